Context: an optimization exercise on an open-source flow, tuned for small area and a short achievable clock period. The choices shown serve that exercise and are no tape-out recipe.
RTL that was checked went through simulation tests only; none was proved equivalent to the original.
The runs stand in the order in which they began. Some may have run side by side, so a run need not build on the results above it, and the first need not be the original design.
Not every run is shown, and edits may drop behaviour that the tests do not exercise.
Only the layout flow was run in run 1; the RTL was not checked for function there.

--- design/flow/config.mk ---
export PLATFORM = sky130hd
export DESIGN_NAME = ExecBackend
export DESIGN_NICKNAME = ExecBackend
export VERILOG_FILES = /design/flow/design.v
export SDC_FILE = /design/flow/constraint.sdc
export NUM_CORES = 4
export LEC_CHECK = 0
export CAP_MARGIN = 20
export CORE_MARGIN = 2
export CORE_UTILIZATION = 40
export SETUP_SLACK_MARGIN = 0.3
export SLEW_MARGIN = 20
--- design/flow/constraint.sdc ---
create_clock -name core_clock -period 5.5 [get_ports {clk}]
set_input_delay 1.1000 -clock core_clock [delete_from_list [all_inputs] [get_ports {clk}]]
set_output_delay 1.1000 -clock core_clock [all_outputs]
set_load 0.01 [all_outputs]
--- design/flow/design.v ---
`timescale 1ps/1ps
module ReservationStation(input clk, input rst,
    input wen, input flush,
    input [3:0]instr_index, input [3:0]instr_opcode, input [7:0]instr_i, input [3:0]in_op1, input [3:0]in_op2, input [15:0]in_val1, input [15:0]in_val2, input is_val_op1, input is_val_op2,
    output [3:0]out_instr_index, output [3:0]out_opcode, output [7:0]out_i, output out_valid,
    output [15:0]out_val1, output [15:0]out_val2, output is_full,
    input [3:0]cdb_valid_flat, input [15:0]cdb_rob_index_flat, input [63:0]cdb_result_flat
    );
    genvar n;
    wire cdb_valid[0:3];
    wire [3:0]cdb_rob_index[0:3];
    wire [15:0]cdb_result[0:3];
    generate
        for (n=0;n<4;n=n+1) assign cdb_valid[3-n] = cdb_valid_flat[1*n+0:1*n];
        for (n=0;n<4;n=n+1) assign cdb_rob_index[3-n] = cdb_rob_index_flat[4*n+3:4*n];
        for (n=0;n<4;n=n+1) assign cdb_result[3-n] = cdb_result_flat[16*n+15:16*n];
    endgenerate
    reg [15:0]instruction_indices[0:3];  
    reg [3:0]instr_opcodes[0:3];  
    reg [7:0]instr_i_values[0:3];      
    reg instruction_valid[0:3];   
    reg [3:0]op1[0:3];    
    reg op1_valid[0:3];   
    reg [15:0]val1[0:3];  
    reg [3:0]op2[0:3];    
    reg op2_valid[0:3];   
    reg [15:0]val2[0:3];  
    reg [3:0] out_instr_index_reg;  
    reg [3:0] out_opcode_reg;  
    reg [7:0] out_i_reg;       
    reg       out_valid_reg;             
    reg [15:0]out_val1_reg;        
    reg [15:0]out_val2_reg;        
    reg is_full_reg;
    assign out_instr_index = out_instr_index_reg;
    assign out_opcode = out_opcode_reg;
    assign out_i = out_i_reg;
    assign out_valid = out_valid_reg;
    assign out_val1 = out_val1_reg;
    assign out_val2 = out_val2_reg;
    assign is_full = is_full_reg;
    integer i;
    wire i0_valid = instruction_valid[2'b00];
    wire [3:0] i0_opcode = instr_opcodes[0];
    wire i0_op1_valid = op1_valid[0];
    wire i0_op2_valid = op2_valid[0];
    always @(posedge clk) begin
        if (rst) begin
            instruction_valid[0] <= 0;
            instruction_valid[1] <= 0;
            instruction_valid[2] <= 0;
            instruction_valid[3] <= 0;
            out_valid_reg <= 0;
            is_full_reg <= 0;
        end
        else if (~flush) begin
            if (wen & ~instruction_valid[2'b00]) begin
                instruction_valid[2'b00] <= 1;
                instr_opcodes[2'b00] <= instr_opcode;
                instr_i_values[2'b00] <= instr_i;
                instruction_indices[2'b00] <= instr_index;
                op1[2'b00] <= in_op1;
                op2[2'b00] <= in_op2;
                val1[2'b00] <= in_val1;
                val2[2'b00] <= in_val2;
                op1_valid[2'b00] <= is_val_op1;
                op2_valid[2'b00] <= is_val_op2;
            end
            else if (wen & ~instruction_valid[2'b01]) begin
                instruction_valid[2'b01] <= 1;
                instr_opcodes[2'b01] <= instr_opcode;
                instr_i_values[2'b01] <= instr_i;
                instruction_indices[2'b01] <= instr_index;
                op1[2'b01] <= in_op1;
                op2[2'b01] <= in_op2;
                val1[2'b01] <= in_val1;
                val2[2'b01] <= in_val2;
                op1_valid[2'b01] <= is_val_op1;
                op2_valid[2'b01] <= is_val_op2;
            end
            else if (wen & ~instruction_valid[2'b10]) begin
                instruction_valid[2'b10] <= 1;
                instr_opcodes[2'b10] <= instr_opcode;
                instr_i_values[2'b10] <= instr_i;
                instruction_indices[2'b10] <= instr_index;
                op1[2'b10] <= in_op1;
                op2[2'b10] <= in_op2;
                val1[2'b10] <= in_val1;
                val2[2'b10] <= in_val2;
                op1_valid[2'b10] <= is_val_op1;
                op2_valid[2'b10] <= is_val_op2;
            end
            else if (wen & ~instruction_valid[2'b11]) begin
                instruction_valid[2'b11] <= 1;
                instr_opcodes[2'b11] <= instr_opcode;
                instr_i_values[2'b11] <= instr_i;
                instruction_indices[2'b11] <= instr_index;
                op1[2'b11] <= in_op1;
                op2[2'b11] <= in_op2;
                val1[2'b11] <= in_val1;
                val2[2'b11] <= in_val2;
                op1_valid[2'b11] <= is_val_op1;
                op2_valid[2'b11] <= is_val_op2;
            end
            is_full_reg <= instruction_valid[0] & instruction_valid[1] & instruction_valid[2] & instruction_valid[3];
            for(i = 0; i < 4; i = i + 1) begin
                if (instruction_valid[i] & ~op1_valid[i] & cdb_valid[0] & (cdb_rob_index[0] == op1[i])) begin
                    val1[i] <= cdb_result[0];
                    op1_valid[i] <= 1;
                end
                else if (instruction_valid[i] & ~op1_valid[i] & cdb_valid[1] & (cdb_rob_index[1] == op1[i])) begin
                    val1[i] <= cdb_result[1];
                    op1_valid[i] <= 1;
                end
                else if (instruction_valid[i] & ~op1_valid[i] & cdb_valid[2] & (cdb_rob_index[2] == op1[i])) begin
                    val1[i] <= cdb_result[2];
                    op1_valid[i] <= 1;
                end
                else if (instruction_valid[i] & ~op1_valid[i] & cdb_valid[3] & (cdb_rob_index[3] == op1[i])) begin
                    val1[i] <= cdb_result[3];
                    op1_valid[i] <= 1;
                end
                if (instruction_valid[i] & ~op2_valid[i] & cdb_valid[0] & (cdb_rob_index[0] == op2[i])) begin
                    val2[i] <= cdb_result[0];
                    op2_valid[i] <= 1;
                end
                else if (instruction_valid[i] & ~op2_valid[i] & cdb_valid[1] & (cdb_rob_index[1] == op2[i])) begin
                    val2[i] <= cdb_result[1];
                    op2_valid[i] <= 1;
                end
                else if (instruction_valid[i] & ~op2_valid[i] & cdb_valid[2] & (cdb_rob_index[2] == op2[i])) begin
                    val2[i] <= cdb_result[2];
                    op2_valid[i] <= 1;
                end
                else if (instruction_valid[i] & ~op2_valid[i] & cdb_valid[3] & (cdb_rob_index[3] == op2[i])) begin
                    val2[i] <= cdb_result[3];
                    op2_valid[i] <= 1;
                end
            end
            if (instruction_valid[2'b00] & op1_valid[2'b00] & op2_valid[2'b00]) begin
                instruction_valid[2'b00] <= 0;
                out_instr_index_reg <= instruction_indices[2'b00];
                out_opcode_reg <= instr_opcodes[2'b00]; 
                out_i_reg <= instr_i_values[2'b00];
                out_valid_reg <= 1;      
                out_val1_reg <= val1[2'b00];       
                out_val2_reg <= val2[2'b00];
            end
            else if (instruction_valid[2'b01] & op1_valid[2'b01] & op2_valid[2'b01]) begin
                instruction_valid[2'b01] <= 0;
                out_instr_index_reg <= instruction_indices[2'b01];
                out_opcode_reg <= instr_opcodes[2'b01]; 
                out_i_reg <= instr_i_values[2'b01];
                out_valid_reg <= 1;      
                out_val1_reg <= val1[2'b01];       
                out_val2_reg <= val2[2'b01];
            end
            else if (instruction_valid[2'b10] & op1_valid[2'b10] & op2_valid[2'b10]) begin
                instruction_valid[2'b10] <= 0;
                out_instr_index_reg <= instruction_indices[2'b10];
                out_opcode_reg <= instr_opcodes[2'b10]; 
                out_i_reg <= instr_i_values[2'b10];
                out_valid_reg <= 1;      
                out_val1_reg <= val1[2'b10];       
                out_val2_reg <= val2[2'b10];
            end
            else if (instruction_valid[2'b11] & op1_valid[2'b11] & op2_valid[2'b11]) begin
                instruction_valid[2'b11] <= 0;
                out_instr_index_reg <= instruction_indices[2'b11];
                out_opcode_reg <= instr_opcodes[2'b11]; 
                out_i_reg <= instr_i_values[2'b11];
                out_valid_reg <= 1;      
                out_val1_reg <= val1[2'b11];       
                out_val2_reg <= val2[2'b11];
            end
            else begin
                out_valid_reg <= 0;
            end
        end
    end
endmodule
`timescale 1ps/1ps
module FXU
(input clk, input rst, input flush,
input [3:0] in_opcode, input [3:0] in_index, input in_valid,
input [15:0] in_va, input [15:0] in_vb, input [7:0] in_i,  
output out_valid, output [3:0] out_rob_index, output [15:0] out_return_value);
    reg m_valid;
    reg m_flush;
    reg [3:0] opcode;
    reg [3:0] rob_index;
    reg [15:0] va;
    reg [15:0] vb;
    reg [15:0] i;
    always @(posedge clk) begin 
        if (rst) begin
            m_valid <= 0;
            m_flush <= 0;
        end
        else begin
            m_valid <= in_valid;
            m_flush <= flush;
        end
        opcode <= in_opcode;
        rob_index <= in_index;
        va <= in_va;
        vb <= in_vb;
        i <= in_i;
    end
    wire isAdd = opcode == 4'b0000;
    wire isSub = opcode == 4'b0001;
    wire isMov = opcode == 4'b0100;
    wire isMovl = opcode == 4'b0101;
    wire isMovh = opcode == 4'b0110;
    assign out_return_value = 
    isAdd ? va + vb : 
    isSub ? va - vb :
    isMov ? va :
    isMovl ? {{8{i[7]}}, i} : 
    isMovh ? {i, va[7:0]} : 
    0;
    assign out_valid = m_valid & ~m_flush;
    assign out_rob_index = rob_index;
endmodule
`timescale 1ps/1ps
module BranchUnit
(input clk, input rst,
input [3:0] opcode, input [3:0] in_index, input in_valid,
input [15:0] vt, input [15:0] va,   
output out_valid, output [3:0] rob_index, output [15:0] branch_target);
    reg m_valid;
    reg [3:0] m_opcode;
    reg [3:0] m_in_index;
    reg [15:0] m_vt;
    reg [15:0] m_va;
    always @(posedge clk) begin 
        if (rst) m_valid <= 0;
        else m_valid <= in_valid;
        m_opcode <= opcode;
        m_in_index <= in_index;
        m_vt <= vt;
        m_va <= va;
    end
    wire isJz = m_opcode == 4'b1000;
    wire isJnz = m_opcode == 4'b1001;
    wire isJs = m_opcode == 4'b1010;
    wire isJns = m_opcode == 4'b1011;
    wire branch_taken = 
    isJz ? m_va == 0 : 
    isJnz ? m_va != 0 :
    isJs ? m_va[0] == 1 :
    isJns ? m_va[0] != 1 : 
    0;
    assign out_valid = m_valid & branch_taken;  
    assign rob_index = m_in_index;
    assign branch_target = m_vt;
endmodule
`timescale 1ps/1ps
module ExecBackend
(input clk, input rst, input flush,
input fxu0_valid, input [3:0] fxu0_rob_idx, input [3:0] fxu0_opcode, input [7:0] fxu0_imm,
input [3:0] fxu0_a_owner, input [3:0] fxu0_b_owner, input [15:0] fxu0_a_value, input [15:0] fxu0_b_value,
input fxu0_a_ready, input fxu0_b_ready,
input fxu1_valid, input [3:0] fxu1_rob_idx, input [3:0] fxu1_opcode, input [7:0] fxu1_imm,
input [3:0] fxu1_a_owner, input [3:0] fxu1_b_owner, input [15:0] fxu1_a_value, input [15:0] fxu1_b_value,
input fxu1_a_ready, input fxu1_b_ready,
input br_valid, input [3:0] br_rob_idx, input [3:0] br_opcode,
input [3:0] br_a_owner, input [3:0] br_b_owner, input [15:0] br_a_value, input [15:0] br_b_value,
input br_a_ready, input br_b_ready,
input lsu_cdb_valid, input [3:0] lsu_cdb_index, input [15:0] lsu_cdb_value,
output fxu0_full, output fxu1_full, output br_full,
output fxu0_cdb_valid, output [3:0] fxu0_cdb_index, output [15:0] fxu0_cdb_value,
output fxu1_cdb_valid, output [3:0] fxu1_cdb_index, output [15:0] fxu1_cdb_value,
output br_cdb_valid, output [3:0] br_cdb_index, output [15:0] br_cdb_target
);
    wire cdb_valid_0 = br_cdb_valid;
    wire cdb_valid_1 = lsu_cdb_valid;
    wire cdb_valid_2 = fxu1_cdb_valid;
    wire cdb_valid_3 = fxu0_cdb_valid;
    wire [3:0] cdb_valid = {cdb_valid_3, cdb_valid_2, cdb_valid_1, cdb_valid_0};
    wire [15:0] indices = {fxu0_cdb_index, fxu1_cdb_index, lsu_cdb_index, br_cdb_index};
    wire [63:0] new_values = {fxu0_cdb_value, fxu1_cdb_value, lsu_cdb_value, br_cdb_target};
    wire [3:0]res_fxu0_out_instr_index;
    wire [3:0]res_fxu0_out_opcode;
    wire [7:0]res_fxu0_out_i;
    wire res_fxu0_out_valid;
    wire [15:0]res_fxu0_op1_value;
    wire [15:0]res_fxu0_op2_value;
    ReservationStation fxu0_reservationstation
    (clk, rst,
    fxu0_valid, flush,
    fxu0_rob_idx, fxu0_opcode, fxu0_imm, fxu0_a_owner, fxu0_b_owner, fxu0_a_value, fxu0_b_value, fxu0_a_ready, fxu0_b_ready,
    res_fxu0_out_instr_index, res_fxu0_out_opcode, res_fxu0_out_i, res_fxu0_out_valid,
    res_fxu0_op1_value, res_fxu0_op2_value, fxu0_full,
    cdb_valid, indices, new_values);
    FXU fxu0
    (clk, rst, flush,
    res_fxu0_out_opcode, res_fxu0_out_instr_index, res_fxu0_out_valid,
    res_fxu0_op1_value, res_fxu0_op2_value, res_fxu0_out_i,
    fxu0_cdb_valid, fxu0_cdb_index, fxu0_cdb_value
    );
    wire [3:0]res_fxu1_out_instr_index;
    wire [3:0]res_fxu1_out_opcode;
    wire [7:0]res_fxu1_out_i;
    wire res_fxu1_out_valid;
    wire [15:0]res_fxu1_op1_value;
    wire [15:0]res_fxu1_op2_value;
    ReservationStation fxu1_reservationstation
    (clk, rst,
    fxu1_valid, flush,
    fxu1_rob_idx, fxu1_opcode, fxu1_imm, fxu1_a_owner, fxu1_b_owner, fxu1_a_value, fxu1_b_value, fxu1_a_ready, fxu1_b_ready,
    res_fxu1_out_instr_index, res_fxu1_out_opcode, res_fxu1_out_i, res_fxu1_out_valid,
    res_fxu1_op1_value, res_fxu1_op2_value, fxu1_full,
    cdb_valid, indices, new_values);
    FXU fxu1
    (clk, rst, flush,
    res_fxu1_out_opcode, res_fxu1_out_instr_index, res_fxu1_out_valid,
    res_fxu1_op1_value, res_fxu1_op2_value, res_fxu1_out_i,
    fxu1_cdb_valid, fxu1_cdb_index, fxu1_cdb_value
    );
    wire [3:0]res_branch_out_instr_index;
    wire [3:0]res_branch_out_opcode;
    wire [7:0]res_branch_out_i;
    wire res_branch_out_valid;
    wire [15:0]res_branch_op1_value;
    wire [15:0]res_branch_op2_value;
    wire [7:0] extra = 8'd0;
    wire no = 0;
    ReservationStation branch_unit_reservationstation
    (clk, rst,
    br_valid, no,
    br_rob_idx, br_opcode, extra, br_a_owner, br_b_owner, br_a_value, br_b_value, br_a_ready, br_b_ready,
    res_branch_out_instr_index, res_branch_out_opcode, res_branch_out_i, res_branch_out_valid,
    res_branch_op1_value, res_branch_op2_value, br_full,
    cdb_valid, indices, new_values);
    BranchUnit branch_unit
    (clk, rst,
    res_branch_out_opcode, res_branch_out_instr_index, res_branch_out_valid,
    res_branch_op1_value, res_branch_op2_value,
    br_cdb_valid, br_cdb_index, br_cdb_target
    );
endmodule
--- design/flow/run.sh ---
#!/bin/bash
# synth_recipe.tcl (not shown) runs the flow's synth.tcl, then flattens the netlist and writes it again
# the make line also repeats each setting of config.mk as NAME=value (left out here)
make -C /OpenROAD-flow-scripts/flow DESIGN_CONFIG=/design/flow/config.mk WORK_HOME=/design/flow/orfs CLKGATE_MAP_FILE= SYNTH_SCRIPT=/design/flow/synth_recipe.tcl finish
==> flow_metrics.py, run 1 <==
metrics = {
    "run_status": {
        "outcome": "finished clean",
    },
    "route": {
        "wl_per_cell_um": 29.3,
        "vias": 48100,
        "via_per_inst": 6.13,
        "first_iter_violations": 6632,
        "drt-total-wl_mm": 230,
        "drc": 0,
        "dr.pass1.iters": 8,
        "ant_nets": 0,
    },
    "sta": {
        "slew_violations": 0,
        "fmax_mhz": 194,
        "final-setup-viol-count": 0,
        "clock_skew_ns": 0.0613,
        "fin_crit_ns": 5.15,
        "slew_headroom": 0.177,
        "setup_tns_ns": 0,
        "rsz0062_at_grt": "yes",
        "final.period_utilization": 0.937,
        "worst_pin_slew_ns": 1.23,
        "hold_violations": 0,
    },
    "place": {
        "post-dp-hpwl_mm": 158,
        "port_buffers": 258,
        "place_inst": 7620,
        "gp_congestion": 0.952,
    },
    "global_routing": {
        "grt_pass1_vias": 44500,
        "gr-total-overflow": 0,
        "grt_pass1_wl_mm": 326,
        "grt_max_degree": 85,
        "antenna_found_initial": 26,
        "grt_use_total": 0.308,
    },
    "yosys": {
        "synth_most_common_cell": "edfxtp_1",
        "synth_cell_types": 81,
        "async_reset_ff_frac": 0,
        "synth_edf_count": 800,
        "synth_top_cell_area_share": 0.423,
        "synth-seq-cells": 958,
        "synth_top_cell_by_area": "edfxtp_1",
        "yosysWarnings": 13,
        "syn_area_um2": 56800,
        "synthesis.nets": 6061,
        "seq_area_frac_synth": 0.479,
        "synthCells": 5804,
        "yosys-top-cells-count": "edfxtp_1 (800), a21oi_1 (682), nor2_1 (538)",
        "avgSynthCellArea_um2": 9.78,
        "ys.flop_type": "edfxtp_1",
        "synth.area.top_cells": "edfxtp_1 (42%), mux2i_1 (9.4%), a211oi_1 (6.1%)",
    },
    "min_path": {
        "hold_path_class": "register to register",
    },
    "die": {
        "die_area_um2": 145000,
        "start_util": 0.402,
        "ios": 259,
        "die-height_um": 381,
        "row_count": 138,
        "die_w_um": 381,
        "core_um2": 141000,
    },
    "flow_run": {
        "maxCapViolCount": 0,
    },
    "setup_path": {
        "start_kind": "register",
        "crit_buf_inv": 4,
        "required_ns": 4.40,
        "max_stage_delay_ns": 0.47,
        "cp_common_cell": "inv_1",
        "path_class": "register to output port",
        "crit_arrival_ns": 4.05,
        "cp_cell_sequence": "inv_1, ha_1, a21o_1, nor2b_1, nand4_1, a21oi_1, o21ai_1, o31ai_2, mux2i_1, a2111oi_4, buf_12, inv_1, clkdlybuf4s50_1",
        "crit_slowest_cell": "clkdlybuf4s50_1",
        "crit_family": "compound AO/OA/AOI/OAI gates",
        "cp_max_fo": 7,
        "crit_path_end_kind": "output port",
    },
    "cells_and_area": {
        "drive_gt1_frac": 0.111,
        "post-route-util": 0.469,
        "area_growth_syn_to_layout_pct": 16.6,
        "fill_cells": 13100,
        "finalNonFillerCells": 7845,
        "nets": 6110,
    },
    "cts": {
        "cts.clk_slew.worst_paths_ns": 0.06,
        "cts_num_sinks": 958,
        "cts_root_buffer": "clkbuf_16",
        "cts_buffers": 107,
        "clockBufferDepth": 3,
        "clk_latency_ns": 0.78,
        "cts_tree": "done",
        "cts_max_level": 3,
    },
}
## final timing paths
path,start,endpoint,slack [ns],cells past startpoint
max,fxu0.vb[8],fxu0_cdb_value[15],0.35,13
min,fxu1_reservationstation.out_opcode_reg[2],fxu1.opcode[2],0.33,0
max reg2reg,branch_unit.m_va[2],fxu1_reservationstation.val2[2][10],1.21,9
min reg2reg,fxu1_reservationstation.out_opcode_reg[2],fxu1.opcode[2],0.33,0
## worst reg2reg max path, delay by kind of cell (launching register included)
kind                   cells  cell delay, ns
buffers and inverters      2            0.77
and+or+nand+nor            5            2.27
DFF                        1            0.29
AOI/OAI and AO/OA          1            0.21
muxes                      1            0.43
## cells in the final DEF (no fill, tap or decap), types with 86 or more instances in the layout
cell               n
nand2_1          418
a211oi_1         457
inv_1            101
buf_4            266
nand3_1           86
mux2i_1          532
xor2_1           115
nor2_1           532
edfxtp_1         800
dfxtp_1          144
a21oi_1          668
clkdlybuf4s50_1  247
o21ai_0          355
xnor2_1          281
clkbuf_16        112
## metal layers
layer | global-route usage | vias to the layer above | part of all wire
met1 | 0.420 | 23100 | 0.41
met2 | 0.440 | 3050 | 0.41
li1 | - | 21300 | -
met4 | 0.157 | 28 | 0.055
met5 | 0 | - | 0.00075
met3 | 0.0918 | 550 | 0.13
## logic make-up after synthesis
| family | synth area share |
|---|---|
| multiplexers | 0.0959 |
| XOR/XNOR | 0.0611 |
| AND/OR/NAND/NOR | 0.114 |
| adder cells (fa/ha/maj) | 0.0146 |
| buffers and inverters | 0.0515 |
| flip-flops | 0.479 |
| AO/OA/AOI/OAI | 0.184 |
## through the flow
| step | hold slack (ns) | area (um2) | setup WS [ns] |
|---|---|---|---|
| 2_1_floorplan | 0.323 | 56800 | 0.801 |
| 3_3_place_gp | 0.324 | 62000 | 0.629 |
| 3_5_place_dp | 0.327 | 62000 | 0.612 |
| 4_1_cts | 0.332 | 66000 | 0.215 |
| 5_1_grt | 0.335 | 66200 | 0.156 |
| 6_report | 0.333 | 66200 | 0.347 |
## what timing repair did
action | in CTS | in global routing
gates cloned | 0 | 0
gates resized for setup | 15 | 29
setup endpoints to repair | 15 | 18
hold buffers | 0 | 0
buffers inserted | 6 | 7
pin swaps | 9 | 14
endpoints found under the hold margin | 0 | 0
## final cells by class
| type | instances | area [um2] | area share |
|---|---|---|---|
| Tap cell | 1890 | 2360 | 0.0357 |
| Clock inverter | 60 | 827 | 0.0125 |
| Timing Repair Buffer | 533 | 4720 | 0.0713 |
| Clock buffer | 144 | 3030 | 0.0458 |
| Antenna cell | 7 | 17.5 | 0.000265 |
| Multi-Input combinational cell | 4151 | 27700 | 0.418 |
| Inverter | 102 | 383 | 0.00578 |
| Sequential cell | 958 | 27200 | 0.411 |
Power of run 1 is not shown: the default activity estimate is doubtful for this run.
==> run 2: changes to the inputs <==
==> design/flow/design.v (replaced) <==
`timescale 1ps/1ps
module ReservationStation(input clk, input rst,
    input wen, input flush,
    input [3:0] instr_index, input [3:0] instr_opcode, input [7:0] instr_i,
    input [3:0] in_op1, input [3:0] in_op2, input [15:0] in_val1, input [15:0] in_val2,
    input is_val_op1, input is_val_op2,
    output is_full,
    output iss_valid, output [3:0] iss_index, output [2:0] iss_kind,
    output [15:0] iss_val1, output [15:0] iss_val2,
    input [3:0] cdb_v, input [15:0] cdb_idx, input [63:0] cdb_val
    );
    wire op_add  = instr_opcode == 4'd0;
    wire op_sub  = instr_opcode == 4'd1;
    wire op_mov  = instr_opcode == 4'd4;
    wire op_movl = instr_opcode == 4'd5;
    wire op_movh = instr_opcode == 4'd6;
    wire d_arith = op_add | op_sub;
    wire d_hi = op_sub | op_mov;
    wire d_lo = d_arith | op_mov | op_movh;
    wire [2:0] d_kind = {d_arith, d_hi, d_lo};
    wire [15:0] d_val1;
    assign d_val1[7:0]  = op_movl ? instr_i : (d_lo ? in_val1[7:0] : 8'd0);
    assign d_val1[15:8] = op_movh ? instr_i : ((d_arith | op_mov) ? in_val1[15:8] : 8'd0);
    reg [3:0] valid;
    reg [3:0] rdy1, rdy2;
    reg [3:0] rob [0:3];
    reg [2:0] kind [0:3];
    reg [3:0] tag1 [0:3];
    reg [3:0] tag2 [0:3];
    reg [15:0] val1 [0:3];
    reg [15:0] val2 [0:3];
    reg [3:0] iss;
    reg full_r;
    assign is_full = full_r;
    wire run = ~rst & ~flush;
    wire [3:0] free = {~valid[3] & valid[2] & valid[1] & valid[0],
                       ~valid[2] & valid[1] & valid[0],
                       ~valid[1] & valid[0],
                       ~valid[0]};
    wire [3:0] wr = free & {4{wen & run}};
    wire [3:0] rdy = valid & rdy1 & rdy2;
    wire [3:0] pick = {rdy[3] & ~rdy[2] & ~rdy[1] & ~rdy[0],
                       rdy[2] & ~rdy[1] & ~rdy[0],
                       rdy[1] & ~rdy[0],
                       rdy[0]};
    genvar n;
    generate for (n = 0; n < 4; n = n + 1) begin : e
        wire [3:0] m1, m2;
        genvar c;
        for (c = 0; c < 4; c = c + 1) begin : ch
            assign m1[c] = cdb_v[c] & (cdb_idx[4*c+3:4*c] == tag1[n]);
            assign m2[c] = cdb_v[c] & (cdb_idx[4*c+3:4*c] == tag2[n]);
        end
        wire [15:0] s1 = m1[0] ? cdb_val[15:0] : m1[1] ? cdb_val[31:16] : m1[2] ? cdb_val[47:32] : cdb_val[63:48];
        wire [15:0] s2 = m2[0] ? cdb_val[15:0] : m2[1] ? cdb_val[31:16] : m2[2] ? cdb_val[47:32] : cdb_val[63:48];
        wire snoop1 = run & valid[n] & ~rdy1[n] & (|m1);
        wire snoop2 = run & valid[n] & ~rdy2[n] & (|m2);
        always @(posedge clk) begin
            if (wr[n]) begin
                rob[n] <= instr_index;
                kind[n] <= d_kind;
                tag1[n] <= in_op1;
                tag2[n] <= in_op2;
            end
            if (wr[n]) begin
                val1[n] <= d_val1;
                rdy1[n] <= is_val_op1;
            end else if (snoop1) begin
                if (kind[n][0]) val1[n][7:0] <= s1[7:0];
                if (kind[n][1] | kind[n][2]) val1[n][15:8] <= s1[15:8];
                rdy1[n] <= 1'b1;
            end
            if (wr[n]) begin
                val2[n] <= in_val2;
                rdy2[n] <= is_val_op2;
            end else if (snoop2) begin
                val2[n] <= s2;
                rdy2[n] <= 1'b1;
            end
            if (rst) valid[n] <= 1'b0;
            else if (wr[n]) valid[n] <= 1'b1;
            else if (run & pick[n]) valid[n] <= 1'b0;
        end
    end endgenerate
    always @(posedge clk) begin
        if (rst) begin
            iss <= 4'd0;
            full_r <= 1'b0;
        end else if (~flush) begin
            iss <= pick;
            full_r <= &valid;
        end
    end
    assign iss_valid = |iss;
    assign iss_index = ({4{iss[0]}} & rob[0]) | ({4{iss[1]}} & rob[1]) | ({4{iss[2]}} & rob[2]) | ({4{iss[3]}} & rob[3]);
    assign iss_kind = ({3{iss[0]}} & kind[0]) | ({3{iss[1]}} & kind[1]) | ({3{iss[2]}} & kind[2]) | ({3{iss[3]}} & kind[3]);
    assign iss_val1 = ({16{iss[0]}} & val1[0]) | ({16{iss[1]}} & val1[1]) | ({16{iss[2]}} & val1[2]) | ({16{iss[3]}} & val1[3]);
    assign iss_val2 = ({16{iss[0]}} & val2[0]) | ({16{iss[1]}} & val2[1]) | ({16{iss[2]}} & val2[2]) | ({16{iss[3]}} & val2[3]);
endmodule
module BranchStation(input clk, input rst,
    input wen,
    input [3:0] instr_index, input [3:0] instr_opcode,
    input [3:0] in_op1, input [3:0] in_op2, input [15:0] in_val1, input [15:0] in_val2,
    input is_val_op1, input is_val_op2,
    output is_full,
    output iss_valid, output [3:0] iss_index, output iss_taken, output [15:0] iss_target,
    input [3:0] cdb_v, input [15:0] cdb_idx, input [63:0] cdb_val
    );
    wire op_en = instr_opcode[3:2] == 2'b10;
    wire t0 = op_en & (instr_opcode[1:0] == 2'b00 || instr_opcode[1:0] == 2'b11);
    wire t1 = op_en & instr_opcode[0];
    wire t2 = op_en & (instr_opcode[1:0] == 2'b01 || instr_opcode[1:0] == 2'b10);
    wire d_z = in_val2 == 16'd0;
    wire d_taken = d_z ? t0 : (in_val2[0] ? t2 : t1);
    wire [2:0] d_cond = {t2, t1, is_val_op2 ? d_taken : t0};
    wire [3:0] cz, cb;
    genvar c;
    generate for (c = 0; c < 4; c = c + 1) begin : cls
        assign cz[c] = cdb_val[16*c+15:16*c] == 16'd0;
        assign cb[c] = cdb_val[16*c];
    end endgenerate
    reg [3:0] valid;
    reg [3:0] rdy1, rdy2;
    reg [3:0] rob [0:3];
    reg [2:0] cond [0:3];
    reg [3:0] tag1 [0:3];
    reg [3:0] tag2 [0:3];
    reg [15:0] val1 [0:3];
    reg [3:0] iss;
    reg full_r;
    assign is_full = full_r;
    wire [3:0] free = {~valid[3] & valid[2] & valid[1] & valid[0],
                       ~valid[2] & valid[1] & valid[0],
                       ~valid[1] & valid[0],
                       ~valid[0]};
    wire [3:0] wr = free & {4{wen & ~rst}};
    wire [3:0] rdy = valid & rdy1 & rdy2;
    wire [3:0] pick = {rdy[3] & ~rdy[2] & ~rdy[1] & ~rdy[0],
                       rdy[2] & ~rdy[1] & ~rdy[0],
                       rdy[1] & ~rdy[0],
                       rdy[0]};
    genvar n;
    generate for (n = 0; n < 4; n = n + 1) begin : e
        wire [3:0] m1, m2;
        genvar k;
        for (k = 0; k < 4; k = k + 1) begin : ch
            assign m1[k] = cdb_v[k] & (cdb_idx[4*k+3:4*k] == tag1[n]);
            assign m2[k] = cdb_v[k] & (cdb_idx[4*k+3:4*k] == tag2[n]);
        end
        wire [15:0] s1 = m1[0] ? cdb_val[15:0] : m1[1] ? cdb_val[31:16] : m1[2] ? cdb_val[47:32] : cdb_val[63:48];
        wire sz = m2[0] ? cz[0] : m2[1] ? cz[1] : m2[2] ? cz[2] : cz[3];
        wire sb = m2[0] ? cb[0] : m2[1] ? cb[1] : m2[2] ? cb[2] : cb[3];
        wire snoop1 = ~rst & valid[n] & ~rdy1[n] & (|m1);
        wire snoop2 = ~rst & valid[n] & ~rdy2[n] & (|m2);
        always @(posedge clk) begin
            if (wr[n]) begin
                rob[n] <= instr_index;
                tag1[n] <= in_op1;
                tag2[n] <= in_op2;
            end
            if (wr[n]) begin
                val1[n] <= in_val1;
                rdy1[n] <= is_val_op1;
            end else if (snoop1) begin
                val1[n] <= s1;
                rdy1[n] <= 1'b1;
            end
            if (wr[n]) begin
                cond[n] <= d_cond;
                rdy2[n] <= is_val_op2;
            end else if (snoop2) begin
                cond[n][0] <= sz ? cond[n][0] : (sb ? cond[n][2] : cond[n][1]);
                rdy2[n] <= 1'b1;
            end
            if (rst) valid[n] <= 1'b0;
            else if (wr[n]) valid[n] <= 1'b1;
            else if (pick[n]) valid[n] <= 1'b0;
        end
    end endgenerate
    always @(posedge clk) begin
        if (rst) begin
            iss <= 4'd0;
            full_r <= 1'b0;
        end else begin
            iss <= pick;
            full_r <= &valid;
        end
    end
    assign iss_valid = |iss;
    assign iss_index = ({4{iss[0]}} & rob[0]) | ({4{iss[1]}} & rob[1]) | ({4{iss[2]}} & rob[2]) | ({4{iss[3]}} & rob[3]);
    assign iss_taken = (iss[0] & cond[0][0]) | (iss[1] & cond[1][0]) | (iss[2] & cond[2][0]) | (iss[3] & cond[3][0]);
    assign iss_target = ({16{iss[0]}} & val1[0]) | ({16{iss[1]}} & val1[1]) | ({16{iss[2]}} & val1[2]) | ({16{iss[3]}} & val1[3]);
endmodule
`timescale 1ps/1ps
module FXU
(input clk, input rst, input flush,
input [2:0] in_kind, input [3:0] in_index, input in_valid,
input [15:0] in_va, input [15:0] in_vb,
output out_valid, output [3:0] out_rob_index, output [15:0] out_return_value);
    reg m_valid;
    reg [3:0] rob_index;
    reg [15:0] result;
    wire is_sub = in_kind[1];
    wire [15:0] sum = in_va + (in_vb ^ {16{is_sub}}) + {15'd0, is_sub};
    always @(posedge clk) begin
        m_valid <= ~rst & ~flush & in_valid;
        rob_index <= in_index;
        result <= in_kind[2] ? sum : in_va;
    end
    assign out_valid = m_valid;
    assign out_rob_index = rob_index;
    assign out_return_value = result;
endmodule
`timescale 1ps/1ps
module BranchUnit
(input clk, input rst,
input in_taken, input [3:0] in_index, input in_valid, input [15:0] vt,
output out_valid, output [3:0] rob_index, output [15:0] branch_target);
    reg m_valid;
    reg [3:0] m_in_index;
    reg [15:0] m_vt;
    always @(posedge clk) begin
        m_valid <= ~rst & in_valid & in_taken;
        m_in_index <= in_index;
        m_vt <= vt;
    end
    assign out_valid = m_valid;
    assign rob_index = m_in_index;
    assign branch_target = m_vt;
endmodule
`timescale 1ps/1ps
module ExecBackend
(input clk, input rst, input flush,
input fxu0_valid, input [3:0] fxu0_rob_idx, input [3:0] fxu0_opcode, input [7:0] fxu0_imm,
input [3:0] fxu0_a_owner, input [3:0] fxu0_b_owner, input [15:0] fxu0_a_value, input [15:0] fxu0_b_value,
input fxu0_a_ready, input fxu0_b_ready,
input fxu1_valid, input [3:0] fxu1_rob_idx, input [3:0] fxu1_opcode, input [7:0] fxu1_imm,
input [3:0] fxu1_a_owner, input [3:0] fxu1_b_owner, input [15:0] fxu1_a_value, input [15:0] fxu1_b_value,
input fxu1_a_ready, input fxu1_b_ready,
input br_valid, input [3:0] br_rob_idx, input [3:0] br_opcode,
input [3:0] br_a_owner, input [3:0] br_b_owner, input [15:0] br_a_value, input [15:0] br_b_value,
input br_a_ready, input br_b_ready,
input lsu_cdb_valid, input [3:0] lsu_cdb_index, input [15:0] lsu_cdb_value,
output fxu0_full, output fxu1_full, output br_full,
output fxu0_cdb_valid, output [3:0] fxu0_cdb_index, output [15:0] fxu0_cdb_value,
output fxu1_cdb_valid, output [3:0] fxu1_cdb_index, output [15:0] fxu1_cdb_value,
output br_cdb_valid, output [3:0] br_cdb_index, output [15:0] br_cdb_target
);
    wire [3:0] cdb_v = {br_cdb_valid, lsu_cdb_valid, fxu1_cdb_valid, fxu0_cdb_valid};
    wire [15:0] cdb_idx = {br_cdb_index, lsu_cdb_index, fxu1_cdb_index, fxu0_cdb_index};
    wire [63:0] cdb_val = {br_cdb_target, lsu_cdb_value, fxu1_cdb_value, fxu0_cdb_value};
    wire f0_v; wire [3:0] f0_idx; wire [2:0] f0_kind; wire [15:0] f0_a, f0_b;
    ReservationStation fxu0_reservationstation
    (clk, rst, fxu0_valid, flush,
    fxu0_rob_idx, fxu0_opcode, fxu0_imm, fxu0_a_owner, fxu0_b_owner, fxu0_a_value, fxu0_b_value, fxu0_a_ready, fxu0_b_ready,
    fxu0_full, f0_v, f0_idx, f0_kind, f0_a, f0_b,
    cdb_v, cdb_idx, cdb_val);
    FXU fxu0
    (clk, rst, flush, f0_kind, f0_idx, f0_v, f0_a, f0_b,
    fxu0_cdb_valid, fxu0_cdb_index, fxu0_cdb_value);
    wire f1_v; wire [3:0] f1_idx; wire [2:0] f1_kind; wire [15:0] f1_a, f1_b;
    ReservationStation fxu1_reservationstation
    (clk, rst, fxu1_valid, flush,
    fxu1_rob_idx, fxu1_opcode, fxu1_imm, fxu1_a_owner, fxu1_b_owner, fxu1_a_value, fxu1_b_value, fxu1_a_ready, fxu1_b_ready,
    fxu1_full, f1_v, f1_idx, f1_kind, f1_a, f1_b,
    cdb_v, cdb_idx, cdb_val);
    FXU fxu1
    (clk, rst, flush, f1_kind, f1_idx, f1_v, f1_a, f1_b,
    fxu1_cdb_valid, fxu1_cdb_index, fxu1_cdb_value);
    wire b_v, b_taken; wire [3:0] b_idx; wire [15:0] b_target;
    BranchStation branch_unit_reservationstation
    (clk, rst, br_valid,
    br_rob_idx, br_opcode, br_a_owner, br_b_owner, br_a_value, br_b_value, br_a_ready, br_b_ready,
    br_full, b_v, b_idx, b_taken, b_target,
    cdb_v, cdb_idx, cdb_val);
    BranchUnit branch_unit
    (clk, rst, b_taken, b_idx, b_v, b_target,
    br_cdb_valid, br_cdb_index, br_cdb_target);
endmodule
==> run 2 against run 1 <==
Effect of this change: global-route usage increased by 0.16 points; highest routed layer unchanged; hold slack better by 0.11 ns; maximum frequency increased by 29%; sequential share of layout area is 5.4 points lower; wire length down 24%; synthesized cell count down 20%; critical path depth grew 1; area after synthesis fell by 25%; setup slack improved by 1.1 ns; clock-buffer cell count is 52 lower; sequential cell count down 344; cell area down 26%.
==> flow_metrics.py, run 2 <==
metrics = {
    "yosys": {
        "synth_edf_count": 524,
        "synthesis.nets": 4873,
        "synth-seq-cells": 614,
        "avgSynthCellArea_um2": 9.20,
        "ys.flop_type": "edfxtp_1",
        "synth_cell_types": 78,
        "async_reset_ff_frac": 0,
        "yosysWarnings": 15,
        "synth.area.top_cells": "edfxtp_1 (37%), mux2i_1 (7.9%), xor2_1 (6.2%)",
        "synth_top_cell_by_area": "edfxtp_1",
        "seq_area_frac_synth": 0.410,
        "synth_top_cell_area_share": 0.368,
        "yosys-top-cells-count": "edfxtp_1 (524), nand2_1 (513), a21oi_1 (447)",
        "syn_area_um2": 42800,
        "synthCells": 4650,
        "synth_most_common_cell": "edfxtp_1",
    },
    "min_path": {
        "min-delay-start": "branch_unit_reservationstation.rob[1][1]",
        "hold_depth": 2,
        "hold_path_class": "register to register",
        "hold_end": "branch_unit.m_in_index[1]",
    },
    "cells_and_area": {
        "nets": 4914,
        "seq_area_um2": 17600,
        "fill_cells": 10000,
        "mostFrequentLayoutCells": "edfxtp_1 (524), nand2_1 (513), a21oi_1 (446), nor2_1 (440), mux2i_1 (337)",
        "multi_input_area_um2": 23000,
        "area_growth_syn_to_layout_pct": 15.1,
        "drive_gt1_frac": 0.110,
        "final_common_cell": "edfxtp_1",
    },
    "cts": {
        "cts_max_level": 3,
        "cts_tree": "done",
        "cts_num_sinks": 614,
        "cts_post_setup_buffers_inserted": 0,
        "cts_resized": 0,
        "cts_buffers": 74,
        "cts_root_buffer": "clkbuf_16",
        "cts.clk_slew.worst_paths_ns": 0.06,
        "clk_latency_ns": 0.67,
        "clockBufferDepth": 3,
        "ctsHoldBuffers": 0,
    },
    "setup_path": {
        "timing.rr.end": "fxu0.result[14]",
        "path_class": "register to register",
        "crit_slowest_cell": "dfxtp_1",
        "r2r_slack_ns": 1.50,
        "cp_cell_sequence": "buf_12, a22oi_1, nand2_2, xor2_1, inv_1, fa_1, nor2b_1, o21ai_1, a21boi_1, nor3_1, o31a_1, o21ai_1, a31oi_1, o221a_1",
        "r2r_cells": 14,
        "crit_path_end_kind": "register",
        "required_ns": 6.03,
        "crit_family": "compound AO/OA/AOI/OAI gates",
        "reg2reg_from": "fxu0_reservationstation.iss[2]",
        "max_stage_delay_ns": 0.57,
        "cp_common_cell": "o21ai_1",
        "crit_arrival_ns": 4.54,
        "start_kind": "register",
        "crit_buf_inv": 2,
        "cp_max_fo": 34,
    },
    "route": {
        "via_per_inst": 6.19,
        "first_iter_violations": 4433,
        "vias": 38000,
        "wl_per_cell_um": 28.3,
        "drc": 0,
        "ant_nets": 0,
        "drt-total-wl_mm": 174,
        "dr.pass1.iters": 6,
    },
    "place": {
        "gp_congestion": 0.904,
        "place_ws_ns": 1.08,
        "post-dp-hpwl_mm": 114,
        "port_buffers": 258,
    },
    "sta": {
        "fin_ws_ns": 1.50,
        "hold_violations": 0,
        "fmax_mhz": 250,
        "clock_skew_ns": 0.0357,
        "fin_crit_ns": 4.00,
        "rsz0062_at_grt": "no",
        "final-setup-viol-count": 0,
        "setup_tns_ns": 0,
        "final.period_utilization": 0.728,
        "worst_pin_slew_ns": 1.22,
        "slew_headroom": 0.184,
        "slew_violations": 0,
    },
    "flow_run": {
        "maxCapViolCount": 0,
    },
    "die": {
        "row_count": 119,
        "die-height_um": 331,
        "core_um2": 106000,
        "start_util": 0.405,
        "die_area_um2": 110000,
        "ios": 259,
        "die_w_um": 331,
    },
    "run_status": {
        "outcome": "finished clean",
    },
    "global_routing": {
        "grt_pass1_wl_mm": 248,
        "grt_max_degree": 53,
        "grt_pass1_vias": 35700,
        "grt_use_total": 0.309,
        "antenna_found_initial": 5,
        "gr-total-overflow": 0,
    },
}
-- run 2: worst max path at each step --
stage / from / endpoint / slack (ns) / depth (start not counted)
6_report: fxu0_reservationstation.iss[2] / fxu0.result[14] / 1.50 / 14
5_1_grt: fxu1_reservationstation.iss[3] / fxu1.result[14] / 1.14 / 13
4_1_cts: fxu1_reservationstation.iss[3] / fxu1.result[14] / 1.54 / 13
3_5_place_dp: lsu_cdb_index[2] / fxu1_reservationstation.val1[3][6] / 1.08 / 6
3_3_place_gp: lsu_cdb_index[2] / fxu0_reservationstation.val2[3][6] / 1.09 / 8
2_1_floorplan: lsu_cdb_index[2] / fxu1_reservationstation.rdy2[1] / 1.48 / 8
-- run 2: stage by stage --
stage | hold WS (ns) | std cells | cell area [um2] | util
finish | 0.446 | 6145 | 49200 | 0.466
global placement | 0.432 | 6006 | 46700 | 0.442
floorplan | 0.428 | 4650 | 42800 | -
detailed placement | 0.440 | 6006 | 46700 | 0.442
global route | 0.462 | 6144 | 49200 | 0.466
CTS | 0.440 | 6144 | 49200 | 0.466
-- run 2: kinds of logic (layout without fill, tap and decap cells) --
logic type | after synthesis | count (layout) | synth area share
adder cells (fa/ha/maj) | 30 | 30 | 0.00912
XOR/XNOR | 438 | 438 | 0.0897
multiplexers | 345 | 345 | 0.0811
AO/OA/AOI/OAI | 1389 | 1389 | 0.210
flip-flops | 614 | 614 | 0.410
other | 0 | 1 | 0
buffers and inverters | 562 | 665 | 0.0648
AND/OR/NAND/NOR | 1272 | 1272 | 0.135
-- run 2: routing by layer --
metal  part of all wire  global-route usage
met1               0.39               0.395
met2               0.45               0.490
met3               0.10              0.0674
met4              0.058               0.166
met5            0.00027                   0
-- run 2: area by class of cell --
type | instances | area share
Antenna cell | 1 | 0.0000508
Clock buffer | 92 | 0.0407
Clock inverter | 46 | 0.0108
Inverter | 61 | 0.00465
Multi-Input combinational cell | 3474 | 0.466
Sequential cell | 614 | 0.357
Tap cell | 1391 | 0.0353
Timing Repair Buffer | 466 | 0.0857
-- run 2: worst register-to-register path, stage by stage (launching register included) --
cell and delay (ns):
dfxtp_1 0.57, buf_12 0.29, a22oi_1 0.12, nand2_2 0.50
xor2_1 0.34, inv_1 0.10, fa_1 0.42, nor2b_1 0.13
o21ai_1 0.10, a21boi_1 0.26, nor3_1 0.10, o31a_1 0.32
o21ai_1 0.28, a31oi_1 0.13, o221a_1 0.23
Power of run 2 is not shown: the default activity estimate is doubtful for this run.
==> run 3: changes to the inputs <==
--- a/design/flow/design.v
+++ b/design/flow/design.v
@@ -16,16 +16,14 @@
     wire op_movh = instr_opcode == 4'd6;
     wire d_arith = op_add | op_sub;
-    wire d_hi = op_sub | op_mov;
-    wire d_lo = d_arith | op_mov | op_movh;
-    wire [2:0] d_kind = {d_arith, d_hi, d_lo};
+    wire [2:0] d_kind = {d_arith, op_sub | op_mov | op_movh, ~d_arith & ~op_movh};
     wire [15:0] d_val1;
-    assign d_val1[7:0]  = op_movl ? instr_i : (d_lo ? in_val1[7:0] : 8'd0);
-    assign d_val1[15:8] = op_movh ? instr_i : ((d_arith | op_mov) ? in_val1[15:8] : 8'd0);
+    assign d_val1[15:8] = (op_movh | op_movl) ? instr_i : ((d_arith | op_mov) ? in_val1[15:8] : 8'd0);
+    assign d_val1[7:4]  = in_val1[7:4];
+    assign d_val1[3:0]  = is_val_op1 ? in_val1[3:0] : in_op1;
+    wire [15:0] d_val2 = {in_val2[15:4], is_val_op2 ? in_val2[3:0] : in_op2};
     reg [3:0] valid;
     reg [3:0] rdy1, rdy2;
     reg [3:0] rob [0:3];
     reg [2:0] kind [0:3];
-    reg [3:0] tag1 [0:3];
-    reg [3:0] tag2 [0:3];
     reg [15:0] val1 [0:3];
     reg [15:0] val2 [0:3];
@@ -49,9 +47,13 @@
         genvar c;
         for (c = 0; c < 4; c = c + 1) begin : ch
-            assign m1[c] = cdb_v[c] & (cdb_idx[4*c+3:4*c] == tag1[n]);
-            assign m2[c] = cdb_v[c] & (cdb_idx[4*c+3:4*c] == tag2[n]);
-        end
-        wire [15:0] s1 = m1[0] ? cdb_val[15:0] : m1[1] ? cdb_val[31:16] : m1[2] ? cdb_val[47:32] : cdb_val[63:48];
-        wire [15:0] s2 = m2[0] ? cdb_val[15:0] : m2[1] ? cdb_val[31:16] : m2[2] ? cdb_val[47:32] : cdb_val[63:48];
+            assign m1[c] = cdb_v[c] & (cdb_idx[4*c+3:4*c] == val1[n][3:0]);
+            assign m2[c] = cdb_v[c] & (cdb_idx[4*c+3:4*c] == val2[n][3:0]);
+        end
+        wire [3:0] p1 = {m1[3] & ~m1[2] & ~m1[1] & ~m1[0], m1[2] & ~m1[1] & ~m1[0], m1[1] & ~m1[0], m1[0]};
+        wire [3:0] p2 = {m2[3] & ~m2[2] & ~m2[1] & ~m2[0], m2[2] & ~m2[1] & ~m2[0], m2[1] & ~m2[0], m2[0]};
+        wire [15:0] s1 = ({16{p1[0]}} & cdb_val[15:0]) | ({16{p1[1]}} & cdb_val[31:16]) |
+                         ({16{p1[2]}} & cdb_val[47:32]) | ({16{p1[3]}} & cdb_val[63:48]);
+        wire [15:0] s2 = ({16{p2[0]}} & cdb_val[15:0]) | ({16{p2[1]}} & cdb_val[31:16]) |
+                         ({16{p2[2]}} & cdb_val[47:32]) | ({16{p2[3]}} & cdb_val[63:48]);
         wire snoop1 = run & valid[n] & ~rdy1[n] & (|m1);
         wire snoop2 = run & valid[n] & ~rdy2[n] & (|m2);
@@ -60,6 +62,4 @@
                 rob[n] <= instr_index;
                 kind[n] <= d_kind;
-                tag1[n] <= in_op1;
-                tag2[n] <= in_op2;
             end
             if (wr[n]) begin
@@ -67,10 +67,10 @@
                 rdy1[n] <= is_val_op1;
             end else if (snoop1) begin
-                if (kind[n][0]) val1[n][7:0] <= s1[7:0];
-                if (kind[n][1] | kind[n][2]) val1[n][15:8] <= s1[15:8];
+                val1[n][7:0] <= s1[7:0];
+                if (kind[n][2] | (kind[n][1] & kind[n][0])) val1[n][15:8] <= s1[15:8];
                 rdy1[n] <= 1'b1;
             end
             if (wr[n]) begin
-                val2[n] <= in_val2;
+                val2[n] <= d_val2;
                 rdy2[n] <= is_val_op2;
             end else if (snoop2) begin
@@ -124,5 +124,4 @@
     reg [3:0] rob [0:3];
     reg [2:0] cond [0:3];
-    reg [3:0] tag1 [0:3];
     reg [3:0] tag2 [0:3];
     reg [15:0] val1 [0:3];
@@ -145,10 +144,13 @@
         genvar k;
         for (k = 0; k < 4; k = k + 1) begin : ch
-            assign m1[k] = cdb_v[k] & (cdb_idx[4*k+3:4*k] == tag1[n]);
+            assign m1[k] = cdb_v[k] & (cdb_idx[4*k+3:4*k] == val1[n][3:0]);
             assign m2[k] = cdb_v[k] & (cdb_idx[4*k+3:4*k] == tag2[n]);
         end
-        wire [15:0] s1 = m1[0] ? cdb_val[15:0] : m1[1] ? cdb_val[31:16] : m1[2] ? cdb_val[47:32] : cdb_val[63:48];
-        wire sz = m2[0] ? cz[0] : m2[1] ? cz[1] : m2[2] ? cz[2] : cz[3];
-        wire sb = m2[0] ? cb[0] : m2[1] ? cb[1] : m2[2] ? cb[2] : cb[3];
+        wire [3:0] p1 = {m1[3] & ~m1[2] & ~m1[1] & ~m1[0], m1[2] & ~m1[1] & ~m1[0], m1[1] & ~m1[0], m1[0]};
+        wire [3:0] p2 = {m2[3] & ~m2[2] & ~m2[1] & ~m2[0], m2[2] & ~m2[1] & ~m2[0], m2[1] & ~m2[0], m2[0]};
+        wire [15:0] s1 = ({16{p1[0]}} & cdb_val[15:0]) | ({16{p1[1]}} & cdb_val[31:16]) |
+                         ({16{p1[2]}} & cdb_val[47:32]) | ({16{p1[3]}} & cdb_val[63:48]);
+        wire sz = |(p2 & cz);
+        wire sb = |(p2 & cb);
         wire snoop1 = ~rst & valid[n] & ~rdy1[n] & (|m1);
         wire snoop2 = ~rst & valid[n] & ~rdy2[n] & (|m2);
@@ -156,9 +158,8 @@
             if (wr[n]) begin
                 rob[n] <= instr_index;
-                tag1[n] <= in_op1;
                 tag2[n] <= in_op2;
             end
             if (wr[n]) begin
-                val1[n] <= in_val1;
+                val1[n] <= {in_val1[15:4], is_val_op1 ? in_val1[3:0] : in_op1};
                 rdy1[n] <= is_val_op1;
             end else if (snoop1) begin
@@ -202,13 +203,27 @@
     reg [15:0] result;
     wire is_sub = in_kind[1];
-    wire [15:0] sum = in_va + (in_vb ^ {16{is_sub}}) + {15'd0, is_sub};
+    wire [15:0] sum;
+    Adder16 add (in_va, in_vb ^ {16{is_sub}}, is_sub, sum);
     always @(posedge clk) begin
         m_valid <= ~rst & ~flush & in_valid;
         rob_index <= in_index;
-        result <= in_kind[2] ? sum : in_va;
+        result <= in_kind[2] ? sum : (in_kind[1] ? in_va : {8'd0, in_va[15:8]});
     end
     assign out_valid = m_valid;
     assign out_rob_index = rob_index;
     assign out_return_value = result;
+endmodule
+module Adder16(input [15:0] a, input [15:0] b, input cin, output [15:0] s);
+    wire [15:0] p = a ^ b;
+    wire [15:0] g0 = (a & b) | {15'd0, p[0] & cin};
+    wire [15:0] p0 = p;
+    wire [15:0] g1 = g0 | (p0 & {g0[14:0], 1'b0});
+    wire [15:0] p1 = p0 & {p0[14:0], 1'b0};
+    wire [15:0] g2 = g1 | (p1 & {g1[13:0], 2'b0});
+    wire [15:0] p2 = p1 & {p1[13:0], 2'b0};
+    wire [15:0] g3 = g2 | (p2 & {g2[11:0], 4'b0});
+    wire [15:0] p3 = p2 & {p2[11:0], 4'b0};
+    wire [15:0] g4 = g3 | (p3 & {g3[7:0], 8'b0});
+    assign s = p ^ {g4[14:0], cin};
 endmodule
 `timescale 1ps/1ps
--- a/design/flow/config.mk
+++ b/design/flow/config.mk
@@ -9,4 +9,4 @@
 export CORE_MARGIN = 2
 export CORE_UTILIZATION = 40
-export SETUP_SLACK_MARGIN = 0.3
+export SETUP_SLACK_MARGIN = 2.5
 export SLEW_MARGIN = 20
==> run 3 against run 2 <==
Effect of this change: still clean; wire length grew 3.4%; sequential share of layout area shrank 3.4 points; maximum frequency grew 14%; setup slack gained 0.49 ns; first-iteration DRC count grew 39%; core utilization grew 3.4 points; hold slack lost 0.0045 ns; clock-buffer cell count shrank 5; area after synthesis shrank 11%; largest cell class unchanged; highest routed layer unchanged.
==> flow_metrics.py, run 3 <==
metrics = {
    "run_status": {
        "outcome": "finished clean",
    },
    "setup_path": {
        "timing.rr.end": "fxu0.result[15]",
        "reg2reg_from": "fxu0_reservationstation.iss[3]",
        "r2r_slack_ns": 1.98,
        "r2r_cells": 12,
        "required_ns": 6.00,
        "max_stage_delay_ns": 0.42,
        "cp_cell_sequence": "buf_4, buf_4, bufbuf_16, a22oi_1, nand2_1, ha_1, and3_1, a311o_1, a221o_1, or4_1, a31oi_1, nand2_1",
        "crit_arrival_ns": 4.02,
        "start_kind": "register",
        "crit_path_start": "fxu0_reservationstation.iss[3]",
        "crit_slowest_cell": "ha_1",
        "crit_path_end_kind": "register",
        "cp_max_fo": 10,
        "path_class": "register to register",
    },
    "global_routing": {
        "antenna_found_initial": 6,
        "grt_use_total": 0.349,
        "use_met1": 0.440,
        "grt_use_met3": 0.132,
        "top_usage_layer": "met2",
        "grt_max_degree": 49,
        "grt_pass1_wl_mm": 251,
        "grt_pass1_vias": 35500,
        "gr-total-overflow": 0,
        "grt.met2_usage": 0.496,
    },
    "cts": {
        "cts_tree": "done",
        "cts_root_buffer": "clkbuf_16",
        "ctsHoldBuffers": 0,
        "cts_buffers": 66,
        "cts_num_sinks": 534,
        "cts.clk_slew.worst_paths_ns": 0.06,
        "clockBufferDepth": 3,
        "cts_max_level": 3,
        "clk_latency_ns": 0.66,
    },
    "yosys": {
        "synth_most_common_cell": "nor2_1",
        "synthesis.nets": 4571,
        "synth_edf_count": 444,
        "ys.flop_type": "edfxtp_1",
        "yosys-top-cells-count": "nor2_1 (523), clkbuf_1 (461), a22oi_1 (445)",
        "async_reset_ff_frac": 0,
        "synth-seq-cells": 534,
        "synthCells": 4348,
        "synth_top_cell_area_share": 0.351,
        "avgSynthCellArea_um2": 8.73,
        "synth.area.top_cells": "edfxtp_1 (35%), a22oi_1 (8.8%), a221oi_1 (8.2%)",
        "synth_cell_types": 61,
        "synth_top_cell_by_area": "edfxtp_1",
        "yosysWarnings": 12,
        "syn_area_um2": 38000,
        "seq_area_frac_synth": 0.399,
    },
    "route": {
        "ant_nets": 0,
        "first_iter_violations": 6148,
        "dr.pass1.iters": 10,
        "drc": 0,
        "drt-total-wl_mm": 180,
        "vias": 39100,
        "wl_per_cell_um": 30.9,
        "via_per_inst": 6.72,
    },
    "place": {
        "gp_congestion": 0.951,
        "post-dp-hpwl_mm": 109,
        "port_buffers": 258,
        "place_inst": 5526,
    },
    "die": {
        "ios": 259,
        "die-height_um": 312,
        "die_w_um": 312,
        "die_area_um2": 97400,
        "row_count": 113,
        "start_util": 0.401,
        "core_um2": 94600,
    },
    "cells_and_area": {
        "fill_cells": 8588,
        "final_common_cell": "nor2_1",
        "nets": 4719,
        "finalNonFillerCells": 5819,
        "mostFrequentLayoutCells": "nor2_1 (514), edfxtp_1 (444), a22oi_1 (437), nand2_1 (412), a221oi_1 (331)",
        "drive_gt1_frac": 0.163,
        "area_growth_syn_to_layout_pct": 24.5,
    },
    "min_path": {
        "hold_depth": 2,
        "hold_end": "fxu1.rob_index[2]",
        "min-delay-start": "fxu1_reservationstation.rob[1][2]",
        "hold_path_class": "register to register",
    },
    "sta": {
        "setup_tns_ns": 0,
        "fmax_mhz": 284,
        "hold_violations": 0,
        "final-setup-viol-count": 0,
        "rsz0062_at_grt": "yes",
        "final.period_utilization": 0.640,
        "fin_crit_ns": 3.52,
        "slew_headroom": 0.239,
        "worst_pin_slew_ns": 1.14,
        "clock_skew_ns": 0.0437,
        "slew_violations": 0,
    },
    "flow_run": {
        "maxCapViolCount": 0,
    },
}
-- run 3: cell families (layout without fill, tap and decap cells) --
family	Yosys count	count (layout)	share of synthesized area
XOR/XNOR	437	437	0.101
multiplexers	47	47	0.0132
AO/OA/AOI/OAI	1398	1398	0.262
flip-flops	534	534	0.399
adder cells (fa/ha/maj)	30	30	0.0103
buffers and inverters	582	777	0.0590
other	0	8	0
AND/OR/NAND/NOR	1320	1323	0.157
-- run 3: critical path: cells and delay by family, from the launching register on --
kind / cells / cell delay, ns
buf+inv: 3 / 0.56
simple gates: 4 / 0.99
compound gates: 4 / 1.07
fa+ha+maj: 1 / 0.42
flops: 1 / 0.36
-- run 3: per-stage QoR --
stage / area [um2] / util / setup WS, ns / hold slack [ns]
2_1_floorplan: 38900 / - / 2.05 / 0.428
3_3_place_gp: 42300 / 0.447 / 1.18 / 0.436
3_5_place_dp: 42300 / 0.448 / 1.24 / 0.438
4_1_cts: 46600 / 0.493 / 1.99 / 0.450
5_1_grt: 47200 / 0.500 / 1.83 / 0.469
6_report: 47300 / 0.500 / 1.98 / 0.441
-- run 3: worst max-delay path by stage --
stage / end / slack, ns / cells past startpoint
final: fxu0.result[15] / 1.98 / 12
after global routing: fxu0.result[15] / 1.83 / 14
after CTS: fxu0.result[15] / 1.99 / 14
after detailed placement: fxu0_reservationstation.val2[1][14] / 1.24 / 9
after global placement: branch_unit_reservationstation.cond[3][0] / 1.18 / 8
after floorplan: fxu0.result[15] / 2.05 / 15
-- run 3: what timing repair did --
item,4_1_cts,5_1_grt
gates resized for setup,167,67
endpoints found under the setup margin,666,219
pin swaps,56,43
buffers inserted,119,27
cloned,13,8
-- run 3: final cells by class --
| class | instances | area [um2] | area share |
|---|---|---|---|
| Timing Repair Buffer | 634 | 6280 | 0.133 |
| Multi-Input combinational cell | 3235 | 21800 | 0.462 |
| Timing Repair inverter | 1 | 7.51 | 0.000159 |
| Antenna cell | 8 | 20.0 | 0.000424 |
| Tap cell | 1265 | 1580 | 0.0335 |
| Inverter | 24 | 120 | 0.00254 |
| Sequential cell | 534 | 15200 | 0.322 |
| Clock buffer | 87 | 1800 | 0.0381 |
| Clock inverter | 31 | 374 | 0.00792 |
-- run 3: per-layer routing --
| metal | routed length (um) | vias up |
|---|---|---|
| li1 | - | 16600 |
| met1 | 64800 | 18600 |
| met2 | 73500 | 3170 |
| met3 | 27300 | 768 |
| met4 | 14100 | 4 |
| met5 | 128 | - |
Power of run 3 is not shown: the default activity estimate is doubtful for this run.
==> run 4: changes to the inputs <==
--- a/design/flow/design.v
+++ b/design/flow/design.v
@@ -6,6 +6,6 @@
     input is_val_op1, input is_val_op2,
     output is_full,
-    output iss_valid, output [3:0] iss_index, output [2:0] iss_kind,
-    output [15:0] iss_val1, output [15:0] iss_val2,
+    output iss_valid, output [3:0] iss_index,
+    output [15:0] iss_a, output [15:0] iss_b, output iss_cin,
     input [3:0] cdb_v, input [15:0] cdb_idx, input [63:0] cdb_val
     );
@@ -28,5 +28,4 @@
     reg [15:0] val1 [0:3];
     reg [15:0] val2 [0:3];
-    reg [3:0] iss;
     reg full_r;
     assign is_full = full_r;
@@ -36,5 +35,5 @@
                        ~valid[1] & valid[0],
                        ~valid[0]};
-    wire [3:0] wr = free & {4{wen & run}};
+    wire [3:0] wr = free & {4{wen & ~flush}};
     wire [3:0] rdy = valid & rdy1 & rdy2;
     wire [3:0] pick = {rdy[3] & ~rdy[2] & ~rdy[1] & ~rdy[0],
@@ -56,6 +55,6 @@
         wire [15:0] s2 = ({16{p2[0]}} & cdb_val[15:0]) | ({16{p2[1]}} & cdb_val[31:16]) |
                          ({16{p2[2]}} & cdb_val[47:32]) | ({16{p2[3]}} & cdb_val[63:48]);
-        wire snoop1 = run & valid[n] & ~rdy1[n] & (|m1);
-        wire snoop2 = run & valid[n] & ~rdy2[n] & (|m2);
+        wire snoop1 = ~flush & ~rdy1[n] & (|m1);
+        wire snoop2 = ~flush & ~rdy2[n] & (|m2);
         always @(posedge clk) begin
             if (wr[n]) begin
@@ -83,18 +82,35 @@
         end
     end endgenerate
+    wire [3:0] p_rob = ({4{pick[0]}} & rob[0]) | ({4{pick[1]}} & rob[1]) | ({4{pick[2]}} & rob[2]) | ({4{pick[3]}} & rob[3]);
+    wire [2:0] p_kind = ({3{pick[0]}} & kind[0]) | ({3{pick[1]}} & kind[1]) | ({3{pick[2]}} & kind[2]) | ({3{pick[3]}} & kind[3]);
+    wire [15:0] p_v1 = ({16{pick[0]}} & val1[0]) | ({16{pick[1]}} & val1[1]) | ({16{pick[2]}} & val1[2]) | ({16{pick[3]}} & val1[3]);
+    wire [15:0] p_v2 = ({16{pick[0]}} & val2[0]) | ({16{pick[1]}} & val2[1]) | ({16{pick[2]}} & val2[2]) | ({16{pick[3]}} & val2[3]);
+    wire p_sub = p_kind[2] & p_kind[1];
+    wire [15:0] p_a = (p_kind[2] | p_kind[1]) ? p_v1 : {8'd0, p_v1[15:8]};
+    wire [15:0] p_b = {16{p_kind[2]}} & (p_v2 ^ {16{p_sub}});
+    reg iv;
+    reg [3:0] irob;
+    reg [15:0] ia, ib;
+    reg icin;
     always @(posedge clk) begin
         if (rst) begin
-            iss <= 4'd0;
+            iv <= 1'b0;
             full_r <= 1'b0;
         end else if (~flush) begin
-            iss <= pick;
+            iv <= |rdy;
             full_r <= &valid;
         end
+        if (~flush) begin
+            irob <= p_rob;
+            ia <= p_a;
+            ib <= p_b;
+            icin <= p_sub;
+        end
     end
-    assign iss_valid = |iss;
-    assign iss_index = ({4{iss[0]}} & rob[0]) | ({4{iss[1]}} & rob[1]) | ({4{iss[2]}} & rob[2]) | ({4{iss[3]}} & rob[3]);
-    assign iss_kind = ({3{iss[0]}} & kind[0]) | ({3{iss[1]}} & kind[1]) | ({3{iss[2]}} & kind[2]) | ({3{iss[3]}} & kind[3]);
-    assign iss_val1 = ({16{iss[0]}} & val1[0]) | ({16{iss[1]}} & val1[1]) | ({16{iss[2]}} & val1[2]) | ({16{iss[3]}} & val1[3]);
-    assign iss_val2 = ({16{iss[0]}} & val2[0]) | ({16{iss[1]}} & val2[1]) | ({16{iss[2]}} & val2[2]) | ({16{iss[3]}} & val2[3]);
+    assign iss_valid = iv;
+    assign iss_index = irob;
+    assign iss_a = ia;
+    assign iss_b = ib;
+    assign iss_cin = icin;
 endmodule
 module BranchStation(input clk, input rst,
@@ -133,5 +149,5 @@
                        ~valid[1] & valid[0],
                        ~valid[0]};
-    wire [3:0] wr = free & {4{wen & ~rst}};
+    wire [3:0] wr = free & {4{wen}};
     wire [3:0] rdy = valid & rdy1 & rdy2;
     wire [3:0] pick = {rdy[3] & ~rdy[2] & ~rdy[1] & ~rdy[0],
@@ -153,6 +169,6 @@
         wire sz = |(p2 & cz);
         wire sb = |(p2 & cb);
-        wire snoop1 = ~rst & valid[n] & ~rdy1[n] & (|m1);
-        wire snoop2 = ~rst & valid[n] & ~rdy2[n] & (|m2);
+        wire snoop1 = ~rdy1[n] & (|m1);
+        wire snoop2 = ~rdy2[n] & (|m2);
         always @(posedge clk) begin
             if (wr[n]) begin
@@ -196,17 +212,16 @@
 module FXU
 (input clk, input rst, input flush,
-input [2:0] in_kind, input [3:0] in_index, input in_valid,
-input [15:0] in_va, input [15:0] in_vb,
+input [3:0] in_index, input in_valid,
+input [15:0] in_a, input [15:0] in_b, input in_cin,
 output out_valid, output [3:0] out_rob_index, output [15:0] out_return_value);
     reg m_valid;
     reg [3:0] rob_index;
     reg [15:0] result;
-    wire is_sub = in_kind[1];
     wire [15:0] sum;
-    Adder16 add (in_va, in_vb ^ {16{is_sub}}, is_sub, sum);
+    Adder16 add (in_a, in_b, in_cin, sum);
     always @(posedge clk) begin
         m_valid <= ~rst & ~flush & in_valid;
         rob_index <= in_index;
-        result <= in_kind[2] ? sum : (in_kind[1] ? in_va : {8'd0, in_va[15:8]});
+        result <= sum;
     end
     assign out_valid = m_valid;
@@ -265,21 +280,21 @@
     wire [15:0] cdb_idx = {br_cdb_index, lsu_cdb_index, fxu1_cdb_index, fxu0_cdb_index};
     wire [63:0] cdb_val = {br_cdb_target, lsu_cdb_value, fxu1_cdb_value, fxu0_cdb_value};
-    wire f0_v; wire [3:0] f0_idx; wire [2:0] f0_kind; wire [15:0] f0_a, f0_b;
+    wire f0_v, f0_cin; wire [3:0] f0_idx; wire [15:0] f0_a, f0_b;
     ReservationStation fxu0_reservationstation
     (clk, rst, fxu0_valid, flush,
     fxu0_rob_idx, fxu0_opcode, fxu0_imm, fxu0_a_owner, fxu0_b_owner, fxu0_a_value, fxu0_b_value, fxu0_a_ready, fxu0_b_ready,
-    fxu0_full, f0_v, f0_idx, f0_kind, f0_a, f0_b,
+    fxu0_full, f0_v, f0_idx, f0_a, f0_b, f0_cin,
     cdb_v, cdb_idx, cdb_val);
     FXU fxu0
-    (clk, rst, flush, f0_kind, f0_idx, f0_v, f0_a, f0_b,
+    (clk, rst, flush, f0_idx, f0_v, f0_a, f0_b, f0_cin,
     fxu0_cdb_valid, fxu0_cdb_index, fxu0_cdb_value);
-    wire f1_v; wire [3:0] f1_idx; wire [2:0] f1_kind; wire [15:0] f1_a, f1_b;
+    wire f1_v, f1_cin; wire [3:0] f1_idx; wire [15:0] f1_a, f1_b;
     ReservationStation fxu1_reservationstation
     (clk, rst, fxu1_valid, flush,
     fxu1_rob_idx, fxu1_opcode, fxu1_imm, fxu1_a_owner, fxu1_b_owner, fxu1_a_value, fxu1_b_value, fxu1_a_ready, fxu1_b_ready,
-    fxu1_full, f1_v, f1_idx, f1_kind, f1_a, f1_b,
+    fxu1_full, f1_v, f1_idx, f1_a, f1_b, f1_cin,
     cdb_v, cdb_idx, cdb_val);
     FXU fxu1
-    (clk, rst, flush, f1_kind, f1_idx, f1_v, f1_a, f1_b,
+    (clk, rst, flush, f1_idx, f1_v, f1_a, f1_b, f1_cin,
     fxu1_cdb_valid, fxu1_cdb_index, fxu1_cdb_value);
     wire b_v, b_taken; wire [3:0] b_idx; wire [15:0] b_target;
--- a/design/flow/config.mk
+++ b/design/flow/config.mk
@@ -9,4 +9,4 @@
 export CORE_MARGIN = 2
 export CORE_UTILIZATION = 40
-export SETUP_SLACK_MARGIN = 2.5
+export SETUP_SLACK_MARGIN = 3.0
 export SLEW_MARGIN = 20
==> run 4 against run 3 <==
Effect of this change: critical path type unchanged; maximum frequency is 27% higher; clock skew increased by 0.011 ns; via count grew 9.0%; sequential share of layout area down 0.88 points; wire length rose by 18%; cell count grew 3.3%; global-route usage is 3.3 points higher; largest cell class unchanged; synthesized cell count fell by 2.5%; clock-buffer cell count increased by 8; critical path depth shrank 3.
==> flow_metrics.py, run 4 <==
metrics = {
    "route": {
        "drt-total-wl_mm": 211,
        "wl_per_cell_um": 35.2,
        "ant_nets": 0,
        "vias": 42600,
        "dr.pass1.iters": 21,
        "first_iter_violations": 7768,
        "via_per_inst": 7.09,
        "drc": 0,
    },
    "sta": {
        "slew_violations": 0,
        "fmax_mhz": 360,
        "fin_crit_ns": 2.78,
        "rsz0062_at_grt": "yes",
        "worst_pin_slew_ns": 1.18,
        "holdWs_ns": 0.337,
        "final-setup-viol-count": 0,
        "hold_violations": 0,
        "setup_tns_ns": 0,
        "clock_skew_ns": 0.0550,
        "final.period_utilization": 0.505,
        "slew_headroom": 0.214,
    },
    "setup_path": {
        "crit_arrival_ns": 3.15,
        "crit_slowest_cell": "edfxtp_1",
        "r2r_cells": 9,
        "timing.rr.end": "fxu0_reservationstation.ia[3]",
        "r2r_slack_ns": 2.72,
        "start_kind": "register",
        "crit_path_end_kind": "register",
        "cp_cell_sequence": "and3_4, buf_12, nor2_4, a221oi_4, nor2_4, or3_4, buf_12, o211ai_1, o221ai_1",
        "required_ns": 5.87,
        "cp_max_fo": 4,
        "path_class": "register to register",
        "max_stage_delay_ns": 0.49,
        "reg2reg_from": "fxu0_reservationstation.rdy2[1]",
    },
    "place": {
        "post-dp-hpwl_mm": 119,
        "gp_congestion": 0.959,
        "port_buffers": 258,
    },
    "cts": {
        "cts_buffers": 69,
        "cts_tree": "done",
        "cts_root_buffer": "clkbuf_16",
        "cts.clk_slew.worst_paths_ns": 0.06,
        "cts_num_sinks": 602,
        "clockBufferDepth": 3,
        "cts_max_level": 3,
        "clk_latency_ns": 0.67,
    },
    "min_path": {
        "min-delay-start": "fxu0_reservationstation.irob[3]",
        "hold_end": "fxu0.rob_index[3]",
        "hold_path_class": "register to register",
        "hold_depth": 0,
    },
    "yosys": {
        "synth_top_cell_area_share": 0.386,
        "yosysWarnings": 12,
        "async_reset_ff_frac": 0,
        "synth_top_cell_by_area": "edfxtp_1",
        "synthesis.nets": 4463,
        "synth-seq-cells": 602,
        "yosys-top-cells-count": "edfxtp_1 (518), clkbuf_1 (370), nand2_1 (370)",
        "seq_area_frac_synth": 0.428,
        "syn_area_um2": 40300,
        "synth.area.top_cells": "edfxtp_1 (39%), a221oi_1 (6.7%), xor2_1 (6.1%)",
        "synthCells": 4238,
        "avgSynthCellArea_um2": 9.51,
        "ys.flop_type": "edfxtp_1",
        "synth_edf_count": 518,
        "synth_most_common_cell": "edfxtp_1",
        "synth_cell_types": 77,
    },
    "global_routing": {
        "grt_max_degree": 46,
        "grt_pass1_vias": 39100,
        "grt_pass1_wl_mm": 285,
        "antenna_found_initial": 13,
        "grt_use_total": 0.382,
        "gr-total-overflow": 0,
    },
    "die": {
        "core_um2": 100000,
        "die_w_um": 321,
        "die_area_um2": 103000,
        "start_util": 0.403,
        "die-height_um": 321,
        "row_count": 116,
        "ios": 259,
    },
    "cells_and_area": {
        "mostFrequentLayoutCells": "edfxtp_1 (518), buf_4 (402), nand2_1 (351), nor2_1 (274), xor2_1 (262)",
        "final_common_cell": "edfxtp_1",
        "nets": 4868,
        "area_growth_syn_to_layout_pct": 37.5,
        "drive_gt1_frac": 0.296,
    },
    "flow_run": {
        "maxCapViolCount": 0,
    },
    "run_status": {
        "outcome": "finished clean",
    },
}
[run 4: worst max-delay path by stage]
stage	start	endpoint	cells past startpoint
2_1_floorplan	lsu_cdb_index[3]	fxu0_reservationstation.rdy2[3]	8
4_1_cts	fxu0.m_valid	fxu1_reservationstation.val1[3][13]	9
5_1_grt	fxu0_reservationstation.rdy2[1]	fxu0_reservationstation.ia[3]	9
3_3_place_gp	lsu_cdb_valid	fxu0_reservationstation.val2[3][13]	7
3_5_place_dp	lsu_cdb_valid	fxu0_reservationstation.val2[3][6]	7
6_report	fxu0_reservationstation.rdy2[1]	fxu0_reservationstation.ia[3]	9
[run 4: layout make-up]
type / count / area, um2
Tap cell: 1298 / 1620
Fill cell: 8325 / 44600
Clock buffer: 95 / 2000
Inverter: 37 / 221
Timing Repair Buffer: 883 / 9440
Timing Repair inverter: 4 / 27.5
Antenna cell: 15 / 37.5
Sequential cell: 602 / 17400
Multi-Input combinational cell: 3046 / 24400
Clock inverter: 33 / 318
[run 4: stage by stage]
step | util | cells | setup slack (ns) | instance area (um2)
6_report | 0.554 | 6013 | 2.72 | 55400
5_1_grt | 0.554 | 5998 | 2.80 | 55400
4_1_cts | 0.519 | 5808 | 2.74 | 51900
3_5_place_dp | 0.455 | 5445 | 1.11 | 45500
3_3_place_gp | 0.455 | 5443 | 1.15 | 45500
2_1_floorplan | - | 4238 | 2.36 | 42500
[run 4: routing by layer]
| layer | GRT usage | routed length [um] | vias to the layer above | part of all wire |
|---|---|---|---|---|
| li1 | - | - | 17000 | - |
| met1 | 0.454 | 71400 | 20100 | 0.34 |
| met2 | 0.555 | 85400 | 4202 | 0.40 |
| met3 | 0.173 | 35100 | 1247 | 0.17 |
| met4 | 0.254 | 19300 | 16 | 0.091 |
| met5 | 0 | 255 | - | 0.0012 |
[run 4: what timing repair did]
action | in CTS | in global routing
cloned | 33 | 18
setup endpoints to repair | 882 | 607
hold buffers | 0 | 0
resized for setup | 448 | 359
pin swaps | 74 | 119
setup buffers | 202 | 172
[run 4: kinds of logic (layout without fill, tap and decap cells)]
family / count (synthesis) / in the layout / share of synthesized area
compound gates: 1476 / 1476 / 0.255
other cells: 0 / 15 / 0
flops: 602 / 602 / 0.428
mux: 41 / 41 / 0.0103
simple gates: 1061 / 1071 / 0.138
fa+ha+maj: 32 / 32 / 0.0107
buf+inv: 600 / 1052 / 0.0660
xor+xnor: 426 / 426 / 0.0926
[run 4: critical path: cells and delay by family (launching register included)]
kind / cells / cell delay [ns]
flops: 1 / 0.49
simple gates: 4 / 0.88
compound gates: 3 / 0.83
buf+inv: 2 / 0.28
Power of run 4 is not shown: the default activity estimate is doubtful for this run.
==> run 5: changes to the inputs <==
--- a/design/flow/design.v
+++ b/design/flow/design.v
@@ -63,18 +63,23 @@
             end
             if (wr[n]) begin
-                val1[n] <= d_val1;
+                val1[n][3:0] <= d_val1[3:0];
                 rdy1[n] <= is_val_op1;
             end else if (snoop1) begin
-                val1[n][7:0] <= s1[7:0];
-                if (kind[n][2] | (kind[n][1] & kind[n][0])) val1[n][15:8] <= s1[15:8];
+                val1[n][3:0] <= s1[3:0];
                 rdy1[n] <= 1'b1;
             end
+            if (wr[n]) val1[n][7:4] <= d_val1[7:4];
+            else if (~rdy1[n]) val1[n][7:4] <= s1[7:4];
+            if (wr[n]) val1[n][15:8] <= d_val1[15:8];
+            else if (~rdy1[n] & (kind[n][2] | (kind[n][1] & kind[n][0]))) val1[n][15:8] <= s1[15:8];
             if (wr[n]) begin
-                val2[n] <= d_val2;
+                val2[n][3:0] <= d_val2[3:0];
                 rdy2[n] <= is_val_op2;
             end else if (snoop2) begin
-                val2[n] <= s2;
+                val2[n][3:0] <= s2[3:0];
                 rdy2[n] <= 1'b1;
             end
+            if (wr[n]) val2[n][15:4] <= d_val2[15:4];
+            else if (~rdy2[n]) val2[n][15:4] <= s2[15:4];
             if (rst) valid[n] <= 1'b0;
             else if (wr[n]) valid[n] <= 1'b1;
@@ -177,10 +182,12 @@
             end
             if (wr[n]) begin
-                val1[n] <= {in_val1[15:4], is_val_op1 ? in_val1[3:0] : in_op1};
+                val1[n][3:0] <= is_val_op1 ? in_val1[3:0] : in_op1;
                 rdy1[n] <= is_val_op1;
             end else if (snoop1) begin
-                val1[n] <= s1;
+                val1[n][3:0] <= s1[3:0];
                 rdy1[n] <= 1'b1;
             end
+            if (wr[n]) val1[n][15:4] <= in_val1[15:4];
+            else if (~rdy1[n]) val1[n][15:4] <= s1[15:4];
             if (wr[n]) begin
                 cond[n] <= d_cond;
--- a/design/flow/config.mk
+++ b/design/flow/config.mk
@@ -11,2 +11,3 @@
 export SETUP_SLACK_MARGIN = 3.0
 export SLEW_MARGIN = 20
+export TNS_END_PERCENT = 5
==> run 5 against run 4 <==
Effect of this change: still clean on timing, DRC and antenna; sequential cell count did not move; area after synthesis rose by 2.5%; die area rose by 2.4%; setup slack got worse by 0.015 ns; critical path depth fell by 2.
==> flow_metrics.py, run 5 <==
metrics = {
    "sta": {
        "hold_violations": 0,
        "rsz0062_at_grt": "yes",
        "fin_ws_ns": 2.71,
        "setup_tns_ns": 0,
        "slew_headroom": 0.209,
        "fin_crit_ns": 2.79,
        "slew_violations": 0,
        "worst_pin_slew_ns": 1.19,
        "clock_skew_ns": 0.0504,
        "final.period_utilization": 0.508,
        "final-setup-viol-count": 0,
        "fmax_mhz": 358,
    },
    "cts": {
        "cts_tree": "done",
        "cts_buffers": 74,
        "cts.clk_slew.worst_paths_ns": 0.06,
        "cts_root_buffer": "clkbuf_16",
        "clk_latency_ns": 0.67,
        "clockBufferDepth": 3,
        "cts_max_level": 3,
        "ctsHoldBuffers": 0,
        "cts_num_sinks": 602,
    },
    "yosys": {
        "synth_edf_count": 518,
        "seq_area_frac_synth": 0.417,
        "synth-seq-cells": 602,
        "ys.flop_type": "edfxtp_1",
        "synth_cell_types": 79,
        "yosysWarnings": 12,
        "avgSynthCellArea_um2": 8.98,
        "synth_most_common_cell": "nand2_1",
        "synthCells": 4601,
        "synth.area.top_cells": "edfxtp_1 (38%), xor2_1 (6.5%), a221oi_1 (4.9%)",
        "synthesis.nets": 4826,
        "synth_top_cell_area_share": 0.377,
        "yosys-top-cells-count": "nand2_1 (522), edfxtp_1 (518), clkbuf_1 (410)",
        "synth_top_cell_by_area": "edfxtp_1",
        "syn_area_um2": 41300,
        "async_reset_ff_frac": 0,
    },
    "cells_and_area": {
        "mostFrequentLayoutCells": "nand2_1 (518), edfxtp_1 (518), xor2_1 (306), nor2_1 (304), o21ai_0 (270)",
        "post-route-util": 0.492,
        "design_area_um2": 50200,
        "area_growth_syn_to_layout_pct": 21.7,
        "nets": 4919,
        "drive_gt1_frac": 0.146,
    },
    "route": {
        "drc": 0,
        "drt-total-wl_mm": 201,
        "first_iter_violations": 7665,
        "ant_nets": 0,
        "wl_per_cell_um": 32.7,
        "vias": 42700,
        "via_per_inst": 6.95,
        "dr.pass1.iters": 12,
    },
    "place": {
        "gp_congestion": 0.970,
        "port_buffers": 258,
        "dpl_cell_area_um2": 44400,
        "place_ws_ns": 1.43,
        "post-dp-hpwl_mm": 122,
    },
    "setup_path": {
        "cp_max_fo": 17,
        "crit_slowest_cell": "edfxtp_1",
        "crit_path_end_kind": "register",
        "reg2reg_from": "fxu0_reservationstation.rdy1[2]",
        "path_class": "register to register",
        "crit_arrival_ns": 3.25,
        "cp_cell_sequence": "and3_4, and2_4, buf_4, a221o_1, o21ai_0, nand2b_1, o221ai_1",
        "crit_path_start": "fxu0_reservationstation.rdy1[2]",
        "required_ns": 5.96,
        "start_kind": "register",
        "max_stage_delay_ns": 0.60,
    },
    "die": {
        "die_w_um": 325,
        "row_count": 117,
        "die-height_um": 325,
        "ios": 259,
        "core_um2": 102000,
        "start_util": 0.405,
        "die_area_um2": 106000,
    },
    "global_routing": {
        "gr-total-overflow": 0,
        "grt_pass1_vias": 37800,
        "grt_pass1_wl_mm": 276,
        "grt_use_total": 0.359,
        "grt_max_degree": 61,
        "antenna_found_initial": 19,
    },
    "min_path": {
        "hold_path_class": "register to register",
        "min-delay-start": "fxu0_reservationstation.irob[2]",
    },
    "run_status": {
        "outcome": "finished clean",
    },
    "flow_run": {
        "maxCapViolCount": 0,
    },
}
[run 5: changes by cell type in the layout (fill, tap and decap cells not counted), moves of 52 or more]
cell / previous run / this run
nor3_1: 17 / 81
a221oi_2: 200 / 3
buf_4: 402 / 247
o21ai_1: 189 / 29
nand2_1: 351 / 518
a221oi_1: 99 / 226
clkdlybuf4s50_1: 163 / 215
a221o_1: 131 / 47
a32oi_1: 1 / 73
nor4_4: 72 / 15
buf_6: 75 / 11
nand3_1: 38 / 227
o21ai_0: 169 / 270
o311ai_0: 0 / 100
[run 5: worst max-delay path, delay by kind of cell (launching register included)]
kind,cells,cell delay (ns)
buffers and inverters,1,0.33
DFF,1,0.60
and+or+nand+nor,3,1.05
AOI/OAI and AO/OA,3,0.62
[run 5: kinds of logic (layout without fill, tap and decap cells)]
kind of cell / count (synthesis) / in the layout / share of synthesized area
compound gates: 1368 / 1368 / 0.230
buf+inv: 645 / 789 / 0.0671
mux: 39 / 39 / 0.00948
flops: 602 / 602 / 0.417
other cells: 0 / 22 / 0
xor+xnor: 424 / 424 / 0.0899
simple gates: 1491 / 1500 / 0.175
fa+ha+maj: 32 / 32 / 0.0104
[run 5: repair_timing]
action	CTS	global route
pin swaps	15	25
setup endpoints to repair	832	761
buffers inserted	95	57
gates resized for setup	218	187
gates cloned	16	11
[run 5: layout make-up]
class	instances	area [um2]
Timing Repair inverter	5	35.0
Antenna cell	22	55.1
Fill cell	9416	51800
Multi-Input combinational cell	3363	22300
Tap cell	1368	1710
Timing Repair Buffer	581	5990
Inverter	67	353
Clock buffer	108	2200
Sequential cell	602	17300
Clock inverter	28	310
[run 5: final timing paths]
path,end,cells past startpoint,slack (ns)
worst min register to register,fxu0.rob_index[2],0,0.34
worst max-delay path,fxu0_reservationstation.ia[2],7,2.71
worst max register to register,fxu0_reservationstation.ia[2],7,2.71
worst min-delay path,fxu0.rob_index[2],0,0.34
[run 5: routing by layer]
layer  global-route usage  wire length (um)  up-vias
li1                     -                 -    17400
met1                0.441             69100    20100
met2                0.515             82400     4055
met3                0.137             32000     1070
met4                0.252             17400       20
met5                    0               207        -
[run 5: stage by stage]
step / hold slack [ns] / cells
5_1_grt: 0.345 / 6124
3_5_place_dp: 0.327 / 5807
3_3_place_gp: 0.325 / 5805
4_1_cts: 0.340 / 6054
6_report: 0.339 / 6144
2_1_floorplan: 0.323 / 4601
Power of run 5 is not shown: the default activity estimate is doubtful for this run.
==> run 6: changes to the inputs <==
==> design/flow/flow/run.sh (new file) <==
#!/bin/bash
# The standard layout, except that the port buffers are plain
# sky130_fd_sc_hd__buf_2 cells instead of the delay buffers that buffer_ports
# picks by default. Every input and output port still gets its buffer, and
# timing repair may resize them as before.
set -euo pipefail
export BUFFER_PORTS_ARGS="-buffer_cell sky130_fd_sc_hd__buf_2"
bash standard.sh > standard_flow.log 2>&1
==> design/flow/standard.sh (new file) <==
#!/bin/bash
# synth_recipe.tcl (not shown) runs the flow's synth.tcl, then flattens the netlist and writes it again
# the make line also repeats each setting of config.mk as NAME=value (left out here)
make -C /OpenROAD-flow-scripts/flow DESIGN_CONFIG=/design/flow/config.mk WORK_HOME=/design/flow/orfs CLKGATE_MAP_FILE= SYNTH_SCRIPT=/design/flow/synth_recipe.tcl "${@:-finish}"
removed: design/flow/run.sh
==> run 6 against run 5 <==
Effect of this change: setup slack better by 0.0039 ns; synthesized cell count unchanged; global-route usage down 0.53 points; critical path depth fell by 2; sequential cell count unchanged; hold slack gained 0.0038 ns; largest cell class unchanged; highest routed layer unchanged.
==> flow_metrics.py, run 6 <==
metrics = {
    "sta": {
        "final.period_utilization": 0.507,
        "slew_violations": 0,
        "hold_violations": 0,
        "worst_pin_slew_ns": 1.27,
        "rsz0062_at_grt": "yes",
        "final-setup-viol-count": 0,
        "clock_skew_ns": 0.0429,
        "fmax_mhz": 358,
        "holdWs_ns": 0.342,
        "slew_headroom": 0.127,
        "setup_tns_ns": 0,
        "fin_crit_ns": 2.79,
    },
    "yosys": {
        "seq_area_frac_synth": 0.417,
        "async_reset_ff_frac": 0,
        "synthesis.nets": 4826,
        "syn_area_um2": 41300,
        "synth_cell_types": 79,
        "synth_most_common_cell": "nand2_1",
        "synth.area.top_cells": "edfxtp_1 (38%), xor2_1 (6.5%), a221oi_1 (4.9%)",
        "synth-seq-cells": 602,
        "yosysWarnings": 12,
        "ys.flop_type": "edfxtp_1",
        "avgSynthCellArea_um2": 8.98,
        "synth_edf_count": 518,
        "synth_top_cell_by_area": "edfxtp_1",
        "synthCells": 4601,
        "yosys-top-cells-count": "nand2_1 (522), edfxtp_1 (518), clkbuf_1 (410)",
        "synth_top_cell_area_share": 0.377,
    },
    "place": {
        "gp_congestion": 0.974,
        "post-dp-hpwl_mm": 123,
        "port_buffers": 258,
    },
    "die": {
        "ios": 259,
        "die_w_um": 325,
        "die-height_um": 325,
        "die_area_um2": 106000,
        "row_count": 117,
        "start_util": 0.405,
        "core_um2": 102000,
    },
    "setup_path": {
        "start_kind": "primary input",
        "r2r_cells": 6,
        "reg2reg_from": "fxu1_reservationstation.val2[1][1]",
        "crit_path_start": "lsu_cdb_value[15]",
        "crit_arrival_ns": 3.29,
        "cp_max_fo": 14,
        "required_ns": 6.00,
        "crit_path_end_kind": "register",
        "cp_cell_sequence": "buf_2, inv_1, o311ai_0, o21ai_0, a21oi_1",
        "crit_slowest_cell": "buf_2",
        "path_class": "primary input to register",
        "max_stage_delay_ns": 0.61,
    },
    "cells_and_area": {
        "fill_cells": 9563,
        "mostFrequentLayoutCells": "nand2_1 (519), edfxtp_1 (518), xor2_1 (306), nor2_1 (304), o21ai_0 (269)",
        "final_common_cell": "nand2_1",
        "post-route-util": 0.473,
        "drive_gt1_frac": 0.189,
        "area_growth_syn_to_layout_pct": 16.8,
        "nets": 4880,
    },
    "route": {
        "first_iter_violations": 6976,
        "via_per_inst": 6.92,
        "wl_per_cell_um": 32.5,
        "dr.pass1.iters": 10,
        "drc": 0,
        "drt-total-wl_mm": 198,
        "vias": 42200,
        "ant_nets": 0,
    },
    "run_status": {
        "outcome": "finished clean",
    },
    "flow_run": {
        "maxCapViolCount": 0,
    },
    "global_routing": {
        "grt_max_degree": 58,
        "gr-total-overflow": 0,
        "grt_pass1_vias": 38500,
        "grt_use_total": 0.353,
        "grt_pass1_wl_mm": 275,
        "antenna_found_initial": 24,
    },
    "cts": {
        "cts_max_level": 3,
        "cts_root_buffer": "clkbuf_16",
        "clockBufferDepth": 3,
        "cts_num_sinks": 602,
        "cts_buffers": 74,
        "ctsHoldBuffers": 0,
        "cts.clk_slew.worst_paths_ns": 0.06,
        "clk_latency_ns": 0.68,
        "cts_tree": "done",
    },
    "min_path": {
        "min-delay-start": "fxu0_reservationstation.irob[1]",
        "hold_path_class": "register to register",
        "hold_depth": 0,
    },
}
## run 6: cell counts after synthesis
Identical to the previous run, type by type.
## run 6: final cells by class
cell class / instances / area, um2 / share of cell area
repair buffers: 551 / 4130 / 0.0855
inverters: 67 / 314 / 0.00651
well taps: 1368 / 1710 / 0.0355
diodes: 12 / 30.0 / 0.000622
multi-input cells: 3357 / 22200 / 0.460
repair inverters: 2 / 12.5 / 0.000259
clock inverters: 38 / 354 / 0.00734
clock buffers: 98 / 2180 / 0.0452
flip-flops and latches: 602 / 17300 / 0.359
## run 6: critical path, delay by kind of cell
family	cells	cell delay, ns
AO/OA/AOI/OAI	3	1.01
buffers and inverters	2	1.14
## run 6: cells by family (layout without fill, tap and decap cells)
family / count (synthesis) / after routing / synth area share
xor gates and xnor gates: 424 / 424 / 0.0899
muxes: 39 / 39 / 0.00948
other: 0 / 12 / 0
adders and majority gates: 32 / 32 / 0.0104
and+or+nand+nor: 1491 / 1494 / 0.175
AOI/OAI and AO/OA: 1368 / 1368 / 0.230
buffers and inverters: 645 / 756 / 0.0671
DFF: 602 / 602 / 0.417
## run 6: metrics by stage
| stage | instance area [um2] | instances | setup WS, ns |
|---|---|---|---|
| 6_report | 48300 | 6095 | 2.71 |
| 2_1_floorplan | 41400 | 4601 | 2.47 |
| 3_3_place_gp | 43000 | 5789 | 1.51 |
| 4_1_cts | 46900 | 6007 | 2.78 |
| 5_1_grt | 48200 | 6087 | 2.76 |
| 3_5_place_dp | 43000 | 5789 | 1.47 |
## run 6: per-layer routing
layer	routed length (um)	global-route usage
met5	160	0.00725
met3	30700	0.131
met4	16400	0.237
met1	69300	0.439
met2	81300	0.510
## run 6: worst paths after layout
path                                               to  slack (ns)
setup reg to reg   fxu1_reservationstation.val2[1][3]        2.79
hold reg to reg                     fxu0.rob_index[1]        0.34
setup / recovery  fxu0_reservationstation.val2[2][15]        2.71
hold / removal                      fxu0.rob_index[1]        0.34
## run 6: what timing repair did
action | in CTS | in global routing
cloned | 3 | 8
setup buffers | 79 | 66
pin swaps | 25 | 13
setup endpoints to repair | 706 | 640
resized for setup | 168 | 137
Power of run 6 is not shown: the default activity estimate is doubtful for this run.
==> run 7: changes to the inputs <==
--- a/design/flow/config.mk
+++ b/design/flow/config.mk
@@ -8,5 +8,5 @@
 export CAP_MARGIN = 20
 export CORE_MARGIN = 2
-export CORE_UTILIZATION = 40
+export CORE_UTILIZATION = 45
 export SETUP_SLACK_MARGIN = 3.0
 export SLEW_MARGIN = 20
==> run 7 against run 6 <==
Effect of this change: cell count fell by 3.3%; hold slack got worse by 0.0032 ns; first-iteration DRC count rose by 5.9%; area after synthesis did not move; die area fell by 11%; non-clock buffer count fell by 25; register-to-register slack got worse by 0.04 ns.
==> flow_metrics.py, run 7 <==
metrics = {
    "place": {
        "gp_congestion": 0.967,
        "post-dp-hpwl_mm": 120,
        "port_buffers": 258,
    },
    "sta": {
        "holdWs_ns": 0.339,
        "fmax_mhz": 353,
        "final-setup-viol-count": 0,
        "fin_crit_ns": 2.84,
        "hold_violations": 0,
        "worst_pin_slew_ns": 1.23,
        "slew_headroom": 0.155,
        "setup_tns_ns": 0,
        "final.period_utilization": 0.516,
        "slew_violations": 0,
        "clock_skew_ns": 0.0454,
        "rsz0062_at_grt": "yes",
    },
    "yosys": {
        "synth_edf_count": 518,
        "synthCells": 4601,
        "ys.flop_type": "edfxtp_1",
        "synth_top_cell_by_area": "edfxtp_1",
        "avgSynthCellArea_um2": 8.98,
        "yosysWarnings": 12,
        "syn_area_um2": 41300,
        "seq_area_frac_synth": 0.417,
        "synth_cell_types": 79,
        "synth-seq-cells": 602,
        "async_reset_ff_frac": 0,
        "synth.area.top_cells": "edfxtp_1 (38%), xor2_1 (6.5%), a221oi_1 (4.9%)",
        "synth_most_common_cell": "nand2_1",
        "synthesis.nets": 4826,
        "yosys-top-cells-count": "nand2_1 (522), edfxtp_1 (518), clkbuf_1 (410)",
        "synth_top_cell_area_share": 0.377,
    },
    "die": {
        "start_util": 0.453,
        "row_count": 111,
        "die_w_um": 307,
        "die_area_um2": 94200,
        "core_um2": 91200,
        "ios": 259,
        "die-height_um": 307,
    },
    "run_status": {
        "outcome": "finished clean",
    },
    "global_routing": {
        "grt_pass1_wl_mm": 268,
        "grt_max_degree": 61,
        "grt_use_total": 0.388,
        "grt_pass1_vias": 38100,
        "gr-total-overflow": 0,
        "antenna_found_initial": 15,
    },
    "cells_and_area": {
        "area_growth_syn_to_layout_pct": 15.4,
        "nets": 4856,
        "mostFrequentLayoutCells": "nand2_1 (520), edfxtp_1 (518), xor2_1 (306), nor2_1 (305), o21ai_0 (273)",
        "drive_gt1_frac": 0.183,
        "final_common_cell": "nand2_1",
    },
    "cts": {
        "clk_latency_ns": 0.66,
        "cts_num_sinks": 602,
        "cts_root_buffer": "clkbuf_16",
        "ctsHoldBuffers": 0,
        "cts_max_level": 3,
        "cts_tree": "done",
        "clockBufferDepth": 3,
        "cts_buffers": 73,
        "cts.clk_slew.worst_paths_ns": 0.06,
    },
    "route": {
        "ant_nets": 0,
        "via_per_inst": 7.05,
        "top_layer": "met5",
        "wl_per_cell_um": 32.3,
        "drt-total-wl_mm": 190,
        "wl_met3_mm": 28.2,
        "drc": 0,
        "dr.pass1.iters": 18,
        "wl_met1_mm": 68.0,
        "vias": 41600,
        "first_iter_violations": 7388,
        "wl_met2_mm": 78.2,
    },
    "setup_path": {
        "path_class": "primary input to register",
        "crit_arrival_ns": 3.32,
        "max_stage_delay_ns": 0.58,
        "crit_slowest_cell": "buf_2",
        "cp_max_fo": 14,
        "start_kind": "primary input",
        "required_ns": 5.98,
        "cp_cell_sequence": "buf_2, inv_1, o311ai_0, o21ai_0, o21ai_0",
        "cp_common_cell": "o21ai_0",
        "crit_path_end_kind": "register",
    },
    "min_path": {
        "hold_path_class": "register to register",
    },
    "flow_run": {
        "maxCapViolCount": 0,
    },
}
run 7: cells by family (layout without fill, tap and decap cells):
family | after synthesis | after routing | share of synthesized area
AO/OA/AOI/OAI | 1368 | 1368 | 0.230
buffers and inverters | 645 | 727 | 0.0671
AND/OR/NAND/NOR | 1491 | 1497 | 0.175
adder cells (fa/ha/maj) | 32 | 32 | 0.0104
other | 0 | 16 | 0
XOR/XNOR | 424 | 424 | 0.0899
flip-flops | 602 | 602 | 0.417
multiplexers | 39 | 39 | 0.00948
run 7: path summary, 6_finish.rpt:
kind	startpoint	end	slack (ns)	cells past startpoint
worst max-delay path	lsu_cdb_value[7]	fxu1_reservationstation.val1[1][7]	2.66	5
worst min-delay path	fxu0_reservationstation.irob[3]	fxu0.rob_index[3]	0.34	0
worst max register to register	fxu1.result[9]	branch_unit_reservationstation.cond[1][0]	2.75	6
worst min register to register	fxu0_reservationstation.irob[3]	fxu0.rob_index[3]	0.34	0
run 7: layout make-up:
type                            instances  area (um2)
Timing Repair Buffer                  526        3870
Inverter                               67         307
Tap cell                             1186        1480
Sequential cell                       602       17300
Fill cell                            8268       43600
Clock inverter                         37         439
Clock buffer                           96        1980
Multi-Input combinational cell       3360       22200
Timing Repair inverter                  1        7.51
Antenna cell                           16        40.0
run 7: per-layer routing:
metal,track usage,up-vias
met1,0.489,19700
met2,0.558,3555
li1,-,17300
met5,0.00155,-
met4,0.267,12
met3,0.135,976
run 7: metrics by stage:
step / utilization / setup WS (ns) / cells / area (um2)
global placement: 0.469 / 1.48 / 5604 / 42800
finish: 0.522 / 2.66 / 5891 / 47600
floorplan: - / 2.47 / 4601 / 41400
detailed placement: 0.469 / 1.47 / 5605 / 42800
global route: 0.522 / 2.72 / 5879 / 47600
CTS: 0.511 / 2.73 / 5811 / 46600
run 7: repair_timing:
| action | in CTS | in global routing |
|---|---|---|
| endpoints found under the setup margin | 770 | 648 |
| setup buffers | 68 | 59 |
| gates cloned | 5 | 4 |
| pin swaps | 21 | 20 |
| resized for setup | 178 | 89 |
run 7: worst max-delay path, delay by kind of cell:
family          cells  cell delay, ns
compound gates      3            1.04
buf+inv             2            1.16
Power of run 7 is not shown: the default activity estimate is doubtful for this run.
==> run 8: changes to the inputs <==
--- a/design/flow/design.v
+++ b/design/flow/design.v
@@ -87,15 +87,17 @@
         end
     end endgenerate
-    wire [3:0] p_rob = ({4{pick[0]}} & rob[0]) | ({4{pick[1]}} & rob[1]) | ({4{pick[2]}} & rob[2]) | ({4{pick[3]}} & rob[3]);
-    wire [2:0] p_kind = ({3{pick[0]}} & kind[0]) | ({3{pick[1]}} & kind[1]) | ({3{pick[2]}} & kind[2]) | ({3{pick[3]}} & kind[3]);
-    wire [15:0] p_v1 = ({16{pick[0]}} & val1[0]) | ({16{pick[1]}} & val1[1]) | ({16{pick[2]}} & val1[2]) | ({16{pick[3]}} & val1[3]);
-    wire [15:0] p_v2 = ({16{pick[0]}} & val2[0]) | ({16{pick[1]}} & val2[1]) | ({16{pick[2]}} & val2[2]) | ({16{pick[3]}} & val2[3]);
-    wire p_sub = p_kind[2] & p_kind[1];
-    wire [15:0] p_a = (p_kind[2] | p_kind[1]) ? p_v1 : {8'd0, p_v1[15:8]};
-    wire [15:0] p_b = {16{p_kind[2]}} & (p_v2 ^ {16{p_sub}});
     reg iv;
+    reg [3:0] hptr;
     reg [3:0] irob;
     reg [15:0] ia, ib;
     reg icin;
+    wire [3:0] sel = flush ? hptr : pick;
+    wire [3:0] p_rob = ({4{sel[0]}} & rob[0]) | ({4{sel[1]}} & rob[1]) | ({4{sel[2]}} & rob[2]) | ({4{sel[3]}} & rob[3]);
+    wire [2:0] p_kind = ({3{sel[0]}} & kind[0]) | ({3{sel[1]}} & kind[1]) | ({3{sel[2]}} & kind[2]) | ({3{sel[3]}} & kind[3]);
+    wire [15:0] p_v1 = ({16{sel[0]}} & val1[0]) | ({16{sel[1]}} & val1[1]) | ({16{sel[2]}} & val1[2]) | ({16{sel[3]}} & val1[3]);
+    wire [15:0] p_v2 = ({16{sel[0]}} & val2[0]) | ({16{sel[1]}} & val2[1]) | ({16{sel[2]}} & val2[2]) | ({16{sel[3]}} & val2[3]);
+    wire p_sub = p_kind[2] & p_kind[1];
+    wire [15:0] p_a = (p_kind[2] | p_kind[1]) ? p_v1 : {8'd0, p_v1[15:8]};
+    wire [15:0] p_b = {16{p_kind[2]}} & (p_v2 ^ {16{p_sub}});
     always @(posedge clk) begin
         if (rst) begin
@@ -106,10 +108,9 @@
             full_r <= &valid;
         end
-        if (~flush) begin
-            irob <= p_rob;
-            ia <= p_a;
-            ib <= p_b;
-            icin <= p_sub;
-        end
+        if (~flush) hptr <= pick;
+        irob <= p_rob;
+        ia <= p_a;
+        ib <= p_b;
+        icin <= p_sub;
     end
     assign iss_valid = iv;
--- a/design/flow/config.mk
+++ b/design/flow/config.mk
@@ -8,5 +8,5 @@
 export CAP_MARGIN = 20
 export CORE_MARGIN = 2
-export CORE_UTILIZATION = 45
+export CORE_UTILIZATION = 40
 export SETUP_SLACK_MARGIN = 3.0
 export SLEW_MARGIN = 20
==> run 8 against run 7 <==
Effect of this change: still clean; cell count down 2.9%; clock-buffer cell count rose by 2; synthesized cell count shrank 7.6%; via count shrank 6.8%; die area increased by 7.5%; clock skew rose by 0.0051 ns; critical path depth shrank 4; critical path type is now register to output port.
==> flow_metrics.py, run 8 <==
metrics = {
    "die": {
        "die_area_um2": 101000,
        "ios": 259,
        "die-height_um": 318,
        "die_w_um": 318,
        "row_count": 115,
        "core_um2": 98100,
        "start_util": 0.402,
    },
    "yosys": {
        "yosys-top-cells-count": "nand2_1 (572), edfxtp_1 (444), clkbuf_1 (356)",
        "synth_top_cell_area_share": 0.338,
        "synth_cell_types": 75,
        "synth-seq-cells": 610,
        "avgSynthCellArea_um2": 9.29,
        "synthCells": 4250,
        "synth-xor-area-share": 0.0958,
        "synth_edf_count": 444,
        "async_reset_ff_frac": 0,
        "ys.flop_type": "edfxtp_1",
        "synth-simple-area-share": 0.161,
        "synth_most_common_cell": "nand2_1",
        "syn_area_um2": 39500,
        "seq_area_frac_synth": 0.422,
        "muxShareOfSynthArea": 0.0113,
        "synth_adder_area_share": 0.0109,
        "synth.area.top_cells": "edfxtp_1 (34%), dfxtp_1 (8.4%), a221oi_1 (6.4%)",
        "synth_top_family_by_area": "compound AO/OA/AOI/OAI gates",
        "synth-compound-area-share": 0.232,
        "yosysWarnings": 12,
        "synthesis.nets": 4475,
        "synth_top_cell_by_area": "edfxtp_1",
    },
    "global_routing": {
        "grt_pass1_wl_mm": 250,
        "grt_use_met3": 0.103,
        "grt_max_degree": 54,
        "top_usage_layer": "met2",
        "gr-total-overflow": 0,
        "use_met1": 0.409,
        "grt_use_total": 0.329,
        "grt.met2_usage": 0.503,
        "antenna_found_initial": 6,
        "grt_pass1_vias": 36200,
    },
    "cells_and_area": {
        "final_common_cell": "nand2_1",
        "nets": 4600,
        "fill_cells": 9121,
        "finalNonFillerCells": 5723,
        "area_growth_syn_to_layout_pct": 18.9,
        "drive_gt1_frac": 0.219,
        "mostFrequentLayoutCells": "nand2_1 (569), edfxtp_1 (444), xor2_1 (280), nor2_1 (264), a221oi_1 (263)",
        "post-route-util": 0.479,
    },
    "sta": {
        "slew_violations": 0,
        "worst_pin_slew_ns": 1.24,
        "clock_skew_ns": 0.0505,
        "hold_violations": 0,
        "final.period_utilization": 0.497,
        "final-setup-viol-count": 0,
        "slew_headroom": 0.148,
        "fin_ws_ns": 2.77,
        "fin_crit_ns": 2.73,
        "rsz0062_at_grt": "yes",
        "setup_tns_ns": 0,
        "fmax_mhz": 366,
    },
    "place": {
        "gp_congestion": 0.947,
        "place_ws_ns": 1.43,
        "port_buffers": 258,
        "post-dp-hpwl_mm": 115,
        "place_inst": 5403,
    },
    "route": {
        "drt-total-wl_mm": 177,
        "drc": 0,
        "ant_nets": 0,
        "dr.pass1.iters": 10,
        "first_iter_violations": 6955,
        "wl_per_cell_um": 31.0,
        "via_per_inst": 6.77,
        "vias": 38700,
    },
    "setup_path": {
        "crit_slowest_cell": "dfxtp_2",
        "r2r_slack_ns": 2.81,
        "crit_path_start": "fxu1.result[3]",
        "crit_buf_inv": 1,
        "path_class": "register to output port",
        "path_depth": 1,
        "timing.rr.end": "fxu1_reservationstation.ia[2]",
        "cp_max_fo": 11,
        "r2r_cells": 5,
        "max_stage_delay_ns": 0.74,
        "critPathCapture": "fxu1_cdb_value[3]",
        "crit_arrival_ns": 1.63,
        "crit_family": "flip-flops",
        "crit_path_end_kind": "output port",
        "start_kind": "register",
        "required_ns": 4.40,
        "reg2reg_from": "fxu1_reservationstation.rdy1[1]",
        "cp_cell_sequence": "buf_2",
    },
    "cts": {
        "cts_tree": "done",
        "cts_num_sinks": 610,
        "clk_latency_ns": 0.68,
        "clockBufferDepth": 3,
        "cts.clk_slew.worst_paths_ns": 0.06,
        "cts_max_level": 3,
        "cts_root_buffer": "clkbuf_16",
        "cts_buffers": 72,
    },
    "flow_run": {
        "maxCapViolCount": 0,
    },
    "min_path": {
        "hold_path_class": "register to register",
    },
    "run_status": {
        "outcome": "finished clean",
    },
}
[run 8: cell types whose count changed after synthesis, sizes merged, moves of 82 or more]
| cell | before | now |
|---|---|---|
| nand3 | 246 | 69 |
| o311ai | 104 | 0 |
| o21ai | 302 | 200 |
| a31oi | 119 | 202 |
| dfxtp | 84 | 166 |
[run 8: cell families (layout without fill, tap and decap cells)]
logic type	Yosys count	after routing
other	0	2
buffers and inverters	592	771
adders and majority gates	32	32
DFF	610	610
xor gates and xnor gates	432	432
and+or+nand+nor	1268	1273
muxes	44	44
AOI/OAI and AO/OA	1272	1272
[run 8: what timing repair did]
item / CTS / global route
endpoints found under the setup margin: 719 / 655
cloned: 2 / 10
pin swaps: 9 / 27
hold endpoints to repair: 0 / 0
hold buffers: 0 / 0
gates resized for setup: 131 / 143
setup buffers: 78 / 95
[run 8: routing by layer]
| layer | routed length [um] | part of all wire |
|---|---|---|
| met4 | 13300 | 0.075 |
| met3 | 25100 | 0.14 |
| met5 | 31 | 0.00017 |
| met1 | 62200 | 0.35 |
| met2 | 76800 | 0.43 |
[run 8: layout make-up]
type | count | area [um2] | share of cell area
Tap cell | 1287 | 1610 | 0.0343
Clock inverter | 35 | 388 | 0.00826
Antenna cell | 2 | 5.00 | 0.000107
Inverter | 40 | 180 | 0.00384
Sequential cell | 610 | 16700 | 0.356
Multi-Input combinational cell | 3053 | 21300 | 0.455
Timing Repair Buffer | 598 | 4650 | 0.0990
Clock buffer | 98 | 2040 | 0.0435
[run 8: through the flow]
| step | cell area, um2 | hold slack [ns] |
|---|---|---|
| floorplan | 39900 | 0.310 |
| detailed placement | 41500 | 0.314 |
| finish | 47000 | 0.325 |
| CTS | 45400 | 0.326 |
| global route | 47000 | 0.328 |
| global placement | 41500 | 0.310 |
[run 8: worst min path at each step]
stage / slack, ns / cells after the start / start / endpoint
detailed placement: 0.31 / 0 / fxu1_reservationstation.irob[2] / fxu1.rob_index[2]
floorplan: 0.31 / 0 / fxu0_reservationstation.irob[0] / fxu0.rob_index[0]
global placement: 0.31 / 0 / fxu0_reservationstation.irob[0] / fxu0.rob_index[0]
finish: 0.32 / 0 / fxu1_reservationstation.irob[3] / fxu1.rob_index[3]
global route: 0.33 / 0 / fxu0_reservationstation.irob[0] / fxu0.rob_index[0]
CTS: 0.33 / 0 / fxu1_reservationstation.irob[2] / fxu1.rob_index[2]
Power of run 8 is not shown: the default activity estimate is doubtful for this run.

## afterwards: timing with drivers on the ports
No port has a modelled driver above. Below, the same layouts with a new extraction and two added sets of constraints. Step 1, drivers: a clkbuf_16 drives clk and a buf_2 each remaining input, both assumed. Step 2 times the ports against the registers' clock, not the clock port: input delays grow and output delays shrink by t, the midpoint of the rising clock arrivals with the driver on. a / b / c = ideal / step 1 / step 2; a / b = the first two.
| run | t (ns) | setup slack, ns | hold WS [ns] | slew at the worst register clock pin (ns) | cell pins on the clock port's net |
|---|---|---|---|---|---|
| run 1 | 0.834 | 0.347 / 0.261 / 1.018 | 0.333 / 0.333 / 0.333 | 0.07 / 0.07 | 1 |
| run 2 | 0.734 | 1.496 / 1.496 / 0.977 | 0.446 / 0.446 / 0.446 | 0.07 / 0.07 | 1 |
| run 3 | 0.703 | 1.982 / 1.982 / 1.775 | 0.441 / 0.441 / 0.441 | 0.07 / 0.07 | 1 |
| run 4 | 0.720 | 2.721 / 2.721 / 2.255 | 0.337 / 0.337 / 0.337 | 0.07 / 0.07 | 1 |
| run 5 | 0.719 | 2.706 / 2.671 / 2.088 | 0.339 / 0.339 / 0.339 | 0.07 / 0.07 | 1 |
| run 6 | 0.737 | 2.710 / 2.668 / 2.017 | 0.342 / 0.342 / 0.342 | 0.07 / 0.07 | 1 |
| run 7 | 0.709 | 2.663 / 2.629 / 1.997 | 0.339 / 0.339 / 0.339 | 0.07 / 0.07 | 1 |
| run 8 | 0.728 | 2.765 / 2.690 / 1.989 | 0.325 / 0.325 / 0.325 | 0.07 / 0.07 | 1 |
After both steps every run listed still meets setup and hold. The setup slack of run 8, which loses most, moves by -0.075 ns with the drivers and by -0.776 ns with both steps.
